Context: an optimization exercise on an open-source flow, tuned for small area. The choices shown serve that exercise and are no tape-out recipe. The RTL was checked by simulation tests, not by an equivalence proof against the original design. Order is by start time. A run may have started before the one above it ended, and the first run may already hold edits. Not every run is shown, and edits may drop behaviour that the tests do not exercise.

## flow/config.mk

```make
export PLATFORM = sky130hd
export DESIGN_NAME = transmitter
export DESIGN_NICKNAME = transmitter
export VERILOG_FILES = /design/flow/design.v
export SDC_FILE = /design/flow/constraint.sdc
export NUM_CORES = 4
export LEC_CHECK = 0
export CAP_MARGIN = 20
export CORE_MARGIN = 2
export CORE_UTILIZATION = 45
export SLEW_MARGIN = 20
export SYNTH_MEMORY_MAX_BITS = 16384
```

## flow/nco_cos.hex

```
169
169
169
169
169
169
169
169
169
169
169
169
168
168
168
168
168
167
167
167
167
166
166
166
165
165
165
164
164
164
163
163
162
162
161
161
161
160
160
15f
15f
15e
15d
15d
15c
15c
15b
15a
15a
159
158
158
157
156
156
155
154
153
153
152
151
150
14f
14f
14e
14d
14c
14b
14a
149
149
148
147
146
145
144
143
142
141
140
13f
13e
13d
13b
13a
139
138
137
136
135
134
132
131
130
12f
12e
12c
12b
12a
129
127
126
125
124
122
121
120
11e
11d
11b
11a
119
117
116
114
113
112
110
10f
10d
10c
10a
109
107
106
104
103
101
100
0fe
0fc
0fb
0f9
0f8
0f6
0f4
0f3
0f1
0ef
0ee
0ec
0ea
0e9
0e7
0e5
0e4
0e2
0e0
0de
0dd
0db
0d9
0d7
0d5
0d4
0d2
0d0
0ce
0cc
0cb
0c9
0c7
0c5
0c3
0c1
0bf
0be
0bc
0ba
0b8
0b6
0b4
0b2
0b0
0ae
0ac
0aa
0a8
0a6
0a4
0a2
0a0
09e
09c
09a
098
096
094
092
090
08e
08c
08a
088
086
084
082
080
07e
07c
07a
078
076
073
071
06f
06d
06b
069
067
065
063
060
05e
05c
05a
058
056
053
051
04f
04d
04b
049
046
044
042
040
03e
03c
039
037
035
033
031
02e
02c
02a
028
026
023
021
01f
01d
01b
018
016
014
012
010
00d
00b
009
007
004
002
000
3fe
3fc
3f9
3f7
3f5
3f3
3f0
3ee
3ec
3ea
3e8
3e5
3e3
3e1
3df
3dd
3da
3d8
3d6
3d4
3d2
3cf
3cd
3cb
3c9
3c7
3c4
3c2
3c0
3be
3bc
3ba
3b7
3b5
3b3
3b1
3af
3ad
3aa
3a8
3a6
3a4
3a2
3a0
39d
39b
399
397
395
393
391
38f
38d
38a
388
386
384
382
380
37e
37c
37a
378
376
374
372
370
36e
36c
36a
368
366
364
362
360
35e
35c
35a
358
356
354
352
350
34e
34c
34a
348
346
344
342
341
33f
33d
33b
339
337
335
334
332
330
32e
32c
32b
329
327
325
323
322
320
31e
31c
31b
319
317
316
314
312
311
30f
30d
30c
30a
308
307
305
304
302
301
2ff
2fd
2fc
2fa
2f9
2f7
2f6
2f4
2f3
2f1
2f0
2ee
2ed
2ec
2ea
2e9
2e7
2e6
2e5
2e3
2e2
2e0
2df
2de
2dc
2db
2da
2d9
2d7
2d6
2d5
2d4
2d2
2d1
2d0
2cf
2ce
2cc
2cb
2ca
2c9
2c8
2c7
2c6
2c5
2c3
2c2
2c1
2c0
2bf
2be
2bd
2bc
2bb
2ba
2b9
2b8
2b7
2b7
2b6
2b5
2b4
2b3
2b2
2b1
2b1
2b0
2af
2ae
2ad
2ad
2ac
2ab
2aa
2aa
2a9
2a8
2a8
2a7
2a6
2a6
2a5
2a4
2a4
2a3
2a3
2a2
2a1
2a1
2a0
2a0
29f
29f
29f
29e
29e
29d
29d
29c
29c
29c
29b
29b
29b
29a
29a
29a
299
299
299
299
298
298
298
298
298
297
297
297
297
297
297
297
297
297
297
297
297
297
297
297
297
297
297
297
297
297
297
297
298
298
298
298
298
299
299
299
299
29a
29a
29a
29b
29b
29b
29c
29c
29c
29d
29d
29e
29e
29f
29f
29f
2a0
2a0
2a1
2a1
2a2
2a3
2a3
2a4
2a4
2a5
2a6
2a6
2a7
2a8
2a8
2a9
2aa
2aa
2ab
2ac
2ad
2ad
2ae
2af
2b0
2b1
2b1
2b2
2b3
2b4
2b5
2b6
2b7
2b7
2b8
2b9
2ba
2bb
2bc
2bd
2be
2bf
2c0
2c1
2c2
2c3
2c5
2c6
2c7
2c8
2c9
2ca
2cb
2cc
2ce
2cf
2d0
2d1
2d2
2d4
2d5
2d6
2d7
2d9
2da
2db
2dc
2de
2df
2e0
2e2
2e3
2e5
2e6
2e7
2e9
2ea
2ec
2ed
2ee
2f0
2f1
2f3
2f4
2f6
2f7
2f9
2fa
2fc
2fd
2ff
300
302
304
305
307
308
30a
30c
30d
30f
311
312
314
316
317
319
31b
31c
31e
320
322
323
325
327
329
32b
32c
32e
330
332
334
335
337
339
33b
33d
33f
341
342
344
346
348
34a
34c
34e
350
352
354
356
358
35a
35c
35e
360
362
364
366
368
36a
36c
36e
370
372
374
376
378
37a
37c
37e
380
382
384
386
388
38a
38d
38f
391
393
395
397
399
39b
39d
3a0
3a2
3a4
3a6
3a8
3aa
3ad
3af
3b1
3b3
3b5
3b7
3ba
3bc
3be
3c0
3c2
3c4
3c7
3c9
3cb
3cd
3cf
3d2
3d4
3d6
3d8
3da
3dd
3df
3e1
3e3
3e5
3e8
3ea
3ec
3ee
3f0
3f3
3f5
3f7
3f9
3fc
3fe
000
002
004
007
009
00b
00d
010
012
014
016
018
01b
01d
01f
021
023
026
028
02a
02c
02e
031
033
035
037
039
03c
03e
040
042
044
046
049
04b
04d
04f
051
053
056
058
05a
05c
05e
060
063
065
067
069
06b
06d
06f
071
073
076
078
07a
07c
07e
080
082
084
086
088
08a
08c
08e
090
092
094
096
098
09a
09c
09e
0a0
0a2
0a4
0a6
0a8
0aa
0ac
0ae
0b0
0b2
0b4
0b6
0b8
0ba
0bc
0be
0bf
0c1
0c3
0c5
0c7
0c9
0cb
0cc
0ce
0d0
0d2
0d4
0d5
0d7
0d9
0db
0dd
0de
0e0
0e2
0e4
0e5
0e7
0e9
0ea
0ec
0ee
0ef
0f1
0f3
0f4
0f6
0f8
0f9
0fb
0fc
0fe
0ff
101
103
104
106
107
109
10a
10c
10d
10f
110
112
113
114
116
117
119
11a
11b
11d
11e
120
121
122
124
125
126
127
129
12a
12b
12c
12e
12f
130
131
132
134
135
136
137
138
139
13a
13b
13d
13e
13f
140
141
142
143
144
145
146
147
148
149
149
14a
14b
14c
14d
14e
14f
14f
150
151
152
153
153
154
155
156
156
157
158
158
159
15a
15a
15b
15c
15c
15d
15d
15e
15f
15f
160
160
161
161
161
162
162
163
163
164
164
164
165
165
165
166
166
166
167
167
167
167
168
168
168
168
168
169
169
169
169
169
169
169
169
169
169
169
```

## flow/run.sh

```bash
#!/bin/bash
# synth_recipe.tcl (not shown) runs the flow's synth.tcl, then flattens the netlist and writes it again
# the make line also repeats each setting of config.mk as NAME=value (left out here)
make -C /OpenROAD-flow-scripts/flow DESIGN_CONFIG=/design/flow/config.mk WORK_HOME=/design/flow/orfs CLKGATE_MAP_FILE= SYNTH_SCRIPT=/design/flow/synth_recipe.tcl finish
```

## flow/nco_sin.hex

```
000
3fe
3fc
3f9
3f7
3f5
3f3
3f0
3ee
3ec
3ea
3e8
3e5
3e3
3e1
3df
3dd
3da
3d8
3d6
3d4
3d2
3cf
3cd
3cb
3c9
3c7
3c4
3c2
3c0
3be
3bc
3ba
3b7
3b5
3b3
3b1
3af
3ad
3aa
3a8
3a6
3a4
3a2
3a0
39d
39b
399
397
395
393
391
38f
38d
38a
388
386
384
382
380
37e
37c
37a
378
376
374
372
370
36e
36c
36a
368
366
364
362
360
35e
35c
35a
358
356
354
352
350
34e
34c
34a
348
346
344
342
341
33f
33d
33b
339
337
335
334
332
330
32e
32c
32b
329
327
325
323
322
320
31e
31c
31b
319
317
316
314
312
311
30f
30d
30c
30a
308
307
305
304
302
301
2ff
2fd
2fc
2fa
2f9
2f7
2f6
2f4
2f3
2f1
2f0
2ee
2ed
2ec
2ea
2e9
2e7
2e6
2e5
2e3
2e2
2e0
2df
2de
2dc
2db
2da
2d9
2d7
2d6
2d5
2d4
2d2
2d1
2d0
2cf
2ce
2cc
2cb
2ca
2c9
2c8
2c7
2c6
2c5
2c3
2c2
2c1
2c0
2bf
2be
2bd
2bc
2bb
2ba
2b9
2b8
2b7
2b7
2b6
2b5
2b4
2b3
2b2
2b1
2b1
2b0
2af
2ae
2ad
2ad
2ac
2ab
2aa
2aa
2a9
2a8
2a8
2a7
2a6
2a6
2a5
2a4
2a4
2a3
2a3
2a2
2a1
2a1
2a0
2a0
29f
29f
29f
29e
29e
29d
29d
29c
29c
29c
29b
29b
29b
29a
29a
29a
299
299
299
299
298
298
298
298
298
297
297
297
297
297
297
297
297
297
297
297
297
297
297
297
297
297
297
297
297
297
297
297
298
298
298
298
298
299
299
299
299
29a
29a
29a
29b
29b
29b
29c
29c
29c
29d
29d
29e
29e
29f
29f
29f
2a0
2a0
2a1
2a1
2a2
2a3
2a3
2a4
2a4
2a5
2a6
2a6
2a7
2a8
2a8
2a9
2aa
2aa
2ab
2ac
2ad
2ad
2ae
2af
2b0
2b1
2b1
2b2
2b3
2b4
2b5
2b6
2b7
2b7
2b8
2b9
2ba
2bb
2bc
2bd
2be
2bf
2c0
2c1
2c2
2c3
2c5
2c6
2c7
2c8
2c9
2ca
2cb
2cc
2ce
2cf
2d0
2d1
2d2
2d4
2d5
2d6
2d7
2d9
2da
2db
2dc
2de
2df
2e0
2e2
2e3
2e5
2e6
2e7
2e9
2ea
2ec
2ed
2ee
2f0
2f1
2f3
2f4
2f6
2f7
2f9
2fa
2fc
2fd
2ff
300
302
304
305
307
308
30a
30c
30d
30f
311
312
314
316
317
319
31b
31c
31e
320
322
323
325
327
329
32b
32c
32e
330
332
334
335
337
339
33b
33d
33f
341
342
344
346
348
34a
34c
34e
350
352
354
356
358
35a
35c
35e
360
362
364
366
368
36a
36c
36e
370
372
374
376
378
37a
37c
37e
380
382
384
386
388
38a
38d
38f
391
393
395
397
399
39b
39d
3a0
3a2
3a4
3a6
3a8
3aa
3ad
3af
3b1
3b3
3b5
3b7
3ba
3bc
3be
3c0
3c2
3c4
3c7
3c9
3cb
3cd
3cf
3d2
3d4
3d6
3d8
3da
3dd
3df
3e1
3e3
3e5
3e8
3ea
3ec
3ee
3f0
3f3
3f5
3f7
3f9
3fc
3fe
000
002
004
007
009
00b
00d
010
012
014
016
018
01b
01d
01f
021
023
026
028
02a
02c
02e
031
033
035
037
039
03c
03e
040
042
044
046
049
04b
04d
04f
051
053
056
058
05a
05c
05e
060
063
065
067
069
06b
06d
06f
071
073
076
078
07a
07c
07e
080
082
084
086
088
08a
08c
08e
090
092
094
096
098
09a
09c
09e
0a0
0a2
0a4
0a6
0a8
0aa
0ac
0ae
0b0
0b2
0b4
0b6
0b8
0ba
0bc
0be
0bf
0c1
0c3
0c5
0c7
0c9
0cb
0cc
0ce
0d0
0d2
0d4
0d5
0d7
0d9
0db
0dd
0de
0e0
0e2
0e4
0e5
0e7
0e9
0ea
0ec
0ee
0ef
0f1
0f3
0f4
0f6
0f8
0f9
0fb
0fc
0fe
0ff
101
103
104
106
107
109
10a
10c
10d
10f
110
112
113
114
116
117
119
11a
11b
11d
11e
120
121
122
124
125
126
127
129
12a
12b
12c
12e
12f
130
131
132
134
135
136
137
138
139
13a
13b
13d
13e
13f
140
141
142
143
144
145
146
147
148
149
149
14a
14b
14c
14d
14e
14f
14f
150
151
152
153
153
154
155
156
156
157
158
158
159
15a
15a
15b
15c
15c
15d
15d
15e
15f
15f
160
160
161
161
161
162
162
163
163
164
164
164
165
165
165
166
166
166
167
167
167
167
168
168
168
168
168
169
169
169
169
169
169
169
169
169
169
169
169
169
169
169
169
169
169
169
169
169
169
169
168
168
168
168
168
167
167
167
167
166
166
166
165
165
165
164
164
164
163
163
162
162
161
161
161
160
160
15f
15f
15e
15d
15d
15c
15c
15b
15a
15a
159
158
158
157
156
156
155
154
153
153
152
151
150
14f
14f
14e
14d
14c
14b
14a
149
149
148
147
146
145
144
143
142
141
140
13f
13e
13d
13b
13a
139
138
137
136
135
134
132
131
130
12f
12e
12c
12b
12a
129
127
126
125
124
122
121
120
11e
11d
11b
11a
119
117
116
114
113
112
110
10f
10d
10c
10a
109
107
106
104
103
101
100
0fe
0fc
0fb
0f9
0f8
0f6
0f4
0f3
0f1
0ef
0ee
0ec
0ea
0e9
0e7
0e5
0e4
0e2
0e0
0de
0dd
0db
0d9
0d7
0d5
0d4
0d2
0d0
0ce
0cc
0cb
0c9
0c7
0c5
0c3
0c1
0bf
0be
0bc
0ba
0b8
0b6
0b4
0b2
0b0
0ae
0ac
0aa
0a8
0a6
0a4
0a2
0a0
09e
09c
09a
098
096
094
092
090
08e
08c
08a
088
086
084
082
080
07e
07c
07a
078
076
073
071
06f
06d
06b
069
067
065
063
060
05e
05c
05a
058
056
053
051
04f
04d
04b
049
046
044
042
040
03e
03c
039
037
035
033
031
02e
02c
02a
028
026
023
021
01f
01d
01b
018
016
014
012
010
00d
00b
009
007
004
002
```

## flow/constraint.sdc

```tcl
create_clock -name core_clock -period 10.0 [get_ports {clk}]
set_input_delay 2.0000 -clock core_clock [delete_from_list [all_inputs] [get_ports {clk}]]
set_output_delay 2.0000 -clock core_clock [all_outputs]
set_load 0.01 [all_outputs]
```

## flow/design.v

```verilog
module lfsr #(
  parameter [63:0] INIT = 64'h0000000000000001
) (
  input             clk,
  input             rst,
  output reg [31:0] rnd
);
  reg [63:0] shifter;
  always @(posedge clk) begin
    if (rst) begin
      shifter <= INIT;
      rnd    <= 32'd0;
    end else begin
      if (shifter[0])
        shifter <= {1'b0, shifter[63:1]} ^ 64'hd800000000000000;
      else
        shifter <= {1'b0, shifter[63:1]};
      rnd <= shifter[63:32] ^ shifter[31:0];
    end
  end
endmodule
module nco (
  input             clk,
  input             rst,
  input      [31:0] frequency,
  output reg [79:0] lo_i,     
  output reg [79:0] lo_q
);
  reg [9:0] sin_array [0:1023];
  reg [9:0] cos_array [0:1023];
  initial begin
    $readmemh("nco_sin.hex", sin_array);
    $readmemh("nco_cos.hex", cos_array);
  end
  reg [31:0] frequency_d1, frequency_d2, frequency_d3;
  reg [31:0] accum;
  reg [31:0] tree_0, tree_1;
  reg [31:0] tree_00, tree_01, tree_10, tree_11;
  reg [31:0] tree_000, tree_001, tree_010, tree_011;
  reg [31:0] tree_100, tree_101, tree_110, tree_111;
  reg [31:0] w_0, w_1, w_2, w_3, w_4, w_5, w_6, w_7;
  always @(posedge clk) begin
    frequency_d1 <= frequency;
    frequency_d2 <= frequency_d1;
    frequency_d3 <= frequency_d2;
    if (rst)
      accum <= 32'd0;
    else
      accum <= accum + {frequency[28:0], 3'b000};
    tree_0 <= accum;
    tree_1 <= accum + {frequency_d1[29:0], 2'b00};
    tree_00 <= tree_0;
    tree_01 <= tree_0 + {frequency_d2[30:0], 1'b0};
    tree_10 <= tree_1;
    tree_11 <= tree_1 + {frequency_d2[30:0], 1'b0};
    tree_000 <= tree_00;
    tree_001 <= tree_00 + frequency_d3;
    tree_010 <= tree_01;
    tree_011 <= tree_01 + frequency_d3;
    tree_100 <= tree_10;
    tree_101 <= tree_10 + frequency_d3;
    tree_110 <= tree_11;
    tree_111 <= tree_11 + frequency_d3;
    w_0 <= tree_000;
    w_1 <= tree_001;
    w_2 <= tree_010;
    w_3 <= tree_011;
    w_4 <= tree_100;
    w_5 <= tree_101;
    w_6 <= tree_110;
    w_7 <= tree_111;
    lo_q[ 9: 0] <= sin_array[w_0[31:22]];
    lo_q[19:10] <= sin_array[w_1[31:22]];
    lo_q[29:20] <= sin_array[w_2[31:22]];
    lo_q[39:30] <= sin_array[w_3[31:22]];
    lo_q[49:40] <= sin_array[w_4[31:22]];
    lo_q[59:50] <= sin_array[w_5[31:22]];
    lo_q[69:60] <= sin_array[w_6[31:22]];
    lo_q[79:70] <= sin_array[w_7[31:22]];
    lo_i[ 9: 0] <= cos_array[w_0[31:22]];
    lo_i[19:10] <= cos_array[w_1[31:22]];
    lo_i[29:20] <= cos_array[w_2[31:22]];
    lo_i[39:30] <= cos_array[w_3[31:22]];
    lo_i[49:40] <= cos_array[w_4[31:22]];
    lo_i[59:50] <= cos_array[w_5[31:22]];
    lo_i[69:60] <= cos_array[w_6[31:22]];
    lo_i[79:70] <= cos_array[w_7[31:22]];
  end
endmodule
module interpolate #(
  parameter INTERPOLATION_FACTOR = 8192,
  parameter OUTPUT_WIDTH         = 24,
  parameter WIDTH                = 8
) (
  input                             clk,
  input                             rst,
  input      [WIDTH-1:0]            in_data,
  output reg                        in_ack,
  output reg [8*OUTPUT_WIDTH-1:0]   out_data   
);
  localparam OW = OUTPUT_WIDTH;
  reg [$clog2(INTERPOLATION_FACTOR)-1:0] count;
  reg signed [OW-1:0] last_input, delta;
  reg signed [OW-1:0] delta_d1, delta_d2, delta_d3;
  reg signed [OW-1:0] accum;
  reg signed [OW-1:0] tree_0, tree_1;
  reg signed [OW-1:0] tree_00, tree_01, tree_10, tree_11;
  reg signed [OW-1:0] tree_000, tree_001, tree_010, tree_011;
  reg signed [OW-1:0] tree_100, tree_101, tree_110, tree_111;
  wire signed [OW-1:0] in_ext = {{(OW-WIDTH){in_data[WIDTH-1]}}, in_data};
  always @(posedge clk) begin
    if (rst) begin
      count      <= 0;
      last_input <= 0;
      delta      <= 0;
      in_ack     <= 1'b0;
      accum      <= 0;
    end else begin
      if (count == 0) begin
        count      <= INTERPOLATION_FACTOR - 1;
        last_input <= in_ext;
        delta      <= in_ext - last_input;
        in_ack     <= 1'b1;
      end else begin
        count      <= count - 1'b1;
        in_ack     <= 1'b0;
      end
      accum <= accum + {delta[OW-4:0], 3'b000};
    end
    delta_d1 <= delta;
    delta_d2 <= delta_d1;
    delta_d3 <= delta_d2;
    tree_0 <= accum;
    tree_1 <= accum + {delta_d1[OW-3:0], 2'b00};
    tree_00 <= tree_0;
    tree_01 <= tree_0 + {delta_d2[OW-2:0], 1'b0};
    tree_10 <= tree_1;
    tree_11 <= tree_1 + {delta_d2[OW-2:0], 1'b0};
    tree_000 <= tree_00;
    tree_001 <= tree_00 + delta_d3;
    tree_010 <= tree_01;
    tree_011 <= tree_01 + delta_d3;
    tree_100 <= tree_10;
    tree_101 <= tree_10 + delta_d3;
    tree_110 <= tree_11;
    tree_111 <= tree_11 + delta_d3;
    out_data <= {tree_111, tree_110, tree_101, tree_100,
                 tree_011, tree_010, tree_001, tree_000};
  end
endmodule
module dac_interface #(
  parameter WIDTH = 32
) (
  input                  clk,
  input                  rst,
  input  [8*WIDTH-1:0]   in_data,    
  input                  dithering,
  output reg [7:0]       dac
);
  wire [31:0] rand_0, rand_1, rand_2, rand_3, rand_4, rand_5, rand_6, rand_7;
  lfsr #(.INIT(64'h0000004000800001)) lfsr_0 (.clk(clk), .rst(rst), .rnd(rand_0));
  lfsr #(.INIT(64'h000e000600000004)) lfsr_1 (.clk(clk), .rst(rst), .rnd(rand_1));
  lfsr #(.INIT(64'h0000005000400001)) lfsr_2 (.clk(clk), .rst(rst), .rnd(rand_2));
  lfsr #(.INIT(64'h0000500000000001)) lfsr_3 (.clk(clk), .rst(rst), .rnd(rand_3));
  lfsr #(.INIT(64'h000000000c000005)) lfsr_4 (.clk(clk), .rst(rst), .rnd(rand_4));
  lfsr #(.INIT(64'h00000a00d0000001)) lfsr_5 (.clk(clk), .rst(rst), .rnd(rand_5));
  lfsr #(.INIT(64'h000000000f000007)) lfsr_6 (.clk(clk), .rst(rst), .rnd(rand_6));
  lfsr #(.INIT(64'h00000a0000000001)) lfsr_7 (.clk(clk), .rst(rst), .rnd(rand_7));
  wire [8*32-1:0] rand_all = {rand_7, rand_6, rand_5, rand_4,
                              rand_3, rand_2, rand_1, rand_0};
  reg [7:0] dithered;
  integer k;
  always @(posedge clk) begin
    for (k = 0; k < 8; k = k + 1) begin
      dithered[k] <= $signed(in_data[WIDTH*k +: WIDTH]) >
                     $signed(rand_all[32*k +: WIDTH]);
      if (dithering)
        dac[k] <= dithered[k];
      else
        dac[k] <= in_data[WIDTH*k + WIDTH - 1];
    end
  end
endmodule
module transmitter (
  input         clk,
  input         rst,
  input  [31:0] frequency,
  input         frequency_stb,
  output        frequency_ack,
  input  [31:0] control,
  input         control_stb,
  output        control_ack,
  input  [31:0] amplitude,
  input         amplitude_stb,
  output        amplitude_ack,
  output [7:0]  rf,
  output reg    tx_rx,
  output reg    tx_pa
);
  reg        dithering;
  reg [31:0] frequency_reg;
  always @(posedge clk) begin
    if (rst) begin
      dithering     <= 1'b0;
      tx_rx         <= 1'b0;
      tx_pa         <= 1'b0;
      frequency_reg <= 32'd0;
    end else begin
      if (control_stb) begin
        dithering <= control[0];
        tx_rx     <= control[1];
        tx_pa     <= control[2];
      end
      if (frequency_stb)
        frequency_reg <= frequency;
    end
  end
  assign control_ack   = 1'b1;
  assign frequency_ack = 1'b1;
  wire [79:0]   lo_i, lo_q;
  wire [8*24-1:0] i_full_rate, q_full_rate;
  nco nco_inst_1 (
    .clk(clk), .rst(rst), .frequency(frequency_reg),
    .lo_i(lo_i), .lo_q(lo_q)
  );
  interpolate #(.INTERPOLATION_FACTOR(8192), .OUTPUT_WIDTH(13 + 3 + 8), .WIDTH(8))
  interpolate_inst_1 (
    .clk(clk), .rst(rst), .in_data(amplitude[23:16]), .in_ack(amplitude_ack),
    .out_data(i_full_rate)
  );
  interpolate #(.INTERPOLATION_FACTOR(8192), .OUTPUT_WIDTH(13 + 3 + 8), .WIDTH(8))
  interpolate_inst_2 (
    .clk(clk), .rst(rst), .in_data(amplitude[7:0]), .in_ack(),
    .out_data(q_full_rate)
  );
  reg signed [33:0] i_out [0:7];
  reg signed [33:0] q_out [0:7];
  reg [8*32-1:0] out_all;
  integer k;
  reg signed [34:0] temp;
  always @(posedge clk) begin
    for (k = 0; k < 8; k = k + 1) begin
      i_out[k] <= $signed(i_full_rate[24*k +: 24]) * $signed(lo_i[10*k +: 10]);
      q_out[k] <= $signed(q_full_rate[24*k +: 24]) * $signed(lo_q[10*k +: 10]);
      temp = {i_out[k][33], i_out[k]} + {q_out[k][33], q_out[k]};
      out_all[32*k +: 32] <= temp[32:1];
    end
  end
  dac_interface #(.WIDTH(32)) dac_interface_inst_1 (
    .clk(clk), .rst(rst), .in_data(out_all), .dithering(dithering), .dac(rf)
  );
endmodule
```

==> results of run 1 <==
[cell type report]
cell class	instances	area share
Sequential cell	3321	0.2184
Multi-Input combinational cell	23393	0.6434
Clock inverter	189	0.008503
Tap cell	8379	0.03437
Timing Repair Buffer	355	0.009516
Antenna cell	30	0.0002461
Inverter	4208	0.05178
Clock buffer	484	0.03371
[layer usage]
layer  up-vias  routed length [um]  track usage
li1     104613                   -            -
met1    110705              361300       0.3509
met2      7919              366000       0.4023
met3      1677               61850      0.04362
met4        30               43450       0.1183
met5         -                 185            0
[synth_stat cells (82+ instances only)]
| master | n |
|---|---|
| clkbuf_1 | 1512 |
| o21bai_1 | 146 |
| nand4_1 | 105 |
| xor2_1 | 317 |
| a221oi_1 | 105 |
| a211oi_1 | 308 |
| and2_1 | 1399 |
| or3_1 | 83 |
| nand3_1 | 355 |
| nand2_1 | 3623 |
| o31ai_1 | 108 |
| a31oi_1 | 251 |
| nor2_1 | 1991 |
| ha_1 | 2412 |
| nor2b_1 | 922 |
| o21ai_0 | 1553 |
| dfxtp_1 | 3321 |
| o211ai_1 | 250 |
| inv_1 | 4173 |
| buf_1 | 231 |
| xnor2_1 | 1217 |
| and3_1 | 122 |
| o221ai_1 | 82 |
| a311oi_1 | 85 |
| mux4_2 | 100 |
| nor3_1 | 367 |
| or2_2 | 102 |
| a21o_1 | 528 |
| o22ai_1 | 121 |
| fa_1 | 3116 |
| nand2b_1 | 322 |
| mux2i_1 | 176 |
| o21a_1 | 218 |
| a21oi_1 | 1956 |
[through the flow]
stage	instances	hold WS, ns
after floorplan	32677	0.3096
after global placement	39656	0.3089
after detailed placement	39656	0.3118
after CTS	40329	0.2444
after global routing	40334	0.2674
final	40359	0.2640
[worst max path at each step]
stage                                      from      endpoint  slack, ns
4_1_cts        interpolate_inst_1.out_data[168]  i_out[7][32]       2.81
5_1_grt                     nco_inst_1.lo_q[49]  q_out[4][30]       2.39
3_5_place_dp   interpolate_inst_1.out_data[168]  i_out[7][32]       2.90
6_report       interpolate_inst_1.out_data[168]  i_out[7][32]       2.79
3_3_place_gp                nco_inst_1.lo_q[49]  q_out[4][32]       2.95
2_1_floorplan               nco_inst_1.lo_q[31]  q_out[3][32]       4.07
[cell families (layout without fill, tap and decap cells)]
kind of cell	count (synthesis)	count (layout)
simple gates	9511	9511
xor+xnor	1534	1534
other cells	1	32
flops	3321	3321
buf+inv	5963	5236
mux	333	333
fa+ha+maj	5529	5529
compound gates	6484	6484
[worst max-delay path, stage by stage, from the launching register on]
cell,delay [ns]
dfxtp_4,0.83
buf_4,0.52
nand2b_1,0.19
fa_1,0.44
fa_1,0.51
inv_1,0.06
fa_1,0.49
fa_1,0.51
inv_1,0.06
fa_1,0.47
inv_1,0.04
ha_1,0.19
or3_1,0.41
a211oi_1,0.53
o41ai_1,0.20
a211oi_1,0.42
a21oi_1,0.18
o21ai_0,0.31
o21ai_0,0.20
a21o_1,0.21
a21oi_1,0.17
xnor2_1,0.15
==> flow_summary.ini, run 1 <==
[sta]
finalSetupViolCount = 0
min_period_ns = 7.206
setup_ws_ns = 2.794
rsz0062_at_grt = no
finalCritPeriodShare = 0.7206
slew_viol_final = 0
fmax_mhz = 138.8
hold_violations = 0
worst_pin_slew_ns = 1.233
max_slew_margin = 0.1690
tns_ns = 0
fin_skew_ns = 0.1174

[setup_path]
path_class = flop to flop
reg2regPathDepth = 21
start_kind = flop
worst-path-max-fanout = 30
rr_startpoint = interpolate_inst_1.out_data[168]
critPathCaptureType = flop
r2r-end = i_out[7][32]
cp.required_ns = 10.93
rrSetupSlack_ns = 2.79
cp_data_arrival_time_ns = 8.13

[finish]
post-route-cell-area_um2 = 305000
largestRegisters = i_out x257, q_out x257, out_all x253
post-route-util = 0.4829
final_common_cell = inv_1
area_growth_pct = 6.978
final_cell_mix = inv_1 (4,167), nand2_1 (3,623), dfxtp_1 (3,261), fa_1 (3,116), ha_1 (2,412)
n_fill_cell = 60390
ff_latch_area_um2 = 66630
multi_input_area_um2 = 196300
drive_gt1_frac = 0.04150
nets = 37276

[detailed_routing]
drt-initial-drc-count = 18916
drc = 0
drt-total-wl_um = 832800
ant_nets = 0
viasPerCell = 5.574
wl_per_cell_um = 20.64
via_count = 224944
dr.pass1.iters = 8

[grt]
grt_pass1_wl_um = 1308000
grt_pass1_vias = 226194
gr-total-overflow = 0
grt.total_usage = 0.2580
antenna_found_initial = 92
grt_max_degree = 193

[clock_tree]
ctsHoldBuffers = 0
path_clk_slew_ns = 0.06
cts_tree = built
insertion_delay_ns = 1.10
root_buffer = clkbuf_16
cts_buffer_depth = 4
post_cts_resized = 0
post_cts_buffers = 0
numCtsBuffers = 368
cts_sinks = 3321
h-tree-depth = 5

[synthesis]
synth_top_cell_by_area = dfxtp_1
synth-seq-cells = 3321
ys_top_cells_by_area = dfxtp_1 (23%), fa_1 (22%), ha_1 (11%), inv_1 (5.5%), nand2_1 (4.8%)
yosys.cell_types.count = 100
syn_area_um2 = 285100
synth_warnings = 14
synth_top_family_by_area = adder cells
synthSimpleGateAreaFrac = 0.1567
synth_seq_area_share = 0.2332
synth_compound_area_frac = 0.1434
yosys.area_share.adder = 0.3247
yosysTopAreaCellShare = 0.2332
synth.avg_cell_area_um2 = 8.726
syn_inst = 32676
synthXorXnorAreaFrac = 0.04712
synthMuxAreaShare = 0.01633
synth_edf_count = 0
async_reset_ff_frac = 0
ys.flop_type = dfxtp_1

[hold_path]
hp-start = interpolate_inst_1.tree_000[15]
min_path_cells = 0
hp-class = flop to flop
min_to = interpolate_inst_1.out_data[15]

[placement]
place_area_um2 = 292100
hpwl_um = 637100
gp_congestion = 0.9906
portBuffers = 65
pre_cts_ws_ns = 2.900

[floorplanning]
coreArea_um2 = 631700
pin_count = 114
dieArea_um2 = 640000
die_y_um = 800.0
die_width_um = 800.0
fp-row-count = 292
start_util = 0.4514

[flow_run]
maxCapViolCount = 0

[run_status]
outcome = timing/DRC/antenna clean
Power of run 1 is not shown: default switching activity piles up to over one toggle a cycle in this logic, so the estimate is an artifact.
## Run 2: large edit since run 1, in outline
flow/design.v: 252 -> 2641 lines; modules unchanged: 0
  lfsr: edited, 21 -> 81 lines
  nco: edited, 68 -> 47 lines
  nco_rom: new, 286 lines
  interpolate: edited, 61 -> 59 lines
  interp_lanes: new, 27 lines
  dac_interface: edited, 33 -> 43 lines
  mix_lane: new, 21 lines
  mix_tree: new, 1497 lines, shown in part
  mix_final: new, 525 lines
  transmitter: edited, 69 -> 55 lines
==> module lfsr as of run 2 <==
module lfsr #(
  parameter [63:0] INIT = 64'h0000000000000001
) (
  input         clk,
  input         rst,
  output [31:0] rnd
);
  reg [31:0] r, l;
  assign rnd = r;
  always @(posedge clk) begin
    if (rst) begin
      r <= INIT[63:32] ^ INIT[31:0];
      l <= INIT[31:0];
    end else begin
      r[0] <= r[1];
      r[1] <= r[2];
      r[2] <= r[3];
      r[3] <= r[4];
      r[4] <= r[5];
      r[5] <= r[6];
      r[6] <= r[7];
      r[7] <= r[8];
      r[8] <= r[9];
      r[9] <= r[10];
      r[10] <= r[11];
      r[11] <= r[12];
      r[12] <= r[13];
      r[13] <= r[14];
      r[14] <= r[15];
      r[15] <= r[16];
      r[16] <= r[17];
      r[17] <= r[18];
      r[18] <= r[19];
      r[19] <= r[20];
      r[20] <= r[21];
      r[21] <= r[22];
      r[22] <= r[23];
      r[23] <= r[24];
      r[24] <= r[25];
      r[25] <= r[26];
      r[26] <= r[27];
      r[27] <= l[0] ^ r[28];
      r[28] <= l[0] ^ r[29];
      r[29] <= r[30];
      r[30] <= l[0] ^ r[31];
      r[31] <= r[0];
      l[0] <= l[1];
      l[1] <= l[2];
      l[2] <= l[3];
      l[3] <= l[4];
      l[4] <= l[5];
      l[5] <= l[6];
      l[6] <= l[7];
      l[7] <= l[8];
      l[8] <= l[9];
      l[9] <= l[10];
      l[10] <= l[11];
      l[11] <= l[12];
      l[12] <= l[13];
      l[13] <= l[14];
      l[14] <= l[15];
      l[15] <= l[16];
      l[16] <= l[17];
      l[17] <= l[18];
      l[18] <= l[19];
      l[19] <= l[20];
      l[20] <= l[21];
      l[21] <= l[22];
      l[22] <= l[23];
      l[23] <= l[24];
      l[24] <= l[25];
      l[25] <= l[26];
      l[26] <= l[27];
      l[27] <= l[28];
      l[28] <= l[29];
      l[29] <= l[30];
      l[30] <= l[31];
      l[31] <= l[0] ^ r[0];
    end
  end
endmodule
==> module nco as of run 2 <==
module nco (
  input             clk,
  input             rst_d5,      
  input      [31:0] frequency,   
  output reg [71:0] mc,          
  output reg [71:0] ms,
  output reg [7:0]  nc,
  output reg [7:0]  ns
);
  reg [31:0] d1, d2, d3, d4, d5, d6;
  reg [31:0] b;
  wire [31:0] p0 = b;
  wire [31:0] p4 = b  + {d6[29:0], 2'b00};
  wire [31:0] p2 = p0 + {d6[30:0], 1'b0};
  wire [31:0] p6 = p4 + {d6[30:0], 1'b0};
  wire [31:0] p1 = p0 + d6;
  wire [31:0] p3 = p2 + d6;
  wire [31:0] p5 = p4 + d6;
  wire [31:0] p7 = p6 + d6;
  always @(posedge clk) begin
    d1 <= frequency;
    d2 <= d1;
    d3 <= d2;
    d4 <= d3;
    d5 <= d4;
    d6 <= d5;
    if (rst_d5)
      b <= 32'd0;
    else
      b <= b + {d5[28:0], 3'b000};
    mc <= mc_w;
    ms <= ms_w;
    nc <= nc_w;
    ns <= ns_w;
  end
  wire [79:0] addr = {p7[31:22], p6[31:22], p5[31:22], p4[31:22],
                      p3[31:22], p2[31:22], p1[31:22], p0[31:22]};
  wire [71:0] mc_w, ms_w;
  wire [7:0]  nc_w, ns_w;
  genvar g;
  generate
    for (g = 0; g < 8; g = g + 1) begin : lane
      nco_rom rom (.a(addr[10*g +: 10]), .mc(mc_w[9*g +: 9]), .ms(ms_w[9*g +: 9]),
                   .nc(nc_w[g]), .ns(ns_w[g]));
    end
  endgenerate
endmodule
==> module nco_rom as of run 2 <==
module nco_rom (
  input  [9:0] a,
  output [8:0] mc,
  output [8:0] ms,
  output       nc,
  output       ns
);
  wire [7:0] k    = a[7:0];
  wire       half = k[7];                     
  wire       mid  = half & (k[6:0] == 7'd0);  
  wire [6:0] m    = half ? (7'd0 - k[6:0]) : k[6:0];
  reg  [8:0] d, r;
  always @* begin
    case (m)
      7'd0: d = 9'd361;
      7'd1: d = 9'd361;
      7'd2: d = 9'd361;
      7'd3: d = 9'd361;
      7'd4: d = 9'd361;
      7'd5: d = 9'd361;
      7'd6: d = 9'd361;
      7'd7: d = 9'd361;
      7'd8: d = 9'd361;
      7'd9: d = 9'd361;
      7'd10: d = 9'd361;
      7'd11: d = 9'd361;
      7'd12: d = 9'd360;
      7'd13: d = 9'd360;
      7'd14: d = 9'd360;
      7'd15: d = 9'd360;
      7'd16: d = 9'd360;
      7'd17: d = 9'd359;
      7'd18: d = 9'd359;
      7'd19: d = 9'd359;
      7'd20: d = 9'd359;
      7'd21: d = 9'd358;
      7'd22: d = 9'd358;
      7'd23: d = 9'd358;
      7'd24: d = 9'd357;
      7'd25: d = 9'd357;
      7'd26: d = 9'd357;
      7'd27: d = 9'd356;
      7'd28: d = 9'd356;
      7'd29: d = 9'd356;
      7'd30: d = 9'd355;
      7'd31: d = 9'd355;
      7'd32: d = 9'd354;
      7'd33: d = 9'd354;
      7'd34: d = 9'd353;
      7'd35: d = 9'd353;
      7'd36: d = 9'd353;
      7'd37: d = 9'd352;
      7'd38: d = 9'd352;
      7'd39: d = 9'd351;
      7'd40: d = 9'd351;
      7'd41: d = 9'd350;
      7'd42: d = 9'd349;
      7'd43: d = 9'd349;
      7'd44: d = 9'd348;
      7'd45: d = 9'd348;
      7'd46: d = 9'd347;
      7'd47: d = 9'd346;
      7'd48: d = 9'd346;
      7'd49: d = 9'd345;
      7'd50: d = 9'd344;
      7'd51: d = 9'd344;
      7'd52: d = 9'd343;
      7'd53: d = 9'd342;
      7'd54: d = 9'd342;
      7'd55: d = 9'd341;
      7'd56: d = 9'd340;
      7'd57: d = 9'd339;
      7'd58: d = 9'd339;
      7'd59: d = 9'd338;
      7'd60: d = 9'd337;
      7'd61: d = 9'd336;
      7'd62: d = 9'd335;
      7'd63: d = 9'd335;
      7'd64: d = 9'd334;
      7'd65: d = 9'd333;
      7'd66: d = 9'd332;
      7'd67: d = 9'd331;
      7'd68: d = 9'd330;
      7'd69: d = 9'd329;
      7'd70: d = 9'd329;
      7'd71: d = 9'd328;
      7'd72: d = 9'd327;
      7'd73: d = 9'd326;
      7'd74: d = 9'd325;
      7'd75: d = 9'd324;
      7'd76: d = 9'd323;
      7'd77: d = 9'd322;
      7'd78: d = 9'd321;
      7'd79: d = 9'd320;
      7'd80: d = 9'd319;
      7'd81: d = 9'd318;
      7'd82: d = 9'd317;
      7'd83: d = 9'd315;
      7'd84: d = 9'd314;
      7'd85: d = 9'd313;
      7'd86: d = 9'd312;
      7'd87: d = 9'd311;
      7'd88: d = 9'd310;
      7'd89: d = 9'd309;
      7'd90: d = 9'd308;
      7'd91: d = 9'd306;
      7'd92: d = 9'd305;
      7'd93: d = 9'd304;
      7'd94: d = 9'd303;
      7'd95: d = 9'd302;
      7'd96: d = 9'd300;
      7'd97: d = 9'd299;
      7'd98: d = 9'd298;
      7'd99: d = 9'd297;
      7'd100: d = 9'd295;
      7'd101: d = 9'd294;
      7'd102: d = 9'd293;
      7'd103: d = 9'd292;
      7'd104: d = 9'd290;
      7'd105: d = 9'd289;
      7'd106: d = 9'd288;
      7'd107: d = 9'd286;
      7'd108: d = 9'd285;
      7'd109: d = 9'd283;
      7'd110: d = 9'd282;
      7'd111: d = 9'd281;
      7'd112: d = 9'd279;
      7'd113: d = 9'd278;
      7'd114: d = 9'd276;
      7'd115: d = 9'd275;
      7'd116: d = 9'd274;
      7'd117: d = 9'd272;
      7'd118: d = 9'd271;
      7'd119: d = 9'd269;
      7'd120: d = 9'd268;
      7'd121: d = 9'd266;
      7'd122: d = 9'd265;
      7'd123: d = 9'd263;
      7'd124: d = 9'd262;
      7'd125: d = 9'd260;
      7'd126: d = 9'd259;
      7'd127: d = 9'd257;
      default: d = 9'd0;
    endcase
  end
  always @* begin
    case (m)
      7'd0: r = 9'd0;
      7'd1: r = 9'd2;
      7'd2: r = 9'd4;
      7'd3: r = 9'd7;
      7'd4: r = 9'd9;
      7'd5: r = 9'd11;
      7'd6: r = 9'd13;
      7'd7: r = 9'd16;
      7'd8: r = 9'd18;
      7'd9: r = 9'd20;
      7'd10: r = 9'd22;
      7'd11: r = 9'd24;
      7'd12: r = 9'd27;
      7'd13: r = 9'd29;
      7'd14: r = 9'd31;
      7'd15: r = 9'd33;
      7'd16: r = 9'd35;
      7'd17: r = 9'd38;
      7'd18: r = 9'd40;
      7'd19: r = 9'd42;
      7'd20: r = 9'd44;
      7'd21: r = 9'd46;
      7'd22: r = 9'd49;
      7'd23: r = 9'd51;
      7'd24: r = 9'd53;
      7'd25: r = 9'd55;
      7'd26: r = 9'd57;
      7'd27: r = 9'd60;
      7'd28: r = 9'd62;
      7'd29: r = 9'd64;
      7'd30: r = 9'd66;
      7'd31: r = 9'd68;
      7'd32: r = 9'd70;
      7'd33: r = 9'd73;
      7'd34: r = 9'd75;
      7'd35: r = 9'd77;
      7'd36: r = 9'd79;
      7'd37: r = 9'd81;
      7'd38: r = 9'd83;
      7'd39: r = 9'd86;
      7'd40: r = 9'd88;
      7'd41: r = 9'd90;
      7'd42: r = 9'd92;
      7'd43: r = 9'd94;
      7'd44: r = 9'd96;
      7'd45: r = 9'd99;
      7'd46: r = 9'd101;
      7'd47: r = 9'd103;
      7'd48: r = 9'd105;
      7'd49: r = 9'd107;
      7'd50: r = 9'd109;
      7'd51: r = 9'd111;
      7'd52: r = 9'd113;
      7'd53: r = 9'd115;
      7'd54: r = 9'd118;
      7'd55: r = 9'd120;
      7'd56: r = 9'd122;
      7'd57: r = 9'd124;
      7'd58: r = 9'd126;
      7'd59: r = 9'd128;
      7'd60: r = 9'd130;
      7'd61: r = 9'd132;
      7'd62: r = 9'd134;
      7'd63: r = 9'd136;
      7'd64: r = 9'd138;
      7'd65: r = 9'd140;
      7'd66: r = 9'd142;
      7'd67: r = 9'd144;
      7'd68: r = 9'd146;
      7'd69: r = 9'd148;
      7'd70: r = 9'd150;
      7'd71: r = 9'd152;
      7'd72: r = 9'd154;
      7'd73: r = 9'd156;
      7'd74: r = 9'd158;
      7'd75: r = 9'd160;
      7'd76: r = 9'd162;
      7'd77: r = 9'd164;
      7'd78: r = 9'd166;
      7'd79: r = 9'd168;
      7'd80: r = 9'd170;
      7'd81: r = 9'd172;
      7'd82: r = 9'd174;
      7'd83: r = 9'd176;
      7'd84: r = 9'd178;
      7'd85: r = 9'd180;
      7'd86: r = 9'd182;
      7'd87: r = 9'd184;
      7'd88: r = 9'd186;
      7'd89: r = 9'd188;
      7'd90: r = 9'd190;
      7'd91: r = 9'd191;
      7'd92: r = 9'd193;
      7'd93: r = 9'd195;
      7'd94: r = 9'd197;
      7'd95: r = 9'd199;
      7'd96: r = 9'd201;
      7'd97: r = 9'd203;
      7'd98: r = 9'd204;
      7'd99: r = 9'd206;
      7'd100: r = 9'd208;
      7'd101: r = 9'd210;
      7'd102: r = 9'd212;
      7'd103: r = 9'd213;
      7'd104: r = 9'd215;
      7'd105: r = 9'd217;
      7'd106: r = 9'd219;
      7'd107: r = 9'd221;
      7'd108: r = 9'd222;
      7'd109: r = 9'd224;
      7'd110: r = 9'd226;
      7'd111: r = 9'd228;
      7'd112: r = 9'd229;
      7'd113: r = 9'd231;
      7'd114: r = 9'd233;
      7'd115: r = 9'd234;
      7'd116: r = 9'd236;
      7'd117: r = 9'd238;
      7'd118: r = 9'd239;
      7'd119: r = 9'd241;
      7'd120: r = 9'd243;
      7'd121: r = 9'd244;
      7'd122: r = 9'd246;
      7'd123: r = 9'd248;
      7'd124: r = 9'd249;
      7'd125: r = 9'd251;
      7'd126: r = 9'd252;
      7'd127: r = 9'd254;
      default: r = 9'd0;
    endcase
  end
  wire       sw = half & ~mid;
  wire [8:0] dk = mid ? 9'd256 : (sw ? r : d);    
  wire [8:0] rk = mid ? 9'd255 : (sw ? d : r);    
  assign mc = a[8] ? rk : dk;
  assign ms = a[8] ? dk : rk;
  assign nc = a[9] ^ a[8];
  assign ns = ~a[9];
endmodule
==> module interpolate as of run 2 <==
module interpolate (
  input              clk,
  input              rst,
  input              rst_d5,     
  input      [7:0]   in_i,
  input      [7:0]   in_q,
  output reg         in_ack,
  output     [191:0] out_i,      
  output     [191:0] out_q
);
  reg [12:0] count;
  reg [7:0]  last_i, last_q;
  reg [8:0]  di, di1, di2, di3, di4, di5, di6;
  reg [8:0]  dq, dq1, dq2, dq3, dq4, dq5, dq6;
  reg [20:0] ai, aq;
  reg [11:0] di6x3, di6x5, di6x7;    
  reg [11:0] dq6x3, dq6x5, dq6x7;
  wire [11:0] di5e = {{3{di5[8]}}, di5};
  wire [11:0] dq5e = {{3{dq5[8]}}, dq5};
  always @(posedge clk) begin
    if (rst) begin
      count  <= 13'd0;
      last_i <= 8'd0;
      last_q <= 8'd0;
      di     <= 9'd0;
      dq     <= 9'd0;
      in_ack <= 1'b0;
    end else begin
      if (count == 13'd0) begin
        count  <= 13'd8191;
        last_i <= in_i;
        last_q <= in_q;
        di     <= {in_i[7], in_i} - {last_i[7], last_i};
        dq     <= {in_q[7], in_q} - {last_q[7], last_q};
        in_ack <= 1'b1;
      end else begin
        count  <= count - 1'b1;
        in_ack <= 1'b0;
      end
    end
    di1 <= di;  di2 <= di1; di3 <= di2; di4 <= di3; di5 <= di4; di6 <= di5;
    dq1 <= dq;  dq2 <= dq1; dq3 <= dq2; dq4 <= dq3; dq5 <= dq4; dq6 <= dq5;
    di6x3 <= di5e + {di5e[10:0], 1'b0};
    di6x5 <= di5e + {di5e[9:0], 2'b00};
    di6x7 <= {di5e[8:0], 3'b000} - di5e;
    dq6x3 <= dq5e + {dq5e[10:0], 1'b0};
    dq6x5 <= dq5e + {dq5e[9:0], 2'b00};
    dq6x7 <= {dq5e[8:0], 3'b000} - dq5e;
    if (rst_d5) begin
      ai <= 21'd0;
      aq <= 21'd0;
    end else begin
      ai <= ai + {{12{di5[8]}}, di5};
      aq <= aq + {{12{dq5[8]}}, dq5};
    end
  end
  interp_lanes li (.a(ai), .d(di6), .m3(di6x3), .m5(di6x5), .m7(di6x7), .out(out_i));
  interp_lanes lq (.a(aq), .d(dq6), .m3(dq6x3), .m5(dq6x5), .m7(dq6x7), .out(out_q));
endmodule
==> module interp_lanes as of run 2 <==
module interp_lanes (
  input  [20:0]  a,
  input  [8:0]   d,
  input  [11:0]  m3,      
  input  [11:0]  m5,      
  input  [11:0]  m7,      
  output [191:0] out
);
  wire [11:0] m1 = {{3{d[8]}}, d};
  wire [11:0] m2 = {{2{d[8]}}, d, 1'b0};
  wire [11:0] m4 = {d[8], d, 2'b00};
  wire [11:0] m6 = {m3[10:0], 1'b0};
  wire [11:0] hi  = a[20:9];
  wire [11:0] hip = hi + 1'b1;
  wire [11:0] him = hi - 1'b1;
  wire [95:0] e = {m7, m6, m5, m4, m3, m2, m1, 12'd0};
  genvar j;
  generate
    for (j = 0; j < 8; j = j + 1) begin : lane
      wire [11:0] ej = e[12*j +: 12];
      wire [9:0]  lo = {1'b0, a[8:0]} + {1'b0, ej[11:3]};
      wire        up = lo[9] & ~ej[11];
      wire        dn = ~lo[9] & ej[11];
      assign out[24*j +: 24] = {up ? hip : (dn ? him : hi), lo[8:0], ej[2:0]};
    end
  endgenerate
endmodule
==> module dac_interface as of run 2 <==
module dac_interface (
  input              clk,
  input              rst,
  input      [71:0]  mc,
  input      [71:0]  ms,
  input      [7:0]   nc,
  input      [7:0]   ns,
  input      [191:0] in_i,
  input      [191:0] in_q,
  input              dithering,
  output reg [7:0]   dac
);
  wire [31:0] rand_0, rand_1, rand_2, rand_3, rand_4, rand_5, rand_6, rand_7;
  lfsr #(.INIT(64'h0000004000800001)) lfsr_0 (.clk(clk), .rst(rst), .rnd(rand_0));
  lfsr #(.INIT(64'h000e000600000004)) lfsr_1 (.clk(clk), .rst(rst), .rnd(rand_1));
  lfsr #(.INIT(64'h0000005000400001)) lfsr_2 (.clk(clk), .rst(rst), .rnd(rand_2));
  lfsr #(.INIT(64'h0000500000000001)) lfsr_3 (.clk(clk), .rst(rst), .rnd(rand_3));
  lfsr #(.INIT(64'h000000000c000005)) lfsr_4 (.clk(clk), .rst(rst), .rnd(rand_4));
  lfsr #(.INIT(64'h00000a00d0000001)) lfsr_5 (.clk(clk), .rst(rst), .rnd(rand_5));
  lfsr #(.INIT(64'h000000000f000007)) lfsr_6 (.clk(clk), .rst(rst), .rnd(rand_6));
  lfsr #(.INIT(64'h00000a0000000001)) lfsr_7 (.clk(clk), .rst(rst), .rnd(rand_7));
  wire [8*32-1:0] rand_all = {rand_7, rand_6, rand_5, rand_4,
                              rand_3, rand_2, rand_1, rand_0};
  wire [7:0] sgn, gt;
  reg  [7:0] sgn_r, gt_r, gt_d;
  genvar g;
  generate
    for (g = 0; g < 8; g = g + 1) begin : lane
      mix_lane m (
        .mc(mc[9*g +: 9]), .ms(ms[9*g +: 9]), .nc(nc[g]), .ns(ns[g]),
        .i(in_i[24*g +: 24]), .q(in_q[24*g +: 24]),
        .rnd(rand_all[32*g +: 32]), .rnd_zero(rst),
        .sgn(sgn[g]), .gt(gt[g])
      );
    end
  endgenerate
  always @(posedge clk) begin
    sgn_r <= sgn;
    gt_r  <= gt;
    gt_d  <= gt_r;
    dac   <= dithering ? gt_d : sgn_r;
  end
endmodule
==> module mix_lane as of run 2 <==
module mix_lane (
  input  [8:0]  mc,
  input  [8:0]  ms,
  input         nc,
  input         ns,
  input  [23:0] i,
  input  [23:0] q,
  input  [31:0] rnd,
  input         rnd_zero,
  output        sgn,
  output        gt
);
  wire [32:0] sv, cv;
  mix_tree tree (.i(i), .q(q), .mc(mc), .ms(ms), .nc(nc), .ns(ns),
                 .sv(sv), .cv(cv));
  wire [31:0] rg = rnd & ~{32{rnd_zero}};
  wire [32:0] n2 = {rg[31], ~rg[30:0], 1'b0};
  wire [32:0] s3 = sv ^ cv ^ n2;
  wire [33:0] c3 = {(sv & cv) | (sv & n2) | (cv & n2), 1'b0};
  mix_final fin (.sv(sv), .cv(cv), .s3(s3), .c3(c3), .sgn(sgn), .gt(gt));
endmodule
==> module mix_tree as of run 2, first 105 of 1497 lines <==
module mix_tree (
  input  [23:0] i,
  input  [23:0] q,
  input  [8:0]  mc,
  input  [8:0]  ms,
  input         nc,
  input         ns,
  output [32:0] sv,
  output [32:0] cv
);
  wire one_c0_1;
  wire two_c0_2;
  wire neg_c0_3;
  wire pp_c0_4;
  wire pp_c0_5;
  wire pp_c0_6;
  wire pp_c0_7;
  wire pp_c0_8;
  wire pp_c0_9;
  wire pp_c0_10;
  wire pp_c0_11;
  wire pp_c0_12;
  wire pp_c0_13;
  wire pp_c0_14;
  wire pp_c0_15;
  wire pp_c0_16;
  wire pp_c0_17;
  wire pp_c0_18;
  wire pp_c0_19;
  wire pp_c0_20;
  wire pp_c0_21;
  wire pp_c0_22;
  wire pp_c0_23;
  wire pp_c0_24;
  wire pp_c0_25;
  wire pp_c0_26;
  wire pp_c0_27;
  wire pp_c0_28;
  wire one_c1_29;
  wire two_c1_30;
  wire neg_c1_31;
  wire pp_c1_32;
  wire pp_c1_33;
  wire pp_c1_34;
  wire pp_c1_35;
  wire pp_c1_36;
  wire pp_c1_37;
  wire pp_c1_38;
  wire pp_c1_39;
  wire pp_c1_40;
  wire pp_c1_41;
  wire pp_c1_42;
  wire pp_c1_43;
  wire pp_c1_44;
  wire pp_c1_45;
  wire pp_c1_46;
  wire pp_c1_47;
  wire pp_c1_48;
  wire pp_c1_49;
  wire pp_c1_50;
  wire pp_c1_51;
  wire pp_c1_52;
  wire pp_c1_53;
  wire pp_c1_54;
  wire pp_c1_55;
  wire pp_c1_56;
  wire one_c2_57;
  wire two_c2_58;
  wire neg_c2_59;
  wire pp_c2_60;
  wire pp_c2_61;
  wire pp_c2_62;
  wire pp_c2_63;
  wire pp_c2_64;
  wire pp_c2_65;
  wire pp_c2_66;
  wire pp_c2_67;
  wire pp_c2_68;
  wire pp_c2_69;
  wire pp_c2_70;
  wire pp_c2_71;
  wire pp_c2_72;
  wire pp_c2_73;
  wire pp_c2_74;
  wire pp_c2_75;
  wire pp_c2_76;
  wire pp_c2_77;
  wire pp_c2_78;
  wire pp_c2_79;
  wire pp_c2_80;
  wire pp_c2_81;
  wire pp_c2_82;
  wire pp_c2_83;
  wire pp_c2_84;
  wire one_c3_85;
  wire two_c3_86;
  wire neg_c3_87;
  wire pp_c3_88;
  wire pp_c3_89;
  wire pp_c3_90;
  wire pp_c3_91;
  wire pp_c3_92;
  wire pp_c3_93;
  wire pp_c3_94;
  wire pp_c3_95;
==> module mix_final as of run 2 <==
module mix_final (
  input  [32:0] sv,
  input  [32:0] cv,
  input  [32:0] s3,
  input  [33:0] c3,
  output        sgn,
  output        gt
);
  wire g1;
  wire g2;
  wire g3;
  wire g4;
  wire g5;
  wire g6;
  wire g7;
  wire g8;
  wire g9;
  wire g10;
  wire g11;
  wire g12;
  wire g13;
  wire g14;
  wire g15;
  wire g16;
  wire g17;
  wire g18;
  wire g19;
  wire g20;
  wire g21;
  wire g22;
  wire g23;
  wire g24;
  wire g25;
  wire g26;
  wire g27;
  wire g28;
  wire g29;
  wire g30;
  wire g31;
  wire g32;
  wire g33;
  wire p34;
  wire p35;
  wire p36;
  wire p37;
  wire p38;
  wire p39;
  wire p40;
  wire p41;
  wire p42;
  wire p43;
  wire p44;
  wire p45;
  wire p46;
  wire p47;
  wire p48;
  wire p49;
  wire p50;
  wire p51;
  wire p52;
  wire p53;
  wire p54;
  wire p55;
  wire p56;
  wire p57;
  wire p58;
  wire p59;
  wire p60;
  wire p61;
  wire p62;
  wire p63;
  wire p64;
  wire p65;
  wire p66;
  wire g67;
  wire p68;
  wire g69;
  wire p70;
  wire g71;
  wire p72;
  wire g73;
  wire p74;
  wire g75;
  wire p76;
  wire g77;
  wire p78;
  wire g79;
  wire p80;
  wire g81;
  wire p82;
  wire g83;
  wire p84;
  wire g85;
  wire p86;
  wire g87;
  wire p88;
  wire g89;
  wire p90;
  wire g91;
  wire p92;
  wire g93;
  wire p94;
  wire g95;
  wire p96;
  wire g97;
  wire p98;
  wire g99;
  wire p100;
  wire g101;
  wire p102;
  wire g103;
  wire p104;
  wire g105;
  wire p106;
  wire g107;
  wire p108;
  wire g109;
  wire p110;
  wire g111;
  wire p112;
  wire g113;
  wire p114;
  wire g115;
  wire p116;
  wire g117;
  wire p118;
  wire g119;
  wire p120;
  wire g121;
  wire p122;
  wire g123;
  wire p124;
  wire g125;
  wire p126;
  wire g127;
  wire p128;
  wire g129;
  wire g130;
  wire g131;
  wire g132;
  wire g133;
  wire g134;
  wire g135;
  wire g136;
  wire g137;
  wire g138;
  wire g139;
  wire g140;
  wire g141;
  wire g142;
  wire g143;
  wire g144;
  wire g145;
  wire g146;
  wire g147;
  wire g148;
  wire g149;
  wire g150;
  wire g151;
  wire g152;
  wire g153;
  wire g154;
  wire g155;
  wire g156;
  wire g157;
  wire g158;
  wire g159;
  wire g160;
  wire g161;
  wire g162;
  wire p163;
  wire p164;
  wire p165;
  wire p166;
  wire p167;
  wire p168;
  wire p169;
  wire p170;
  wire p171;
  wire p172;
  wire p173;
  wire p174;
  wire p175;
  wire p176;
  wire p177;
  wire p178;
  wire p179;
  wire p180;
  wire p181;
  wire p182;
  wire p183;
  wire p184;
  wire p185;
  wire p186;
  wire p187;
  wire p188;
  wire p189;
  wire p190;
  wire p191;
  wire p192;
  wire p193;
  wire p194;
  wire p195;
  wire g196;
  wire p197;
  wire g198;
  wire p199;
  wire g200;
  wire p201;
  wire g202;
  wire p203;
  wire g204;
  wire p205;
  wire g206;
  wire p207;
  wire g208;
  wire p209;
  wire g210;
  wire p211;
  wire g212;
  wire p213;
  wire g214;
  wire p215;
  wire g216;
  wire p217;
  wire g218;
  wire p219;
  wire g220;
  wire p221;
  wire g222;
  wire p223;
  wire g224;
  wire p225;
  wire g226;
  wire p227;
  wire g228;
  wire p229;
  wire g230;
  wire p231;
  wire g232;
  wire p233;
  wire g234;
  wire p235;
  wire g236;
  wire p237;
  wire g238;
  wire p239;
  wire g240;
  wire p241;
  wire g242;
  wire p243;
  wire g244;
  wire p245;
  wire g246;
  wire p247;
  wire g248;
  wire p249;
  wire g250;
  wire p251;
  wire g252;
  wire p253;
  wire g254;
  wire p255;
  wire g256;
  wire p257;
  assign g1 = sv[0] & cv[0];
  assign g2 = sv[1] & cv[1];
  assign g3 = sv[2] & cv[2];
  assign g4 = sv[3] & cv[3];
  assign g5 = sv[4] & cv[4];
  assign g6 = sv[5] & cv[5];
  assign g7 = sv[6] & cv[6];
  assign g8 = sv[7] & cv[7];
  assign g9 = sv[8] & cv[8];
  assign g10 = sv[9] & cv[9];
  assign g11 = sv[10] & cv[10];
  assign g12 = sv[11] & cv[11];
  assign g13 = sv[12] & cv[12];
  assign g14 = sv[13] & cv[13];
  assign g15 = sv[14] & cv[14];
  assign g16 = sv[15] & cv[15];
  assign g17 = sv[16] & cv[16];
  assign g18 = sv[17] & cv[17];
  assign g19 = sv[18] & cv[18];
  assign g20 = sv[19] & cv[19];
  assign g21 = sv[20] & cv[20];
  assign g22 = sv[21] & cv[21];
  assign g23 = sv[22] & cv[22];
  assign g24 = sv[23] & cv[23];
  assign g25 = sv[24] & cv[24];
  assign g26 = sv[25] & cv[25];
  assign g27 = sv[26] & cv[26];
  assign g28 = sv[27] & cv[27];
  assign g29 = sv[28] & cv[28];
  assign g30 = sv[29] & cv[29];
  assign g31 = sv[30] & cv[30];
  assign g32 = sv[31] & cv[31];
  assign g33 = sv[32] & cv[32];
  assign p34 = sv[0] | cv[0];
  assign p35 = sv[1] | cv[1];
  assign p36 = sv[2] | cv[2];
  assign p37 = sv[3] | cv[3];
  assign p38 = sv[4] | cv[4];
  assign p39 = sv[5] | cv[5];
  assign p40 = sv[6] | cv[6];
  assign p41 = sv[7] | cv[7];
  assign p42 = sv[8] | cv[8];
  assign p43 = sv[9] | cv[9];
  assign p44 = sv[10] | cv[10];
  assign p45 = sv[11] | cv[11];
  assign p46 = sv[12] | cv[12];
  assign p47 = sv[13] | cv[13];
  assign p48 = sv[14] | cv[14];
  assign p49 = sv[15] | cv[15];
  assign p50 = sv[16] | cv[16];
  assign p51 = sv[17] | cv[17];
  assign p52 = sv[18] | cv[18];
  assign p53 = sv[19] | cv[19];
  assign p54 = sv[20] | cv[20];
  assign p55 = sv[21] | cv[21];
  assign p56 = sv[22] | cv[22];
  assign p57 = sv[23] | cv[23];
  assign p58 = sv[24] | cv[24];
  assign p59 = sv[25] | cv[25];
  assign p60 = sv[26] | cv[26];
  assign p61 = sv[27] | cv[27];
  assign p62 = sv[28] | cv[28];
  assign p63 = sv[29] | cv[29];
  assign p64 = sv[30] | cv[30];
  assign p65 = sv[31] | cv[31];
  assign p66 = sv[32] | cv[32];
  assign g67 = g2 | (p35 & g1);
  assign p68 = p35 & p34;
  assign g69 = g4 | (p37 & g3);
  assign p70 = p37 & p36;
  assign g71 = g69 | (p70 & g67);
  assign p72 = p70 & p68;
  assign g73 = g6 | (p39 & g5);
  assign p74 = p39 & p38;
  assign g75 = g8 | (p41 & g7);
  assign p76 = p41 & p40;
  assign g77 = g75 | (p76 & g73);
  assign p78 = p76 & p74;
  assign g79 = g77 | (p78 & g71);
  assign p80 = p78 & p72;
  assign g81 = g10 | (p43 & g9);
  assign p82 = p43 & p42;
  assign g83 = g12 | (p45 & g11);
  assign p84 = p45 & p44;
  assign g85 = g83 | (p84 & g81);
  assign p86 = p84 & p82;
  assign g87 = g14 | (p47 & g13);
  assign p88 = p47 & p46;
  assign g89 = g16 | (p49 & g15);
  assign p90 = p49 & p48;
  assign g91 = g89 | (p90 & g87);
  assign p92 = p90 & p88;
  assign g93 = g91 | (p92 & g85);
  assign p94 = p92 & p86;
  assign g95 = g93 | (p94 & g79);
  assign p96 = p94 & p80;
  assign g97 = g18 | (p51 & g17);
  assign p98 = p51 & p50;
  assign g99 = g20 | (p53 & g19);
  assign p100 = p53 & p52;
  assign g101 = g99 | (p100 & g97);
  assign p102 = p100 & p98;
  assign g103 = g22 | (p55 & g21);
  assign p104 = p55 & p54;
  assign g105 = g24 | (p57 & g23);
  assign p106 = p57 & p56;
  assign g107 = g105 | (p106 & g103);
  assign p108 = p106 & p104;
  assign g109 = g107 | (p108 & g101);
  assign p110 = p108 & p102;
  assign g111 = g26 | (p59 & g25);
  assign p112 = p59 & p58;
  assign g113 = g28 | (p61 & g27);
  assign p114 = p61 & p60;
  assign g115 = g113 | (p114 & g111);
  assign p116 = p114 & p112;
  assign g117 = g30 | (p63 & g29);
  assign p118 = p63 & p62;
  assign g119 = g32 | (p65 & g31);
  assign p120 = p65 & p64;
  assign g121 = g119 | (p120 & g117);
  assign p122 = p120 & p118;
  assign g123 = g121 | (p122 & g115);
  assign p124 = p122 & p116;
  assign g125 = g123 | (p124 & g109);
  assign p126 = p124 & p110;
  assign g127 = g125 | (p126 & g95);
  assign p128 = p126 & p96;
  assign g129 = g33 | (p66 & g127);
  assign sgn = ~(sv[32] ^ cv[32] ^ g127);
  assign g130 = s3[0] & c3[0];
  assign g131 = s3[1] & c3[1];
  assign g132 = s3[2] & c3[2];
  assign g133 = s3[3] & c3[3];
  assign g134 = s3[4] & c3[4];
  assign g135 = s3[5] & c3[5];
  assign g136 = s3[6] & c3[6];
  assign g137 = s3[7] & c3[7];
  assign g138 = s3[8] & c3[8];
  assign g139 = s3[9] & c3[9];
  assign g140 = s3[10] & c3[10];
  assign g141 = s3[11] & c3[11];
  assign g142 = s3[12] & c3[12];
  assign g143 = s3[13] & c3[13];
  assign g144 = s3[14] & c3[14];
  assign g145 = s3[15] & c3[15];
  assign g146 = s3[16] & c3[16];
  assign g147 = s3[17] & c3[17];
  assign g148 = s3[18] & c3[18];
  assign g149 = s3[19] & c3[19];
  assign g150 = s3[20] & c3[20];
  assign g151 = s3[21] & c3[21];
  assign g152 = s3[22] & c3[22];
  assign g153 = s3[23] & c3[23];
  assign g154 = s3[24] & c3[24];
  assign g155 = s3[25] & c3[25];
  assign g156 = s3[26] & c3[26];
  assign g157 = s3[27] & c3[27];
  assign g158 = s3[28] & c3[28];
  assign g159 = s3[29] & c3[29];
  assign g160 = s3[30] & c3[30];
  assign g161 = s3[31] & c3[31];
  assign g162 = s3[32] & c3[32];
  assign p163 = s3[0] | c3[0];
  assign p164 = s3[1] | c3[1];
  assign p165 = s3[2] | c3[2];
  assign p166 = s3[3] | c3[3];
  assign p167 = s3[4] | c3[4];
  assign p168 = s3[5] | c3[5];
  assign p169 = s3[6] | c3[6];
  assign p170 = s3[7] | c3[7];
  assign p171 = s3[8] | c3[8];
  assign p172 = s3[9] | c3[9];
  assign p173 = s3[10] | c3[10];
  assign p174 = s3[11] | c3[11];
  assign p175 = s3[12] | c3[12];
  assign p176 = s3[13] | c3[13];
  assign p177 = s3[14] | c3[14];
  assign p178 = s3[15] | c3[15];
  assign p179 = s3[16] | c3[16];
  assign p180 = s3[17] | c3[17];
  assign p181 = s3[18] | c3[18];
  assign p182 = s3[19] | c3[19];
  assign p183 = s3[20] | c3[20];
  assign p184 = s3[21] | c3[21];
  assign p185 = s3[22] | c3[22];
  assign p186 = s3[23] | c3[23];
  assign p187 = s3[24] | c3[24];
  assign p188 = s3[25] | c3[25];
  assign p189 = s3[26] | c3[26];
  assign p190 = s3[27] | c3[27];
  assign p191 = s3[28] | c3[28];
  assign p192 = s3[29] | c3[29];
  assign p193 = s3[30] | c3[30];
  assign p194 = s3[31] | c3[31];
  assign p195 = s3[32] | c3[32];
  assign g196 = g132 | (p165 & g131);
  assign p197 = p165 & p164;
  assign g198 = g134 | (p167 & g133);
  assign p199 = p167 & p166;
  assign g200 = g198 | (p199 & g196);
  assign p201 = p199 & p197;
  assign g202 = g136 | (p169 & g135);
  assign p203 = p169 & p168;
  assign g204 = g138 | (p171 & g137);
  assign p205 = p171 & p170;
  assign g206 = g204 | (p205 & g202);
  assign p207 = p205 & p203;
  assign g208 = g206 | (p207 & g200);
  assign p209 = p207 & p201;
  assign g210 = g140 | (p173 & g139);
  assign p211 = p173 & p172;
  assign g212 = g142 | (p175 & g141);
  assign p213 = p175 & p174;
  assign g214 = g212 | (p213 & g210);
  assign p215 = p213 & p211;
  assign g216 = g144 | (p177 & g143);
  assign p217 = p177 & p176;
  assign g218 = g146 | (p179 & g145);
  assign p219 = p179 & p178;
  assign g220 = g218 | (p219 & g216);
  assign p221 = p219 & p217;
  assign g222 = g220 | (p221 & g214);
  assign p223 = p221 & p215;
  assign g224 = g222 | (p223 & g208);
  assign p225 = p223 & p209;
  assign g226 = g148 | (p181 & g147);
  assign p227 = p181 & p180;
  assign g228 = g150 | (p183 & g149);
  assign p229 = p183 & p182;
  assign g230 = g228 | (p229 & g226);
  assign p231 = p229 & p227;
  assign g232 = g152 | (p185 & g151);
  assign p233 = p185 & p184;
  assign g234 = g154 | (p187 & g153);
  assign p235 = p187 & p186;
  assign g236 = g234 | (p235 & g232);
  assign p237 = p235 & p233;
  assign g238 = g236 | (p237 & g230);
  assign p239 = p237 & p231;
  assign g240 = g156 | (p189 & g155);
  assign p241 = p189 & p188;
  assign g242 = g158 | (p191 & g157);
  assign p243 = p191 & p190;
  assign g244 = g242 | (p243 & g240);
  assign p245 = p243 & p241;
  assign g246 = g160 | (p193 & g159);
  assign p247 = p193 & p192;
  assign g248 = g162 | (p195 & g161);
  assign p249 = p195 & p194;
  assign g250 = g248 | (p249 & g246);
  assign p251 = p249 & p247;
  assign g252 = g250 | (p251 & g244);
  assign p253 = p251 & p245;
  assign g254 = g252 | (p253 & g238);
  assign p255 = p253 & p239;
  assign g256 = g254 | (p255 & g224);
  assign p257 = p255 & p225;
  assign gt = c3[33] ^ g256 ^ g129;
endmodule
==> module transmitter as of run 2 <==
module transmitter (
  input         clk,
  input         rst,
  input  [31:0] frequency,
  input         frequency_stb,
  output        frequency_ack,
  input  [31:0] control,
  input         control_stb,
  output        control_ack,
  input  [31:0] amplitude,
  input         amplitude_stb,
  output        amplitude_ack,
  output [7:0]  rf,
  output reg    tx_rx,
  output reg    tx_pa
);
  reg        dithering;
  reg [31:0] frequency_reg;
  reg [4:0]  rst_d;    
  always @(posedge clk) begin
    rst_d <= {rst_d[3:0], rst};
    if (rst) begin
      dithering     <= 1'b0;
      tx_rx         <= 1'b0;
      tx_pa         <= 1'b0;
      frequency_reg <= 32'd0;
    end else begin
      if (control_stb) begin
        dithering <= control[0];
        tx_rx     <= control[1];
        tx_pa     <= control[2];
      end
      if (frequency_stb)
        frequency_reg <= frequency;
    end
  end
  assign control_ack   = 1'b1;
  assign frequency_ack = 1'b1;
  wire [71:0]  mc, ms;
  wire [7:0]   nc, ns;
  wire [191:0] i_full_rate, q_full_rate;
  nco nco_inst_1 (
    .clk(clk), .rst_d5(rst_d[4]), .frequency(frequency_reg),
    .mc(mc), .ms(ms), .nc(nc), .ns(ns)
  );
  interpolate interpolate_inst_1 (
    .clk(clk), .rst(rst), .rst_d5(rst_d[4]),
    .in_i(amplitude[23:16]), .in_q(amplitude[7:0]), .in_ack(amplitude_ack),
    .out_i(i_full_rate), .out_q(q_full_rate)
  );
  dac_interface dac_interface_inst_1 (
    .clk(clk), .rst(rst), .mc(mc), .ms(ms), .nc(nc), .ns(ns), .in_i(i_full_rate), .in_q(q_full_rate),
    .dithering(dithering), .dac(rf)
  );
endmodule
removed: flow/nco_cos.hex
removed: flow/nco_sin.hex
--- a/flow/config.mk
+++ b/flow/config.mk
@@ -5,8 +5,9 @@
 export SDC_FILE = /design/flow/constraint.sdc
 export NUM_CORES = 4
 export LEC_CHECK = 0
+export ABC_AREA = 1
 export CAP_MARGIN = 20
 export CORE_MARGIN = 2
-export CORE_UTILIZATION = 45
+export CORE_UTILIZATION = 50
 export SLEW_MARGIN = 20
 export SYNTH_MEMORY_MAX_BITS = 16384
==> run 2 against run 1 <==
Effect of this change: core utilization increased by 5.4 points; non-clock buffer count is 154 higher; highest routed layer unchanged; final cell count down 32%; sequential share of layout area decreased by 8.4 points.
==> flow_summary.ini, run 2 <==
[clock_tree]
post_cts_resized = 0
h-tree-depth = 4
cts_sinks = 1219
cts_tree = built
path_clk_slew_ns = 0.07
cts_buffer_depth = 4
ctsHoldBuffers = 0
post_cts_buffers = 0
insertion_delay_ns = 0.92
numCtsBuffers = 153
root_buffer = clkbuf_16

[placement]
gp_congestion = 1.028
portBuffers = 65
hpwl_um = 462600

[detailed_routing]
drt-total-wl_um = 594400
wl_per_cell_um = 21.66
dr.pass1.iters = 9
ant_nets = 0
drt-initial-drc-count = 15420
via_count = 152785
drc = 0
viasPerCell = 5.568

[sta]
holdWs_ns = 0.2784
slew_viol_final = 0
max_slew_margin = 0.1716
tns_ns = 0
rsz0062_at_grt = no
finalSetupViolCount = 0
fin_skew_ns = 0.07537
worst_pin_slew_ns = 1.238
hold_violations = 0
fmax_mhz = 107.1
finalCritPeriodShare = 0.9336
min_period_ns = 9.336

[finish]
final_common_cell = inv_1
nets = 25958
n_fill_cell = 33641
final_cell_mix = inv_1 (4,465), nand2_1 (4,259), xor2_1 (2,109), fa_1 (1,800), o22ai_1 (1,632)
post-route-util = 0.5365
ff_latch_area_um2 = 24410
largestRegisters = nco_inst_1.mc x72, nco_inst_1.ms x72
area_growth_pct = 7.032
drive_gt1_frac = 0.05521
multi_input_area_um2 = 124600

[hold_path]
min_to = nco_inst_1.d5[25]
hp-start = nco_inst_1.d4[25]
hp-class = flop to flop
min_path_cells = 0

[floorplanning]
fp-row-count = 214
dieArea_um2 = 344500
coreArea_um2 = 339000
start_util = 0.5013
pin_count = 114
die_y_um = 587.0
die_width_um = 587.0

[grt]
antenna_found_initial = 26
grt_pass1_vias = 147146
grt.total_usage = 0.3379
gr-total-overflow = 0
grt_max_degree = 122
grt_pass1_wl_um = 899900

[synthesis]
async_reset_ff_frac = 0
ys.flop_type = dfxtp_1
synth_seq_area_share = 0.1436
ys_top_cells_by_area = fa_1 (21%), dfxtp_1 (14%), xor2_1 (11%), inv_1 (9.9%), ha_1 (9.5%)
post-synth-top-count-cell = inv_1
synth_edf_count = 0
yosysTopAreaCellShare = 0.2121
yosys.cell_types.count = 82
synth_common_cells = inv_1 (4,471), nand2_1 (4,259), xor2_1 (2,121)
synth-seq-cells = 1219
syn_area_um2 = 169900
syn_inst = 22966
synth.avg_cell_area_um2 = 7.399
synth_top_cell_by_area = fa_1
synth_warnings = 13

[setup_path]
rr_startpoint = interpolate_inst_1.ai[2]
reg2regPathDepth = 37
cpMaxStageDelayCell = dfxtp_1
slowest_delay_ns = 0.82
rrSetupSlack_ns = 0.66
cp_data_arrival_time_ns = 10.11
r2r-end = dac_interface_inst_1.gt_r[4]
critPathCaptureType = flop
cpMostUsedCell = nand2_1
cp.required_ns = 10.78
start_kind = flop
worst-path-max-fanout = 12
path_class = flop to flop

[run_status]
outcome = timing/DRC/antenna clean

[flow_run]
maxCapViolCount = 0
-- run 2: worst max-delay path by stage --
stage                             start                            to  slack (ns)
2_1_floorplan  interpolate_inst_1.ai[1]  dac_interface_inst_1.gt_r[5]        2.77
3_3_place_gp   interpolate_inst_1.ai[1]  dac_interface_inst_1.gt_r[4]        0.93
3_5_place_dp   interpolate_inst_1.ai[1]  dac_interface_inst_1.gt_r[4]        0.96
4_1_cts        interpolate_inst_1.ai[1]  dac_interface_inst_1.gt_r[4]        0.88
5_1_grt        interpolate_inst_1.ai[2]  dac_interface_inst_1.gt_r[2]        0.35
6_report       interpolate_inst_1.ai[2]  dac_interface_inst_1.gt_r[4]        0.66
-- run 2: cells by family (layout without fill, tap and decap cells) --
group	Yosys count	in the layout	share of synthesized area
AND/OR/NAND/NOR	7232	7232	0.1787
buffers and inverters	5547	5473	0.1259
AO/OA/AOI/OAI	3543	3543	0.1238
adder cells (fa/ha/maj)	3084	3084	0.3066
XOR/XNOR	2332	2332	0.1209
flip-flops	1219	1219	0.1436
multiplexers	8	8	0.0005302
other	1	13	0.00002207
-- run 2: stage by stage --
step | setup slack (ns) | cells | area, um2
2_1_floorplan | 2.771 | 22967 | 169900
3_3_place_gp | 0.9277 | 27150 | 176200
3_5_place_dp | 0.9559 | 27151 | 176300
4_1_cts | 0.8792 | 27426 | 181800
5_1_grt | 0.3479 | 27431 | 181900
6_report | 0.6644 | 27440 | 181900
-- run 2: per-layer routing --
layer / vias to the layer above / global-route usage / share of wire
li1: 71597 / - / -
met1: 72710 / 0.4581 / 0.42
met2: 7083 / 0.5158 / 0.43
met3: 1379 / 0.06875 / 0.096
met4: 16 / 0.1578 / 0.054
met5: - / 0 / 0.00019
-- run 2: cell type report --
class | instances | share of cell area
clock buffers | 195 | 0.02329
well taps | 4536 | 0.03120
inverters | 4689 | 0.09687
repair buffers | 509 | 0.02238
clock inverters | 80 | 0.006872
diodes | 11 | 0.0001513
multi-input cells | 16201 | 0.6850
flip-flops and latches | 1219 | 0.1342
-- run 2: worst max-delay path, delay by kind of cell, from the launching register on --
family / cells / cell delay (ns)
compound gates: 7 / 1.89
buf+inv: 6 / 0.54
xor+xnor: 3 / 0.46
simple gates: 13 / 2.08
fa+ha+maj: 8 / 3.37
flops: 1 / 0.82
Power of run 2 is left out for the same reason.

afterwards: timing with drivers on the ports:
The results above use ideal ports. As a check the final layouts listed here were re-extracted and re-timed, cells and wires unchanged.
Step 1, drivers: a clkbuf_16 drives clk and a buf_2 each remaining input, both assumed.
Step 2 adds t to the input delays and takes it off the output delays; t is the mean of the earliest and latest rising clock arrival at the registers after step 1. Input paths then give back, and output paths get back, about the clock's delay inside the block.
Slacks: ideal ports / drivers / drivers and shift; pairs: ideal ports / drivers.
run	shift t [ns]	slack for setup (ns)	worst data-port slew with drivers (ns)
run 1	1.175	2.794 / 2.794 / 2.794	0.32
run 2	1.011	0.664 / 0.664 / 0.664	0.07
After both steps setup and hold are still met in every run listed.
